Context: an optimization exercise on an open-source flow, tuned for a short achievable clock period and few clock cycles. The choices shown serve that exercise and are no tape-out recipe. RTL that was checked went through simulation tests only; none was proved equivalent to the original. Order is by start time. A run may have started before the one above it ended, and the first run may already hold edits. The series may have gaps, and a smaller design here may also do less where the tests do not look. Only the layout flow was run in runs 4 and 5; the RTL was not checked for function there. Power figures rest on the tool's default switching activity, not on a simulated workload.

File: design/flow/design.v
module addr(in_a,in_b,out);
input[31:0] in_a,in_b;
output[31:0] out;
assign out = in_a+in_b;
endmodule
module alu(SrcA,SrcB,ALUResult,zero,ALUControl);
input[31:0] SrcA,SrcB;
input[3:0] ALUControl;
output zero;
output reg[31:0] ALUResult;
always @(*) begin
	case(ALUControl)
	0: ALUResult = SrcA+SrcB;
	1: ALUResult = SrcA-SrcB;
	2: ALUResult = SrcA&SrcB;
	3: ALUResult = SrcA|SrcB;
	4: ALUResult = SrcA<<SrcB[4:0];
	5: ALUResult = ($signed(SrcA)<$signed(SrcB));
	6: ALUResult = SrcA>>SrcB[4:0];
	7: ALUResult = SrcA>>>SrcB[4:0];
	8: ALUResult = SrcA^SrcB;
    9: ALUResult = (SrcB<SrcA)?1:0;
    default: ALUResult = 0;
    endcase
end
assign zero = ((SrcA-SrcB)==0)?1:0;
endmodule
module alu_decoder(ALUOp,funct,ALUControl);
input[1:0] ALUOp;
input[4:0] funct;  
output reg[3:0] ALUControl;
always @(*) begin
	case(ALUOp)
	0: ALUControl = 4'b0000;  
	1: ALUControl = 4'b0001;  
	2: begin
		case(funct[2:0]) 
		0:ALUControl=(funct[4]&funct[3])?4'b0001:4'b0000;  
		1:ALUControl=4'b0100;
		2:ALUControl=4'b0101;
		3:ALUControl=4'b1001;
		4:ALUControl=4'b1000;
		5:ALUControl=funct[4]?4'b0111:4'b0110;
		6:ALUControl=4'b0011;
		7:ALUControl=4'b0010;
		default:ALUControl=0;
		endcase
	end
	default:ALUControl=0;
	endcase
end
endmodule
module main_decoder(opcode,funct3,Branch,Jump,ResultSrc,MemWrite,ALUSrc,ImmSrc,MemStrobe,RegWrite,ALUOp);
input[6:0] opcode;
input[2:0] funct3;
output reg Branch,Jump,MemWrite,ALUSrc,RegWrite;
output reg[1:0] ResultSrc,ImmSrc,ALUOp,MemStrobe;
always @(*) begin
    MemStrobe = 2'b00;
	case(opcode)
    7'b0000011:begin
        {RegWrite,ImmSrc,ALUSrc,MemWrite,ResultSrc,Branch,ALUOp,Jump} = 11'b1_00_1_0_01_0_00_0;  
        case(funct3)
        0: MemStrobe = 2'b01;
        1: MemStrobe = 2'b10;
        default: MemStrobe = 2'b11;
        endcase
    end
    7'b0100011:begin
        {RegWrite,ImmSrc,ALUSrc,MemWrite,ResultSrc,Branch,ALUOp,Jump} = 11'b0_01_1_1_00_0_00_0;  
         case(funct3)
        0: MemStrobe = 2'b01;
        1: MemStrobe = 2'b10;
        default: MemStrobe = 2'b11;
        endcase
    end
    7'b0110011:{RegWrite,ImmSrc,ALUSrc,MemWrite,ResultSrc,Branch,ALUOp,Jump} = 11'b1_00_0_0_00_0_10_0;  
    7'b1100011:{RegWrite,ImmSrc,ALUSrc,MemWrite,ResultSrc,Branch,ALUOp,Jump} = 11'b0_10_0_0_00_1_01_0;  
    7'b0010011:{RegWrite,ImmSrc,ALUSrc,MemWrite,ResultSrc,Branch,ALUOp,Jump} = 11'b1_00_1_0_00_0_10_0;  
    7'b1101111:{RegWrite,ImmSrc,ALUSrc,MemWrite,ResultSrc,Branch,ALUOp,Jump} = 11'b1_11_0_0_10_0_00_1;  
    default:{RegWrite,ImmSrc,ALUSrc,MemWrite,ResultSrc,Branch,ALUOp,Jump} = 0;
    endcase
end
endmodule
module control_unit(opcode,funct,RegWrite,ResultSrc,MemWrite,Jump,Branch,ALUControl,ALUSrc,ImmSrc,MemStrobe);
input[6:0] opcode;
input[4:0] funct;
output RegWrite,MemWrite,Jump,Branch,ALUSrc;
output[1:0] ResultSrc,ImmSrc,MemStrobe;
output[3:0] ALUControl;
wire[1:0] ALUOp;
main_decoder main_dec(opcode,funct[2:0],Branch,Jump,ResultSrc,MemWrite,ALUSrc,ImmSrc,MemStrobe,RegWrite,ALUOp);
alu_decoder alu_dec(ALUOp,funct,ALUControl);
endmodule
module hazard_unit(Rs1E,Rs2E,Rs1D,Rs2D,RdE,RdM,RdW,RegWriteM,RegWriteW,ResultSrc0,PCSrcE,FlushE,FlushD,StallD,StallF,ForwardAE,ForwardBE);
input[4:0] Rs1E,Rs2E,Rs1D,Rs2D,RdE,RdM,RdW;
input RegWriteM,RegWriteW,ResultSrc0,PCSrcE;
output reg[1:0] ForwardAE,ForwardBE;
output reg FlushE,FlushD,StallD,StallF;
reg lwStall;
always @(*) begin
	if((Rs1E==RdM) && RegWriteM && (Rs1E!=0)) ForwardAE=2'b10;
	else if((Rs1E==RdW) && RegWriteW && (Rs1E!=0)) ForwardAE=2'b01;
	else ForwardAE=2'b00;
	if((Rs2E==RdM) && RegWriteM && (Rs2E!=0)) ForwardBE=2'b10;
	else if((Rs2E==RdW) && RegWriteW && (Rs2E!=0)) ForwardBE=2'b01;
	else ForwardBE=2'b00;
	lwStall = ((Rs1D==RdE)||(Rs2D==RdE)) && ResultSrc0;
    {FlushE,FlushD,StallD,StallF} = {lwStall|PCSrcE,PCSrcE,lwStall,lwStall};
end
endmodule
module imm_extend(imm,ImmSrc,ImmExt);
input[24:0] imm;
input[1:0] ImmSrc;
output reg[31:0] ImmExt;
always @(*) begin
	case(ImmSrc)
	0: ImmExt = {{20{imm[24]}},imm[24:13]};  
	1: ImmExt = {{20{imm[24]}},imm[24:18],imm[4:0]};  
	2: ImmExt = {{20{imm[24]}},imm[0],imm[23:18],imm[4:1],1'b0};  
	3: ImmExt = {{12{imm[24]}},imm[12:5],imm[13],imm[23:14],1'b0};  
	default: ImmExt=0;
	endcase
end
endmodule
module pc(pc_current,pc_nxt,clk,rst,StallF);
input clk,rst,StallF;
input[31:0] pc_current;
output reg[31:0] pc_nxt;
always @(posedge clk or posedge rst) begin
	if (rst) pc_nxt<=0;
	else if(StallF==0) pc_nxt<=pc_current;	
end
endmodule
module register_file(clk,A1,A2,A3,WD3,RD1,RD2,rst,WE);
input clk,rst,WE;
input[4:0] A1,A2,A3;
input[31:0] WD3;
output[31:0] RD1,RD2;
reg[31:0] reg_file[1:31];
always @(negedge clk) begin
	if (WE && A3!=0) reg_file[A3]<=WD3;
end
assign RD1 = (A1==0) ? 32'd0 : reg_file[A1];
assign RD2 = (A2==0) ? 32'd0 : reg_file[A2];
endmodule
module IF_DEC_Reg(InstrF,InstrD,PCF,PCD,PCPlus4F,PCPlus4D,clk,rst,StallD,FlushD);
input[31:0] InstrF,PCF,PCPlus4F;
input clk,rst,StallD,FlushD;
output reg[31:0] InstrD,PCD,PCPlus4D;
always @(posedge clk or posedge rst) begin
	if (rst) begin
        InstrD<=0;
        PCD<=0;
        PCPlus4D<=0;
	end
	else if (FlushD) begin
        InstrD<=0;
        PCD<=0;
        PCPlus4D<=0;
	end
	else if(StallD==0) begin
		InstrD<=InstrF;
		PCD<=PCF;
		PCPlus4D<=PCPlus4F;
	end
end
endmodule
module DEC_EX_Reg(
	input clk,rst,RegWriteD,MemWriteD,JumpD,BranchD,ALUSrcD,FlushE,
    input[1:0] ResultSrcD,ImmSrcD,MemStrobeD,
    input[3:0] ALUControlD,
    input[31:0] RD1D,RD2D,PCD,ImmExtD,PCPlus4D,
    input[4:0] RdD,Rs1D,Rs2D,
    output reg RegWriteE,MemWriteE,JumpE,BranchE,ALUSrcE,
    output reg[1:0] ResultSrcE,ImmSrcE,MemStrobeE,
    output reg[3:0] ALUControlE,
    output reg[31:0] RD1E,RD2E,PCE,ImmExtE,PCPlus4E,
	output reg[4:0] RdE,Rs1E,Rs2E
	);
always @(posedge clk or posedge rst) begin
	if (rst) begin
		RegWriteE<=0;
		MemWriteE<=0;
		JumpE<=0;
		BranchE<=0;
		ALUSrcE<=0;
		ResultSrcE<=0;
		ImmSrcE<=0;
		MemStrobeE<=0;
		ALUControlE<=0;
		RD1E<=0;
		RD2E<=0;
		PCE<=0;
		ImmExtE<=0;
		PCPlus4E<=0;
		RdE<=0;
		Rs1E<=0;
		Rs2E<=0;
	end
	else if (FlushE) begin
		RegWriteE<=0;
		MemWriteE<=0;
		JumpE<=0;
		BranchE<=0;
		ALUSrcE<=0;
		ResultSrcE<=0;
		ImmSrcE<=0;
		MemStrobeE<=0;
		ALUControlE<=0;
		RD1E<=0;
		RD2E<=0;
		PCE<=0;
		ImmExtE<=0;
		PCPlus4E<=0;
		RdE<=0;
		Rs1E<=0;
		Rs2E<=0;
	end
	else begin
		RegWriteE<=RegWriteD;
		MemWriteE<=MemWriteD;
		JumpE<=JumpD;
		BranchE<=BranchD;
		ALUSrcE<=ALUSrcD;
		ResultSrcE<=ResultSrcD;
		ImmSrcE<=ImmSrcD;
		MemStrobeE<=MemStrobeD;
		ALUControlE<=ALUControlD;
		RD1E<=RD1D;
		RD2E<=RD2D;
		PCE<=PCD;
		ImmExtE<=ImmExtD;
		PCPlus4E<=PCPlus4D;
		RdE<=RdD;
		Rs1E<=Rs1D;
		Rs2E<=Rs2D;
	end
end
endmodule
module EX_MEM_Reg(
	input clk,rst,RegWriteE,MemWriteE,
	input[1:0] ResultSrcE,MemStrobeE,
	input[31:0] ALUResultE,WriteDataE,
	input[4:0] RdE,
	input[31:0] PCPlus4E,
	output reg RegWriteM,MemWriteM,
	output reg[1:0] ResultSrcM,MemStrobeM,
	output reg[31:0] ALUResultM,WriteDataM,PCPlus4M,
	output reg[4:0] RdM
	);
always @(posedge clk or posedge rst) begin
	if (rst) begin
		RegWriteM<=0;
		MemWriteM<=0;
		ResultSrcM<=0;
		MemStrobeM<=0;
		ALUResultM<=0;
		WriteDataM<=0;
		RdM<=0;
		PCPlus4M<=0;
	end
	else begin
		RegWriteM<=RegWriteE;
		MemWriteM<=MemWriteE;
		ResultSrcM<=ResultSrcE;
		MemStrobeM<=MemStrobeE;
		ALUResultM<=ALUResultE;
		WriteDataM<=WriteDataE;
		RdM<=RdE;
		PCPlus4M<=PCPlus4E;
	end
end
endmodule
module MEM_WB_Reg(
	input clk,rst,RegWriteM,
	input[1:0] ResultSrcM,
	input[4:0] RdM,
	input[31:0] ALUResultM,ReadDataM,PCPlus4M,
	output reg RegWriteW,
	output reg[1:0] ResultSrcW,
	output reg[4:0] RdW,
	output reg[31:0] ALUResultW,ReadDataW,PCPlus4W
	);
always @(posedge clk or posedge rst) begin
	if (rst) begin
		RegWriteW<=0;
		ResultSrcW<=0;
		RdW<=0;
		ALUResultW<=0;
		ReadDataW<=0;
		PCPlus4W<=0;
	end
	else begin
		RegWriteW<=RegWriteM;
		ResultSrcW<=ResultSrcM;
		RdW<=RdM;
		ALUResultW<=ALUResultM;
		ReadDataW<=ReadDataM;
		PCPlus4W<=PCPlus4M;
	end
end
endmodule
module RV32I(clk,rst,imem_addr,imem_data,dmem_addr,dmem_wdata,dmem_we,dmem_strobe,dmem_rdata);
input clk,rst;
output[31:0] imem_addr;
input[31:0] imem_data;
output[31:0] dmem_addr,dmem_wdata;
output dmem_we;
output[1:0] dmem_strobe;
input[31:0] dmem_rdata;
wire[31:0] pc_current,pc_nxt,ImmExtD,ImmExtE,ALUResultE,ALUResultM,ALUResultW,PCTargetE,WriteDataM,ReadDataM,ReadDataW;
wire[31:0] PCPlus4F,InstF,InstD,PCD,PCPlus4D,RD1D,RD2D,RD1E,RD2E,PCE,PCPlus4E,PCPlus4M,PCPlus4W,SrcBE1,SrcBE2,SrcAE,ResultW;
wire ZeroE,PCSrcE,BranchCond,FlushE,FlushD,StallD,StallF;
wire RegWriteD,MemWriteD,JumpD,BranchD,ALUSrcD;
wire RegWriteE,MemWriteE,JumpE,BranchE,ALUSrcE;
wire RegWriteM,MemWriteM;
wire RegWriteW;
wire[4:0] RdE,RdM,RdW,Rs1E,Rs2E;
wire[1:0] ResultSrcD,ImmSrcD,MemStrobeD,ResultSrcE,ResultSrcM,ResultSrcW,ImmSrcE,MemStrobeE,MemStrobeM,ForwardAE,ForwardBE;
wire[3:0] ALUControlD,ALUControlE;
hazard_unit HU(
	Rs1E,Rs2E,InstD[19:15],InstD[24:20],
	RdE,RdM,RdW,RegWriteM,RegWriteW,ResultSrcE[0],
	PCSrcE,FlushE,FlushD,StallD,StallF,ForwardAE,ForwardBE);
pc PC(pc_current,pc_nxt,clk,rst,StallF);
assign imem_addr = pc_nxt;
assign InstF = imem_data;
IF_DEC_Reg FD_Reg(InstF,InstD,pc_nxt,PCD,PCPlus4F,PCPlus4D,clk,rst,StallD,FlushD);
addr PCPlus4(pc_nxt,4,PCPlus4F);
control_unit CU(
	InstD[6:0],{InstD[30],InstD[5],InstD[14:12]},
	RegWriteD,ResultSrcD,MemWriteD,JumpD,BranchD,ALUControlD,ALUSrcD,ImmSrcD,MemStrobeD
	);
register_file RF(clk,InstD[19:15],InstD[24:20],RdW,ResultW,RD1D,RD2D,rst,RegWriteW);
imm_extend ImmExt(InstD[31:7],ImmSrcD,ImmExtD);
DEC_EX_Reg DE_Reg(
	 clk,rst,RegWriteD,MemWriteD,JumpD,BranchD,ALUSrcD,FlushE,
     ResultSrcD,ImmSrcD,MemStrobeD,
     ALUControlD,
     RD1D,RD2D,PCD,ImmExtD,PCPlus4D,
     InstD[11:7],InstD[19:15],InstD[24:20],
     RegWriteE,MemWriteE,JumpE,BranchE,ALUSrcE,
     ResultSrcE,ImmSrcE,MemStrobeE,
     ALUControlE,
     RD1E,RD2E,PCE,ImmExtE,PCPlus4E,
	 RdE,Rs1E,Rs2E
	);
assign SrcBE1 = (ForwardBE==2)?ALUResultM:(ForwardBE==1)?ResultW:RD2E;
assign SrcBE2 = ALUSrcE?ImmExtE:SrcBE1;
assign SrcAE = (ForwardAE==2)?ALUResultM:(ForwardAE==1)?ResultW:RD1E;
alu ALU(SrcAE,SrcBE2,ALUResultE,ZeroE,ALUControlE);
addr JMPADDER(PCE,ImmExtE,PCTargetE);
and(BranchCond,ZeroE,BranchE);
or(PCSrcE,JumpE,BranchCond);
assign pc_current = PCSrcE?PCTargetE:PCPlus4F;
EX_MEM_Reg EM_Reg(
	 clk,rst,RegWriteE,MemWriteE,
	 ResultSrcE,MemStrobeE,
	 ALUResultE,SrcBE1,RdE,PCPlus4E,
     RegWriteM,MemWriteM,
	 ResultSrcM,MemStrobeM,
	 ALUResultM,WriteDataM,PCPlus4M,
	 RdM
	);
assign dmem_addr = ALUResultM;
assign dmem_wdata = WriteDataM;
assign dmem_we = MemWriteM;
assign dmem_strobe = MemStrobeM;
assign ReadDataM = (MemStrobeM == 2'b01) ? {{24{dmem_rdata[7]}}, dmem_rdata[7:0]} :
                   (MemStrobeM == 2'b10) ? {{16{dmem_rdata[15]}}, dmem_rdata[15:0]} :
                   dmem_rdata;
MEM_WB_Reg MW_Reg(
	clk,rst,RegWriteM,
	ResultSrcM,
	RdM,
	ALUResultM,ReadDataM,PCPlus4M,
	RegWriteW,
	ResultSrcW,
	RdW,
	ALUResultW,ReadDataW,PCPlus4W
	);
assign ResultW = (ResultSrcW==0)?ALUResultW:(ResultSrcW==1)?ReadDataW:(ResultSrcW==2)?PCPlus4W:0;
endmodule
File: design/flow/constraint.sdc
create_clock -name core_clock -period 9.0 [get_ports {clk}]
set_input_delay 1.8000 -clock core_clock [delete_from_list [all_inputs] [get_ports {clk}]]
set_output_delay 1.8000 -clock core_clock [all_outputs]
set_load 0.01 [all_outputs]
File: design/flow/config.mk
export PLATFORM = sky130hd
export DESIGN_NAME = RV32I
export DESIGN_NICKNAME = RV32I
export VERILOG_FILES = /design/flow/design.v
export SDC_FILE = /design/flow/constraint.sdc
export NUM_CORES = 4
export LEC_CHECK = 0
export CAP_MARGIN = 20
export CORE_MARGIN = 2
export CORE_UTILIZATION = 40
export SLEW_MARGIN = 20
File: design/flow/run.sh
#!/bin/bash
# synth_recipe.tcl (not shown) runs the flow's synth.tcl, then flattens the netlist and writes it again
# the make line also repeats each setting of config.mk as NAME=value (left out here)
make -C /OpenROAD-flow-scripts/flow DESIGN_CONFIG=/design/flow/config.mk WORK_HOME=/design/flow/orfs CLKGATE_MAP_FILE= SYNTH_SCRIPT=/design/flow/synth_recipe.tcl finish
==> results of run 1 <==
## kinds of logic (layout without fill, tap and decap cells)
family,count (synthesis),after routing,share of synthesized area (%)
other,0,21,0
and+or+nand+nor,1268,1268,7.69
DFF,1503,1503,56.2
xor gates and xnor gates,119,119,1.37
adders and majority gates,134,134,2.24
muxes,870,870,21.1
AOI/OAI and AO/OA,1049,1049,8.76
buffers and inverters,504,1770,2.63
## how the worst max path moves through the flow
stage	cells past startpoint	to	start	slack, ns
floorplan	1	DE_Reg.ALUControlE[0]$_DFF_PP0_	rst	0.26
global placement	20	DE_Reg.ALUControlE[3]$_DFF_PP0_	MW_Reg.RdW[4]$_DFF_PP0_	1.22
detailed placement	20	DE_Reg.ALUControlE[1]$_DFF_PP0_	MW_Reg.RdW[4]$_DFF_PP0_	1.18
CTS	20	DE_Reg.ALUControlE[1]$_DFF_PP0_	MW_Reg.RdW[4]$_DFF_PP0_	1.14
global route	20	DE_Reg.ALUControlE[1]$_DFF_PP0_	MW_Reg.RdW[4]$_DFF_PP0_	0.50
finish	21	DE_Reg.ALUControlE[1]$_DFF_PP0_	MW_Reg.ResultSrcW[0]$_DFF_PP0_	1.01
## power breakdown
part / total (mW) / switching, mW / internal [mW]
sequential: 9.16 / 0.589 / 8.57
combinational: 4.81 / 3.14 / 1.67
clock: 9.03 / 4.10 / 4.93
## placed cells by master (no fill, tap or decap), types with 24 or more instances in the layout
master           count
nand3_1             78
mux4_2             581
nor3_1              55
buf_4              176
nor2_1             363
nand2b_1            28
dfrtp_1            498
a211oi_1            65
o21ai_1             24
clkinvlp_2          28
ha_1               131
a22oi_1             94
mux2i_1            256
mux2_2              33
bufinv_16           26
edfxtp_1           992
and3_1              32
clkdlybuf4s50_1    164
xor2_1              33
nor2_4              24
o21ai_0            181
inv_1             1131
nand2_1            427
a21o_1              42
and2_1             103
xnor2_1             85
clkbuf_16          171
nor2b_1             31
o211ai_1            41
o21a_1              28
a21oi_1            335
## area by class of cell
type	count	area (µm²)
antenna	21	52.6
timing repair buffer	354	3240
clock inverter	1111	5140
multi-input combinational	3440	31800
fill	16600	97100
sequential	1503	42600
tap	2495	3120
inverter	117	443
clock buffer	188	4470
## sequential cells by signal, indices dropped and copies added, names as in the netlist, 4 cells and up
| name | flops |
|---|---|
| EM_Reg.ALUResultM | 32 |
| FD_Reg.InstrD | 32 |
| PC.pc_nxt | 32 |
| EM_Reg.PCPlus4M | 32 |
| DE_Reg.RD1E | 32 |
| MW_Reg.ALUResultW | 32 |
| MW_Reg.PCPlus4W | 32 |
| RF.reg_file | 992 |
| DE_Reg.PCE | 32 |
| DE_Reg.RD2E | 32 |
| EM_Reg.WriteDataM | 32 |
| DE_Reg.ImmExtE | 21 |
| EM_Reg.RdM | 5 |
| DE_Reg.RdE | 5 |
| DE_Reg.Rs2E | 5 |
| DE_Reg.Rs1E | 5 |
| FD_Reg.PCD | 32 |
| FD_Reg.PCPlus4D | 30 |
| MW_Reg.ReadDataW | 32 |
| DE_Reg.ALUControlE | 4 |
| DE_Reg.PCPlus4E | 30 |
| MW_Reg.RdW | 5 |
## layer usage
layer  global-route usage, %  vias to the layer above  part of all wire (%)
met5                       0                        -                0.0049
met4                    18.4                        2                   6.6
met3                    5.93                      569                   7.5
met2                    43.8                     2658                    48
met1                    33.9                    28000                    38
li1                        -                    23400                     -
## cells in the mapped netlist (59+ instances only)
| cell type | n | area share (%) |
|---|---|---|
| nor2_1 | 387 | 1.9 |
| a21oi_1 | 336 | 2.2 |
| mux2i_1 | 256 | 3.4 |
| clkbuf_1 | 273 | 1.4 |
| nand3_1 | 78 | 0.51 |
| mux4_2 | 581 | 17 |
| nand2_1 | 428 | 2.1 |
| a22oi_1 | 94 | 0.93 |
| o21ai_0 | 214 | 1.4 |
| inv_1 | 114 | 0.56 |
| xnor2_1 | 86 | 0.99 |
| buf_1 | 59 | 0.29 |
| ha_1 | 131 | 2.2 |
| a211oi_1 | 65 | 0.64 |
| nor3_1 | 66 | 0.44 |
| edfxtp_1 | 992 | 39 |
| and2_1 | 103 | 0.85 |
| dfrtp_1 | 511 | 17 |
## critical path, delay by kind of cell (launching register included)
kind | cells | cell delay [ns]
and+or+nand+nor | 9 | 2.99
AOI/OAI and AO/OA | 6 | 2.04
buffers and inverters | 3 | 1.32
adders and majority gates | 1 | 0.64
DFF | 1 | 0.45
muxes | 2 | 0.43
==> impl_metrics.tcl, run 1 <==
set metrics [dict create \
    synth_seq_cells 1503 \
    netlist_area_um2 75800 \
    drt_iter0_drc 5964 \
    start_kind "register" \
    postCtsSetupBuffers 0 \
    async_reset_ff_share_pct 34.0 \
    wl_mm 267 \
    yosysWarnings 11 \
    dieArea_um2 193000 \
    area_growth_syn_to_layout_pct 19.9 \
    path_cells "nor2b_4 > buf_4 > nand2_1 > o21ai_2 > buf_4 > mux2i_1 > o21ai_0 > mux2i_1 > ha_1 > or4bb_1 > nor4_1 > o211ai_1 > and3_4 > a2111oi_1 > o21ai_0 > nand4_1 > o31ai_4 > nor2_4 > buf_4 > nand2_1 > nor3_1" \
    slowest_stage "o21ai_0" \
    grt_pass1_vias 56600 \
    routabilityCongestion 1.03 \
    grt_usage_pct 27.6 \
    avgSynthCellArea_um2 13.9 \
    grt_max_degree 153 \
    cts_max_path_buffers 3 \
    cts_tree "yes" \
    syn_inst 5447 \
    grt-ovfl-total 0 \
    worstMarginPinSlew_ns 1.16 \
    synth_enable_flop_cells 992 \
    clock_sinks 1503 \
    hold_viol_final 0 \
    slew_headroom_pct 22.1 \
    finalSetupTns_ns 0 \
    antenna_found_initial 12 \
    r2r-end "DE_Reg.ALUControlE[1]$_DFF_PP0_" \
    clock.fmax_ghz 0.125 \
    worst-r2r-cell-count 21 \
    vias 54700 \
    first_pass_iters 6 \
    timing.rr.start "MW_Reg.ResultSrcW[0]$_DFF_PP0_" \
    post_cts_resized 0 \
    nets 6775 \
    final_cells 9229 \
    slew_violations 0 \
    yosysSeqAreaShare_pct 56.2 \
    whs_endpoint "EM_Reg.PCPlus4M[27]$_DFF_PP0_" \
    cp.arrival_ns 8.72 \
    yosys_most_used_dff "edfxtp_1" \
    status "no timing/DRC/antenna violations" \
    path_class "register to register" \
    fin_crit_ns 7.99 \
    final_util_pct 48.3 \
    power_density_nw_per_um2 253 \
    fin_ws_ns 1.01 \
    cts_root_buffer "clkbuf_16" \
    die_w_um 439 \
    drive_gt1_share_pct 17.9 \
    hp-start "DE_Reg.PCPlus4E[27]$_DFF_PP0_" \
    die_h_um 439 \
    ir_drop_v 0.000181 \
    placed_cell_area_um2 81100 \
    setup_violations 0 \
    ant_nets 0 \
    initial_core_util_pct 40.3 \
    critPathMaxStageDelay_ns 0.80 \
    synth_cell_types 96 \
    grt_first_pass_wirelength_mm 383 \
    reg2reg_slack_ns 1.01 \
    fin_crit_sh_pct 88.8 \
    core_um2 188000 \
    insertion_delay_ns 0.83 \
    cp-end-kind "register" \
    fin_area_um2 90900 \
    post_drt_wl_per_cell_um 29.0 \
    viasPerCell 5.93 \
    required_ns 9.73 \
    place_ws_ns 1.18 \
    rows 159 \
    holdPathStages 0 \
    p_leak_nw 36.4 \
    p_total_mw 23.0 \
    hpwl_mm 178 \
    cpMostUsedCell "buf_4" \
    whs_ns 0.316 \
    fin_skew_ns 0.0738 \
    holdBufCountCts 0 \
    cts_buffers 167 \
    cp_max_fo 65 \
    path_clk_slew_ns 0.06 \
    hp-class "register to register" \
    cap_violations 0 \
    boundaryPins 165 \
    h-tree-depth 4 \
    rsz0062_at_grt "no" \
    synth_fp_nets 5647 \
    port_buffers 164 \
    dp.cells 7907 \
    drc 0 \
]
Testbench counts, summed over its fixed seeds: cycles 75,667.
==> run 2, diff against run 1 <==
==> design/flow/design.v (replaced) <==
module RV32I(clk,rst,imem_addr,imem_data,dmem_addr,dmem_wdata,dmem_we,dmem_strobe,dmem_rdata);
input clk,rst;
output[31:0] imem_addr;
input[31:0] imem_data;
output[31:0] dmem_addr,dmem_wdata;
output dmem_we;
output[1:0] dmem_strobe;
input[31:0] dmem_rdata;
reg [31:0] pcF;
reg        vD;
reg [31:0] instD, pcD;
reg        vE, wenE, ldE, stE, brE;
reg [4:0]  rdE;
reg [1:0]  strbE;
reg [31:0] aE, bE, sdE, tgtE;
reg        fAM, fAW, fBM, fBW, fSM, fSW;
reg        sAdd, sSub, sSll, sSr, sSlt, sSltu, sXor, sOr, sAnd;
reg        wenM, ldM, weM;
reg [4:0]  rdM;
reg [1:0]  strbM;
reg [31:0] resM, sdM;
reg        wenW, ldW;
reg [4:0]  rdW;
reg [1:0]  strbW;
reg [31:0] exW, rawW;
reg [31:0] rf [1:31];
wire [31:0] ldext = (strbW == 2'b01) ? {{24{rawW[7]}}, rawW[7:0]} :
                    (strbW == 2'b10) ? {{16{rawW[15]}}, rawW[15:0]} : rawW;
wire [31:0] resW = ldW ? ldext : exW;
always @(posedge clk)
	if (wenW) rf[rdW] <= resW;
wire [6:0] opD = instD[6:0];
wire [2:0] f3D = instD[14:12];
wire [4:0] rs1D = instD[19:15];
wire [4:0] rs2D = instD[24:20];
wire [4:0] rdD = instD[11:7];
wire isOP  = (opD == 7'b0110011);
wire isOPI = (opD == 7'b0010011);
wire isLD  = (opD == 7'b0000011);
wire isST  = (opD == 7'b0100011);
wire isBR  = (opD == 7'b1100011);
wire isJAL = (opD == 7'b1101111);
wire brSame = isBR & (rs1D == rs2D);
wire brReal = isBR & ~brSame;
wire use1 = isOP | isOPI | isLD | isST | brReal;
wire use2 = isOP | isST | brReal;
wire [31:0] immI = {{20{instD[31]}}, instD[31:20]};
wire [31:0] immS = {{20{instD[31]}}, instD[31:25], instD[11:7]};
wire [31:0] immB = {{20{instD[31]}}, instD[7], instD[30:25], instD[11:8], 1'b0};
wire [31:0] immJ = {{12{instD[31]}}, instD[19:12], instD[20], instD[30:21], 1'b0};
wire [31:0] tgtD = pcD + (isJAL ? immJ : immB);
wire [31:0] linkD = pcD + 32'd4;
wire [31:0] rf1 = (rs1D == 5'd0) ? 32'd0 : rf[rs1D];
wire [31:0] rf2 = (rs2D == 5'd0) ? 32'd0 : rf[rs2D];
wire [31:0] rv1 = (wenW && rdW == rs1D) ? resW : rf1;
wire [31:0] rv2 = (wenW && rdW == rs2D) ? resW : rf2;
wire stall = vD & vE & ldE & wenE & ((use1 & (rs1D == rdE)) | (use2 & (rs2D == rdE)));
wire [31:0] A  = fAM ? resM : fAW ? resW : aE;
wire [31:0] B  = fBM ? resM : fBW ? resW : bE;
wire [31:0] SD = fSM ? resM : fSW ? resW : sdE;
wire [31:0] sum = A + (sSub ? ~B : B) + {31'd0, sSub};
wire [31:0] sll = A << B[4:0];
wire [31:0] sr  = A >> B[4:0];    
wire lt  = $signed(A) < $signed(B);
wire ltu = B < A;
wire eq  = (A == B);
wire [31:0] aluE = ({32{sAdd}} & sum) |
                   ({32{sSll}} & sll) |
                   ({32{sSr}}  & sr)  |
                   {31'd0, (sSlt & lt) | (sSltu & ltu)} |
                   ({32{sXor}} & (A ^ B)) |
                   ({32{sOr}}  & (A | B)) |
                   ({32{sAnd}} & (A & B));
wire takenE = vE & brE & eq;
wire redirD = vD & (isJAL | brSame);
assign imem_addr = pcF;
assign dmem_addr = resM;
assign dmem_wdata = sdM;
assign dmem_we = weM;
assign dmem_strobe = strbM;
always @(posedge clk or posedge rst) begin
	if (rst) begin
		pcF <= 32'd0;
		vD <= 1'b0;
		vE <= 1'b0;
		wenE <= 1'b0;
		ldE <= 1'b0;
		stE <= 1'b0;
		brE <= 1'b0;
		wenM <= 1'b0;
		ldM <= 1'b0;
		weM <= 1'b0;
		wenW <= 1'b0;
		ldW <= 1'b0;
	end else begin
		if (takenE) begin
			pcF <= tgtE;
			vD <= 1'b0;
		end else if (redirD) begin
			pcF <= tgtD;
			vD <= 1'b0;
		end else if (!stall) begin
			pcF <= pcF + 32'd4;
			vD <= 1'b1;
		end
		if (takenE || stall || !vD) begin
			vE <= 1'b0;
			wenE <= 1'b0;
			ldE <= 1'b0;
			stE <= 1'b0;
			brE <= 1'b0;
		end else begin
			vE <= 1'b1;
			wenE <= (isOP | isOPI | isLD | isJAL) & (rdD != 5'd0);
			ldE <= isLD;
			stE <= isST;
			brE <= brReal;
		end
		wenM <= wenE;
		ldM <= ldE;
		weM <= stE;
		wenW <= wenM;
		ldW <= ldM;
	end
end
always @(posedge clk) begin
	if (!stall) begin
		instD <= imem_data;
		pcD <= pcF;
	end
	rdE <= rdD;
	strbE <= (f3D == 3'd0) ? 2'b01 : (f3D == 3'd1) ? 2'b10 : 2'b11;
	tgtE <= tgtD;
	aE <= isJAL ? linkD : rv1;
	bE <= isJAL ? 32'd0 : (isOPI | isLD) ? immI : isST ? immS : rv2;
	sdE <= rv2;
	fAM <= use1 & wenE & (rdE == rs1D);
	fAW <= use1 & wenM & (rdM == rs1D);
	fBM <= use2 & ~isST & wenE & (rdE == rs2D);
	fBW <= use2 & ~isST & wenM & (rdM == rs2D);
	fSM <= isST & wenE & (rdE == rs2D);
	fSW <= isST & wenM & (rdM == rs2D);
	sAdd  <= isLD | isST | isJAL | ((isOP | isOPI) & (f3D == 3'd0));
	sSub  <= isOP & (f3D == 3'd0) & instD[30];
	sSll  <= (isOP | isOPI) & (f3D == 3'd1);
	sSr   <= (isOP | isOPI) & (f3D == 3'd5);
	sSlt  <= (isOP | isOPI) & (f3D == 3'd2);
	sSltu <= (isOP | isOPI) & (f3D == 3'd3);
	sXor  <= (isOP | isOPI) & (f3D == 3'd4);
	sOr   <= (isOP | isOPI) & (f3D == 3'd6);
	sAnd  <= (isOP | isOPI) & (f3D == 3'd7);
	rdM <= rdE;
	strbM <= strbE;
	resM <= aluE;
	sdM <= SD;
	rdW <= rdM;
	strbW <= strbM;
	exW <= resM;
	rawW <= dmem_rdata;
end
endmodule
==> run 2 against run 1 <==
- via count fell by 13%
- design area fell by 11%
- synthesized cell count fell by 6.7%
- utilization fell by 2.4 points
- setup slack improved by 2.0 ns
- total power fell by 28%
- sequential share of layout area rose by 1.1 points
- clock skew fell by 0.0078 ns
- largest cell class unchanged
- highest routed layer unchanged
==> impl_metrics.tcl, run 2 <==
set metrics [dict create \
    status "no timing/DRC/antenna violations" \
    cp.arrival_ns 6.70 \
    grt_first_pass_wirelength_mm 334 \
    holdBufCountCts 0 \
    insertion_delay_ns 0.82 \
    clock_sinks 1401 \
    antenna_found_initial 3 \
    initial_core_util_pct 40.3 \
    grt-ovfl-total 0 \
    final_common_cell "edfxtp_1" \
    final_cells 7658 \
    post_cts_resized 0 \
    worst-r2r-cell-count 19 \
    drive_gt1_share_pct 20.5 \
    power_density_nw_per_um2 204 \
    required_ns 9.74 \
    synth_top_area_share_pct 44.6 \
    port_buffers 164 \
    final_cell_mix "edfxtp_1, mux4_2, nor2_1" \
    yosys-top-cells-count "edfxtp_1, mux4_2, nor2_1, nand2_1, dfxtp_1" \
    cpLargestDelayFamily "simple AND/OR/NAND/NOR gates" \
    setup_violations 0 \
    crit_end "pcF[23]$_DFFE_PP0P_" \
    routabilityCongestion 0.977 \
    critPathMaxStageDelay_ns 0.63 \
    start_kind "register" \
    synth_fp_nets 5343 \
    slew_headroom_pct 21.7 \
    grt_usage_pct 25.5 \
    yosys_most_used_dff "edfxtp_1" \
    drc 0 \
    cp_max_fo 35 \
    cts_tree "yes" \
    viasPerCell 6.20 \
    synth.area.top_cells "edfxtp_1, mux4_2, dfxtp_1" \
    startpoint "strbW[0]$_DFF_P_" \
    boundaryPins 165 \
    hold_viol_final 0 \
    cpMostUsedCell "buf_4" \
    nets 5442 \
    cts_root_buffer "clkbuf_16" \
    clock.fmax_ghz 0.168 \
    top_register "rf" \
    grt_max_degree 135 \
    fin_skew_ns 0.0660 \
    postCtsSetupBuffers 0 \
    avgSynthCellArea_um2 14.0 \
    drt_iter0_drc 5811 \
    timing.rr.start "strbW[0]$_DFF_P_" \
    ir_drop_v 0.000139 \
    ant_nets 0 \
    first_pass_iters 8 \
    cp-end-kind "register" \
    rows 154 \
    synth_enable_flop_cells 1056 \
    path_clk_slew_ns 0.06 \
    rsz0062_at_grt "no" \
    dieArea_um2 181000 \
    wl_mm 235 \
    core_um2 176000 \
    reg2reg_slack_ns 3.04 \
    slew_violations 0 \
    cap_violations 0 \
    grt_pass1_vias 46300 \
    cts_buffers 154 \
    yosysMostFrequentCell "edfxtp_1" \
    synth_cell_types 95 \
    synth_seq_cells 1401 \
    die_w_um 426 \
    hpwl_mm 152 \
    worstMarginPinSlew_ns 1.16 \
    slowest_stage "or3_1" \
    fin_crit_ns 5.96 \
    fillers 15400 \
    r2r-end "pcF[23]$_DFFE_PP0P_" \
    async_reset_ff_share_pct 3.07 \
    syn_inst 5084 \
    cts_max_path_buffers 3 \
    largest_register_ffs 992 \
    path_cells "and3b_1 > nor3_4 > buf_4 > a21oi_2 > buf_4 > mux2i_1 > nor2_1 > a21oi_1 > inv_1 > ha_1 > or4_1 > nor2_1 > nand3_1 > nor4_2 > buf_4 > or3_1 > nand2_1 > nor3_1 > a221o_1" \
    yosysSeqAreaShare_pct 54.6 \
    finalSetupTns_ns 0 \
    hp-class "register to register" \
    fin_crit_sh_pct 66.3 \
    dp.cells 7364 \
    netlist_area_um2 71100 \
    h-tree-depth 4 \
    die_h_um 426 \
    post_drt_wl_per_cell_um 30.6 \
    area_growth_syn_to_layout_pct 13.9 \
    path_class "register to register" \
    final_util_pct 45.9 \
    synth_area_leader_cell "edfxtp_1" \
    path_depth 19 \
    path_buf_inv 4 \
    vias 47500 \
    p_leak_nw 27.3 \
    yosysWarnings 1 \
]
[run 2: per-stage QoR]
stage	hold slack, ns	setup slack [ns]	area [µm²]	power (mW)
floorplan	0.310	3.79	71100	9.20
global placement	0.312	3.15	75700	10.2
detailed placement	0.319	3.11	75700	10.2
CTS	0.339	3.05	80800	16.5
global route	0.352	2.62	80900	17.1
finish	0.333	3.04	80900	16.5
[run 2: cells by family after synthesis]
| logic type | after synthesis | synth area share (%) |
|---|---|---|
| adders and majority gates | 193 | 3.42 |
| and+or+nand+nor | 1026 | 6.32 |
| muxes | 856 | 21.8 |
| AOI/OAI and AO/OA | 974 | 9.01 |
| xor gates and xnor gates | 168 | 2.08 |
| DFF | 1401 | 54.6 |
| buffers and inverters | 466 | 2.69 |
[run 2: power breakdown]
part / total, mW / leakage (nW) / internal, mW / switching (mW)
Clock: 6.40 / 2.48 / 3.66 / 2.74
Combinational: 2.59 / 12.5 / 1.07 / 1.52
Sequential: 7.51 / 12.3 / 7.19 / 0.312
Total: 16.5 / 27.3 / 11.9 / 4.57
[run 2: worst min path at each step]
stage                   startpoint          endpoint  slack [ns]  depth (start not counted)
6_report             ldM$_DFF_PP0_     ldW$_DFF_PP0_        0.33                          0
5_1_grt        strbE[0]$_SDFF_PN1_  strbM[0]$_DFF_P_        0.35                          0
4_1_cts        strbE[1]$_SDFF_PN0_  strbM[1]$_DFF_P_        0.34                          0
3_5_place_dp   strbE[0]$_SDFF_PN1_  strbM[0]$_DFF_P_        0.32                          0
3_3_place_gp   strbE[1]$_SDFF_PN0_  strbM[1]$_DFF_P_        0.31                          0
2_1_floorplan  strbE[0]$_SDFF_PN1_  strbM[0]$_DFF_P_        0.31                          0
[run 2: final cells by class]
cell class / instances / area, µm² / share of cell area (%)
Antenna cell: 5 / 12.5 / 0.0155
Clock buffer: 209 / 4240 / 5.23
Clock inverter: 77 / 897 / 1.11
Inverter: 113 / 427 / 0.527
Multi-Input combinational cell: 3217 / 30800 / 38.0
Sequential cell: 1401 / 38900 / 48.0
Tap cell: 2340 / 2930 / 3.62
Timing Repair Buffer: 296 / 2790 / 3.44
[run 2: worst reg2reg max path, stage by stage, from the launching register on]
cell	delay [ns]
dfxtp_1	0.41
and3b_1	0.43
nor3_4	0.20
buf_4	0.33
a21oi_2	0.10
buf_4	0.25
mux2i_1	0.19
nor2_1	0.05
a21oi_1	0.31
inv_1	0.13
ha_1	0.36
or4_1	0.58
nor2_1	0.25
nand3_1	0.35
nor4_2	0.36
buf_4	0.39
or3_1	0.65
nand2_1	0.18
nor3_1	0.24
a221o_1	0.13
[run 2: routing by layer]
| layer | GRT usage, % | wire length, µm | up-vias |
|---|---|---|---|
| li1 | - | - | 20200 |
| met1 | 34.2 | 92800 | 24400 |
| met2 | 40.5 | 110000 | 2423 |
| met3 | 4.75 | 20000 | 467 |
| met4 | 11.5 | 11500 | 2 |
| met5 | 0 | 13 | - |
Testbench counts for the RTL of run 2, summed over its fixed seeds: cycles 71,167.
==> run 3, diff against run 2 <==
--- a/design/flow/config.mk
+++ b/design/flow/config.mk
@@ -6,6 +6,8 @@
 export NUM_CORES = 4
 export LEC_CHECK = 0
+export ABC_CLOCK_PERIOD_IN_PS = 2000
 export CAP_MARGIN = 20
 export CORE_MARGIN = 2
 export CORE_UTILIZATION = 40
+export SETUP_SLACK_MARGIN = 5
 export SLEW_MARGIN = 20
==> run 3 against run 2 <==
- synthesized area is the same
- wire length grew 5.2%
- non-clock buffer count grew 176
- critical endpoint is now resM[30]$_DFF_P_
==> impl_metrics.tcl, run 3 <==
set metrics [dict create \
    status "no timing/DRC/antenna violations" \
    area_growth_syn_to_layout_pct 18.9 \
    slew_violations 0 \
    fin_crit_ns 4.58 \
    drc 0 \
    drt_iter0_drc 6232 \
    antenna_found_initial 4 \
    fin_ws_ns 4.42 \
    final_common_cell "edfxtp_1" \
    yosys-top-cells-count "edfxtp_1, mux4_2, nor2_1, nand2_1, dfxtp_1" \
    worst-r2r-cell-count 18 \
    yosysMostFrequentCell "edfxtp_1" \
    cp-end-kind "register" \
    rsz0062_at_grt "yes" \
    ant_nets 0 \
    die_h_um 426 \
    post_drt_wl_per_cell_um 31.4 \
    slowest_stage "dfrtp_2" \
    timing.rr.start "ldW$_DFF_PP0_" \
    boundaryPins 165 \
    cts_buffers 155 \
    path_buf_inv 2 \
    h-tree-depth 4 \
    holdPathStages 0 \
    setup_violations 0 \
    holdBufCountCts 0 \
    final_util_pct 47.9 \
    clock.fmax_ghz 0.219 \
    cp.arrival_ns 5.18 \
    required_ns 9.61 \
    core_um2 176000 \
    grt_usage_pct 26.6 \
    dp.cells 7356 \
    drive_gt1_share_pct 26.7 \
    p_leak_nw 28.7 \
    routabilityCongestion 1.00 \
    multi_input_area_um2 32300 \
    register_area_um2 38900 \
    cts_tree "yes" \
    async_reset_ff_share_pct 3.07 \
    start_kind "register" \
    rows 154 \
    clock_sinks 1401 \
    cpLargestDelayFamily "compound AO/OA/AOI/OAI gates" \
    path_class "register to register" \
    avgSynthCellArea_um2 14.0 \
    synth_fp_nets 5343 \
    synth_enable_flop_cells 1056 \
    fillers 15000 \
    top_register "rf" \
    final_cell_mix "edfxtp_1, mux4_2, nor2_1" \
    cp_max_fo 7 \
    port_buffers 164 \
    worstMarginPinSlew_ns 1.21 \
    viasPerCell 6.28 \
    synth.area.top_cells "edfxtp_1, mux4_2, dfxtp_1" \
    synth_top_area_share_pct 44.6 \
    synth_cell_types 95 \
    largest_register_ffs 992 \
    p_total_mw 16.9 \
    syn_inst 5084 \
    insertedDiodeCount 0 \
    netlist_area_um2 71100 \
    grt-ovfl-total 0 \
    path_depth 18 \
    cap_violations 0 \
    path_clk_slew_ns 0.06 \
    synth_seq_cells 1401 \
    slew_headroom_pct 18.6 \
    first_pass_iters 8 \
    wl_mm 247 \
    initial_core_util_pct 40.3 \
    hpwl_mm 148 \
    reg2reg_slack_ns 4.42 \
    hp-class "register to register" \
    die_w_um 426 \
    final_cells 7847 \
    hold_viol_final 0 \
    synth_area_leader_cell "edfxtp_1" \
    power_density_nw_per_um2 200 \
    hp-start "strbE[0]$_SDFF_PN1_" \
    vias 49300 \
    startpoint "ldW$_DFF_PP0_" \
    fin_crit_sh_pct 50.8 \
    finalSetupTns_ns 0 \
    critPathMaxStageDelay_ns 0.46 \
    yosysSeqAreaShare_pct 54.6 \
    fin_skew_ns 0.0800 \
    ir_drop_v 0.000148 \
    yosys_most_used_dff "edfxtp_1" \
    nets 5637 \
    path_cells "buf_12 > mux2i_4 > buf_4 > a21o_1 > a21oi_1 > mux2i_2 > nand2_2 > fa_2 > a211oi_4 > o21ai_2 > a311o_1 > a311o_1 > a31o_1 > a21o_1 > o31ai_4 > o221ai_4 > mux2i_1 > o211ai_1" \
    grt_pass1_vias 47900 \
    yosysWarnings 1 \
    cts_root_buffer "clkbuf_16" \
    insertion_delay_ns 0.84 \
    dieArea_um2 181000 \
    grt_max_degree 84 \
    cts_max_path_buffers 3 \
    grt_first_pass_wirelength_mm 348 \
    place_ws_ns 2.53 \
]
-- run 3: changes by cell type in the layout (fill, tap and decap cells not counted), moves of 12 or more --
| cell | delta |
|---|---|
| nor2_4 | +24 |
| ha_1 | -16 |
| buf_4 | +118 |
| a21oi_4 | +12 |
| a21oi_2 | +42 |
| buf_6 | +24 |
| a21oi_1 | -45 |
| nor2_1 | -24 |
| o21ai_1 | +12 |
| a211oi_1 | -19 |
| o21ai_0 | -23 |
| mux2i_1 | -16 |
| buf_12 | +12 |
-- run 3: per-stage QoR --
step / area [µm²] / hold slack [ns]
CTS: 83300 / 0.328
global route: 84500 / 0.349
finish: 84500 / 0.331
global placement: 75900 / 0.313
detailed placement: 75900 / 0.319
floorplan: 71600 / 0.310
-- run 3: where the power goes --
part | switching, mW | internal [mW] | total [mW]
clock network | 2.76 | 3.70 | 6.46
logic | 1.66 | 1.26 | 2.92
registers | 0.314 | 7.19 | 7.51
-- run 3: kinds of logic (layout without fill, tap and decap cells) --
| logic type | after synthesis | after routing | synth area share [%] |
|---|---|---|---|
| XOR/XNOR | 168 | 168 | 2.08 |
| flip-flops | 1401 | 1401 | 54.6 |
| AND/OR/NAND/NOR | 1026 | 1035 | 6.32 |
| multiplexers | 856 | 856 | 21.8 |
| AO/OA/AOI/OAI | 974 | 983 | 9.01 |
| buffers and inverters | 466 | 871 | 2.69 |
| adder cells (fa/ha/maj) | 193 | 193 | 3.42 |
-- run 3: per-layer routing --
layer | global-route usage [%] | up-vias | routed length [µm]
met2 | 41.2 | 2650 | 114000
met5 | 0 | - | 12
li1 | - | 20600 | -
met3 | 4.70 | 576 | 22200
met1 | 36.3 | 25500 | 97400
met4 | 13.0 | 2 | 13700
-- run 3: final timing paths --
kind / end
hold reg to reg: strbM[0]$_DFF_P_
max in group asynchronous: ldW$_DFF_PP0_
setup reg to reg: resM[30]$_DFF_P_
hold / removal: strbM[0]$_DFF_P_
setup / recovery: resM[30]$_DFF_P_
min in group asynchronous: pcF[31]$_DFFE_PP0P_
-- run 3: area by class of cell --
type                    count  area share, %
clock inverters            87           1.22
clock buffers             199           4.93
flip-flops and latches   1401           46.0
repair buffers            472           5.63
well taps                2340           3.46
inverters                 113          0.526
multi-input cells        3235           38.2
-- run 3: worst register-to-register path, cell delays in order, from the launching register on --
cell      delay (ns)
dfrtp_2         0.46
buf_12          0.20
mux2i_4         0.34
buf_4           0.20
a21o_1          0.12
a21oi_1         0.07
mux2i_2         0.18
nand2_2         0.12
fa_2            0.39
a211oi_4        0.27
o21ai_2         0.10
a311o_1         0.38
a311o_1         0.32
a31o_1          0.25
a21o_1          0.22
o31ai_4         0.28
o221ai_4        0.18
mux2i_1         0.17
o211ai_1        0.11
-- run 3: what timing repair did --
item,4_1_cts,5_1_grt
setup buffers,104,68
setup endpoints to repair,123,94
resized for setup,195,134
hold endpoints to repair,0,0
pin swaps,53,59
cloned,27,6
==> run 4, diff against run 3 <==
--- a/design/flow/design.v
+++ b/design/flow/design.v
@@ -20,12 +20,11 @@
 reg [1:0]  strbM;
 reg [31:0] resM, sdM;
-reg        wenW, ldW;
+reg        wenW;
 reg [4:0]  rdW;
-reg [1:0]  strbW;
-reg [31:0] exW, rawW;
+reg [31:0] resW;
 reg [31:0] rf [1:31];
-wire [31:0] ldext = (strbW == 2'b01) ? {{24{rawW[7]}}, rawW[7:0]} :
-                    (strbW == 2'b10) ? {{16{rawW[15]}}, rawW[15:0]} : rawW;
-wire [31:0] resW = ldW ? ldext : exW;
+wire [31:0] ldext = (strbM == 2'b01) ? {{24{dmem_rdata[7]}}, dmem_rdata[7:0]} :
+                    (strbM == 2'b10) ? {{16{dmem_rdata[15]}}, dmem_rdata[15:0]} : dmem_rdata;
+wire [31:0] resMW = ldM ? ldext : resM;
 always @(posedge clk)
 	if (wenW) rf[rdW] <= resW;
@@ -48,6 +47,5 @@
 wire [31:0] immS = {{20{instD[31]}}, instD[31:25], instD[11:7]};
 wire [31:0] immB = {{20{instD[31]}}, instD[7], instD[30:25], instD[11:8], 1'b0};
-wire [31:0] immJ = {{12{instD[31]}}, instD[19:12], instD[20], instD[30:21], 1'b0};
-wire [31:0] tgtD = pcD + (isJAL ? immJ : immB);
+wire [31:0] tgtD = pcD + immB;
 wire [31:0] linkD = pcD + 32'd4;
 wire [31:0] rf1 = (rs1D == 5'd0) ? 32'd0 : rf[rs1D];
@@ -64,5 +62,13 @@
 wire lt  = $signed(A) < $signed(B);
 wire ltu = B < A;
-wire eq  = (A == B);
+wire eqMW = (resM == resW);
+wire eqMb = (resM == bE);
+wire eqWb = (resW == bE);
+wire eqaM = (aE == resM);
+wire eqaW = (aE == resW);
+wire eqab = (aE == bE);
+wire eq = fAM ? (fBM ? 1'b1 : fBW ? eqMW : eqMb) :
+          fAW ? (fBM ? eqMW : fBW ? 1'b1 : eqWb) :
+                (fBM ? eqaM : fBW ? eqaW : eqab);
 wire [31:0] aluE = ({32{sAdd}} & sum) |
                    ({32{sSll}} & sll) |
@@ -73,6 +79,11 @@
                    ({32{sAnd}} & (A & B));
 wire takenE = vE & brE & eq;
-wire redirD = vD & (isJAL | brSame);
 assign imem_addr = pcF;
+wire [31:0] instF = imem_data;
+wire isJALF = (instF[6:0] == 7'b1101111);
+wire redirF = isJALF | ((instF[6:0] == 7'b1100011) & (instF[19:15] == instF[24:20]));
+wire [31:0] tgtJF = pcF + {{12{instF[31]}}, instF[19:12], instF[20], instF[30:21], 1'b0};
+wire [31:0] tgtBF = pcF + {{20{instF[31]}}, instF[7], instF[30:25], instF[11:8], 1'b0};
+wire [31:0] tgtF = instF[2] ? tgtJF : tgtBF;
 assign dmem_addr = resM;
 assign dmem_wdata = sdM;
@@ -92,14 +103,10 @@
 		weM <= 1'b0;
 		wenW <= 1'b0;
-		ldW <= 1'b0;
 	end else begin
 		if (takenE) begin
 			pcF <= tgtE;
 			vD <= 1'b0;
-		end else if (redirD) begin
-			pcF <= tgtD;
-			vD <= 1'b0;
 		end else if (!stall) begin
-			pcF <= pcF + 32'd4;
+			pcF <= redirF ? tgtF : pcF + 32'd4;
 			vD <= 1'b1;
 		end
@@ -121,5 +128,4 @@
 		weM <= stE;
 		wenW <= wenM;
-		ldW <= ldM;
 	end
 end
@@ -155,7 +161,5 @@
 	sdM <= SD;
 	rdW <= rdM;
-	strbW <= strbM;
-	exW <= resM;
-	rawW <= dmem_rdata;
+	resW <= resMW;
 end
 endmodule
==> run 4 against run 3 <==
- still clean
- clock-buffer cell count down 6
- maximum frequency up 13%
- via count is 1.7% higher
- critical path type unchanged
- critical endpoint is now resM[0]$_DFF_P_
==> impl_metrics.tcl, run 4 <==
set metrics [dict create \
    grt_max_degree 146 \
    power_density_nw_per_um2 205 \
    cts_root_buffer "clkbuf_16" \
    first_pass_iters 6 \
    async_reset_ff_share_pct 3.07 \
    synth.area.top_cells "edfxtp_1, mux4_2, dfxtp_1" \
    p_total_mw 17.2 \
    path_buf_inv 3 \
    wl_mm 251 \
    cp.arrival_ns 4.65 \
    area_growth_syn_to_layout_pct 15.1 \
    setup_violations 0 \
    fin_crit_sh_pct 45.1 \
    die_h_um 431 \
    synth_seq_cells 1366 \
    routabilityCongestion 0.982 \
    rows 156 \
    ir_drop_v 0.000217 \
    final_common_cell "edfxtp_1" \
    core_um2 181000 \
    fin_skew_ns 0.0307 \
    hold_viol_final 0 \
    cts_tree "yes" \
    synth_enable_flop_cells 1056 \
    synth_fp_nets 5705 \
    fillers 15700 \
    holdBufCountCts 0 \
    start_kind "register" \
    port_buffers 164 \
    die_w_um 431 \
    dp.cells 7664 \
    antenna_found_initial 11 \
    post_drt_wl_per_cell_um 31.4 \
    clock.fmax_ghz 0.247 \
    cpLargestDelayFamily "compound AO/OA/AOI/OAI gates" \
    hpwl_mm 163 \
    hp-class "register to register" \
    required_ns 9.60 \
    drt_iter0_drc 6143 \
    grt_first_pass_wirelength_mm 356 \
    yosysWarnings 1 \
    top_register "rf" \
    timing.rr.start "fBW$_DFF_P_" \
    synth_area_leader_cell "edfxtp_1" \
    boundaryPins 165 \
    avgSynthCellArea_um2 13.5 \
    final_cell_mix "edfxtp_1, mux4_2, nand2_1" \
    ant_nets 0 \
    nets 5807 \
    grt_pass1_vias 49000 \
    yosysSeqAreaShare_pct 52.3 \
    critPathMaxStageDelay_ns 0.40 \
    slowest_stage "o21bai_1" \
    initial_core_util_pct 40.3 \
    finalSetupTns_ns 0 \
    insertion_delay_ns 0.81 \
    final_cells 8012 \
    h-tree-depth 4 \
    grt-ovfl-total 0 \
    cp_max_fo 69 \
    synth_cell_types 77 \
    drc 0 \
    yosys_most_used_dff "edfxtp_1" \
    drive_gt1_share_pct 22.4 \
    vias 50100 \
    final_util_pct 46.4 \
    rsz0062_at_grt "yes" \
    worstMarginPinSlew_ns 1.36 \
    p_leak_nw 29.1 \
    syn_inst 5416 \
    grt_usage_pct 26.6 \
    yosys-top-cells-count "edfxtp_1, mux4_2, nand2_1, nor2_1, a21oi_1" \
    startpoint "fBW$_DFF_P_" \
    cap_violations 0 \
    dieArea_um2 186000 \
    hp-start "strbE[1]$_SDFF_PN0_" \
    largest_register_ffs 992 \
    clock_sinks 1366 \
    synth_top_area_share_pct 43.5 \
    cp-end-kind "register" \
    status "no timing/DRC/antenna violations" \
    path_clk_slew_ns 0.06 \
    yosysMostFrequentCell "edfxtp_1" \
    viasPerCell 6.25 \
    path_class "register to register" \
    cts_buffers 148 \
    cts_max_path_buffers 3 \
    fin_crit_ns 4.06 \
    slew_violations 0 \
    path_cells "buf_4 > buf_4 > mux2i_1 > o21a_2 > buf_12 > ha_1 > o21bai_1 > a21oi_1 > nor2_1 > o211ai_1 > a21oi_1 > nor2_1 > o21bai_1 > a221o_1 > mux2i_1 > o221ai_1" \
    slew_headroom_pct 8.28 \
    netlist_area_um2 72900 \
]
[run 4: changes by cell type after synthesis, moves of 24 or more]
| cell | previous run | this run |
|---|---|---|
| dfxtp_1 | 302 | 268 |
| nand4_1 | 21 | 45 |
| a21oi_1 | 285 | 347 |
| clkbuf_1 | 206 | 311 |
| buf_2 | 80 | 38 |
| xor2_1 | 69 | 102 |
| nor2_1 | 423 | 361 |
| nand2_1 | 319 | 368 |
| o21ai_0 | 174 | 233 |
| ha_1 | 191 | 220 |
| xnor2_1 | 98 | 199 |
| o21a_1 | 10 | 55 |
| a211oi_1 | 140 | 87 |
[run 4: cell type report]
| cell class | count | area (µm²) | share of cell area [%] |
|---|---|---|---|
| flip-flops and latches | 1366 | 38200 | 45.6 |
| inverters | 125 | 480 | 0.573 |
| repair buffers | 367 | 3710 | 4.43 |
| clock inverters | 72 | 734 | 0.876 |
| multi-input cells | 3510 | 33700 | 40.1 |
| well taps | 2370 | 2970 | 3.54 |
| clock buffers | 193 | 4100 | 4.89 |
| diodes | 9 | 22.5 | 0.0268 |
[run 4: timing repair]
action                                  4_1_cts  5_1_grt
endpoints found under the setup margin      103       57
resized for setup                           162       84
gates cloned                                  5        4
pin swaps                                    29       40
setup buffers                                28       37
[run 4: routing by layer]
layer | track usage [%] | part of all wire (%) | wire (µm)
met1 | 34.6 | 38 | 96300
met2 | 42.6 | 48 | 120000
met3 | 4.51 | 8.2 | 20500
met4 | 14.4 | 6.0 | 15100
met5 | 0 | 0 | 0
[run 4: cells by family (layout without fill, tap and decap cells)]
logic type	Yosys count	count (layout)	share of synthesized area [%]
AO/OA/AOI/OAI	1059	1059	9.08
AND/OR/NAND/NOR	1048	1048	6.39
other	0	9	0
buffers and inverters	540	757	2.88
XOR/XNOR	301	301	3.62
adder cells (fa/ha/maj)	223	223	3.86
multiplexers	879	879	21.8
flip-flops	1366	1366	52.3
[run 4: report_power, final]
part | total, mW | internal, mW | switching (mW) | leakage, nW
Combinational | 3.62 | 1.54 | 2.08 | 14.0
Sequential | 7.39 | 7.04 | 0.352 | 12.7
Clock | 6.15 | 3.56 | 2.59 | 2.36
Total | 17.2 | 12.1 | 5.03 | 29.1
[run 4: worst paths after layout]
path | end | slack (ns) | cells past startpoint
max | resM[0]$_DFF_P_ | 4.94 | 16
min | strbM[1]$_DFF_P_ | 0.33 | 0
max reg2reg | resM[0]$_DFF_P_ | 4.94 | 16
min reg2reg | strbM[1]$_DFF_P_ | 0.33 | 0
max in group asynchronous | ldM$_DFF_PP0_ | 6.98 | 3
min in group asynchronous | pcF[30]$_DFFE_PP0P_ | 1.49 | 3
[run 4: metrics by stage]
step           hold WS, ns  setup WS [ns]  instance area [µm²]
2_1_floorplan        0.310           4.40                73100
5_1_grt              0.338           4.81                83900
3_5_place_dp         0.313           3.12                77300
4_1_cts              0.332           4.86                83200
3_3_place_gp         0.313           3.12                77300
6_report             0.325           4.94                83900
==> run 5, diff against run 4 <==
--- a/design/flow/design.v
+++ b/design/flow/design.v
@@ -1,2 +1,28 @@
+module ksadd(a,b,cin,s,cout);
+input[31:0] a,b;
+input cin;
+output[31:0] s;
+output cout;
+wire[31:0] g[0:5];
+wire[31:0] p[0:5];
+assign g[0] = (a & b) | {31'd0, (a[0] ^ b[0]) & cin};
+assign p[0] = a ^ b;
+genvar l, i;
+generate
+	for (l = 0; l < 5; l = l + 1) begin : lvl
+		for (i = 0; i < 32; i = i + 1) begin : bitpos
+			if (i >= (1 << l)) begin : comb
+				assign g[l+1][i] = g[l][i] | (p[l][i] & g[l][i-(1<<l)]);
+				assign p[l+1][i] = p[l][i] & p[l][i-(1<<l)];
+			end else begin : pass
+				assign g[l+1][i] = g[l][i];
+				assign p[l+1][i] = p[l][i];
+			end
+		end
+	end
+endgenerate
+assign s = p[0] ^ {g[5][30:0], cin};
+assign cout = g[5][31];
+endmodule
 module RV32I(clk,rst,imem_addr,imem_data,dmem_addr,dmem_wdata,dmem_we,dmem_strobe,dmem_rdata);
 input clk,rst;
@@ -14,5 +40,5 @@
 reg [1:0]  strbE;
 reg [31:0] aE, bE, sdE, tgtE;
-reg        fAM, fAW, fBM, fBW, fSM, fSW;
+reg        fAM, fBM, fSM;
 reg        sAdd, sSub, sSll, sSr, sSlt, sSltu, sXor, sOr, sAnd;
 reg        wenM, ldM, weM;
@@ -24,4 +50,8 @@
 reg [31:0] resW;
 reg [31:0] rf [1:31];
+assign dmem_addr = resM;
+assign dmem_wdata = sdM;
+assign dmem_we = weM;
+assign dmem_strobe = strbM;
 wire [31:0] ldext = (strbM == 2'b01) ? {{24{dmem_rdata[7]}}, dmem_rdata[7:0]} :
                     (strbM == 2'b10) ? {{16{dmem_rdata[15]}}, dmem_rdata[15:0]} : dmem_rdata;
@@ -40,6 +70,5 @@
 wire isBR  = (opD == 7'b1100011);
 wire isJAL = (opD == 7'b1101111);
-wire brSame = isBR & (rs1D == rs2D);
-wire brReal = isBR & ~brSame;
+wire brReal = isBR & (rs1D != rs2D);
 wire use1 = isOP | isOPI | isLD | isST | brReal;
 wire use2 = isOP | isST | brReal;
@@ -47,28 +76,24 @@
 wire [31:0] immS = {{20{instD[31]}}, instD[31:25], instD[11:7]};
 wire [31:0] immB = {{20{instD[31]}}, instD[7], instD[30:25], instD[11:8], 1'b0};
-wire [31:0] tgtD = pcD + immB;
-wire [31:0] linkD = pcD + 32'd4;
+wire [31:0] tgtD, linkD;
+ksadd addTgtD(pcD, immB, 1'b0, tgtD, );
+ksadd addLinkD(pcD, 32'd4, 1'b0, linkD, );
 wire [31:0] rf1 = (rs1D == 5'd0) ? 32'd0 : rf[rs1D];
 wire [31:0] rf2 = (rs2D == 5'd0) ? 32'd0 : rf[rs2D];
-wire [31:0] rv1 = (wenW && rdW == rs1D) ? resW : rf1;
-wire [31:0] rv2 = (wenW && rdW == rs2D) ? resW : rf2;
+wire [31:0] rv1 = (wenM && rdM == rs1D) ? resMW : (wenW && rdW == rs1D) ? resW : rf1;
+wire [31:0] rv2 = (wenM && rdM == rs2D) ? resMW : (wenW && rdW == rs2D) ? resW : rf2;
 wire stall = vD & vE & ldE & wenE & ((use1 & (rs1D == rdE)) | (use2 & (rs2D == rdE)));
-wire [31:0] A  = fAM ? resM : fAW ? resW : aE;
-wire [31:0] B  = fBM ? resM : fBW ? resW : bE;
-wire [31:0] SD = fSM ? resM : fSW ? resW : sdE;
-wire [31:0] sum = A + (sSub ? ~B : B) + {31'd0, sSub};
+wire [31:0] A  = fAM ? resM : aE;
+wire [31:0] B  = fBM ? resM : bE;
+wire [31:0] SD = fSM ? resM : sdE;
+wire [31:0] sum;
+ksadd addE(A, sSub ? ~B : B, sSub, sum, );
+wire geS, geU;
+ksadd cmpS({~A[31], A[30:0]}, {B[31], ~B[30:0]}, 1'b1, , geS);   
+ksadd cmpU(B, ~A, 1'b1, , geU);                                   
+wire lt  = ~geS;
+wire ltu = ~geU;    
 wire [31:0] sll = A << B[4:0];
 wire [31:0] sr  = A >> B[4:0];    
-wire lt  = $signed(A) < $signed(B);
-wire ltu = B < A;
-wire eqMW = (resM == resW);
-wire eqMb = (resM == bE);
-wire eqWb = (resW == bE);
-wire eqaM = (aE == resM);
-wire eqaW = (aE == resW);
-wire eqab = (aE == bE);
-wire eq = fAM ? (fBM ? 1'b1 : fBW ? eqMW : eqMb) :
-          fAW ? (fBM ? eqMW : fBW ? 1'b1 : eqWb) :
-                (fBM ? eqaM : fBW ? eqaW : eqab);
 wire [31:0] aluE = ({32{sAdd}} & sum) |
                    ({32{sSll}} & sll) |
@@ -78,16 +103,18 @@
                    ({32{sOr}}  & (A | B)) |
                    ({32{sAnd}} & (A & B));
+wire eqMb = (resM == bE);
+wire eqaM = (aE == resM);
+wire eqab = (aE == bE);
+wire eq = fAM ? (fBM | eqMb) : (fBM ? eqaM : eqab);
 wire takenE = vE & brE & eq;
 assign imem_addr = pcF;
 wire [31:0] instF = imem_data;
-wire isJALF = (instF[6:0] == 7'b1101111);
-wire redirF = isJALF | ((instF[6:0] == 7'b1100011) & (instF[19:15] == instF[24:20]));
-wire [31:0] tgtJF = pcF + {{12{instF[31]}}, instF[19:12], instF[20], instF[30:21], 1'b0};
-wire [31:0] tgtBF = pcF + {{20{instF[31]}}, instF[7], instF[30:25], instF[11:8], 1'b0};
+wire redirF = (instF[6:0] == 7'b1101111) |
+              ((instF[6:0] == 7'b1100011) & (instF[19:15] == instF[24:20]));
+wire [31:0] tgtJF, tgtBF, pcF4;
+ksadd addJF(pcF, {{12{instF[31]}}, instF[19:12], instF[20], instF[30:21], 1'b0}, 1'b0, tgtJF, );
+ksadd addBF(pcF, {{20{instF[31]}}, instF[7], instF[30:25], instF[11:8], 1'b0}, 1'b0, tgtBF, );
+ksadd addF4(pcF, 32'd4, 1'b0, pcF4, );
 wire [31:0] tgtF = instF[2] ? tgtJF : tgtBF;
-assign dmem_addr = resM;
-assign dmem_wdata = sdM;
-assign dmem_we = weM;
-assign dmem_strobe = strbM;
 always @(posedge clk or posedge rst) begin
 	if (rst) begin
@@ -108,5 +135,5 @@
 			vD <= 1'b0;
 		end else if (!stall) begin
-			pcF <= redirF ? tgtF : pcF + 32'd4;
+			pcF <= redirF ? tgtF : pcF4;
 			vD <= 1'b1;
 		end
@@ -142,9 +169,6 @@
 	sdE <= rv2;
 	fAM <= use1 & wenE & (rdE == rs1D);
-	fAW <= use1 & wenM & (rdM == rs1D);
 	fBM <= use2 & ~isST & wenE & (rdE == rs2D);
-	fBW <= use2 & ~isST & wenM & (rdM == rs2D);
 	fSM <= isST & wenE & (rdE == rs2D);
-	fSW <= isST & wenM & (rdM == rs2D);
 	sAdd  <= isLD | isST | isJAL | ((isOP | isOPI) & (f3D == 3'd0));
 	sSub  <= isOP & (f3D == 3'd0) & instD[30];
==> design/flow/flow/run.sh (new file) <==
#!/bin/bash
set -euo pipefail
export SETUP_SLACK_MARGIN=6.5
bash standard.sh > standard_flow.log 2>&1
==> design/flow/standard.sh (new file) <==
#!/bin/bash
# synth_recipe.tcl (not shown) runs the flow's synth.tcl, then flattens the netlist and writes it again
# the make line also repeats each setting of config.mk as NAME=value (left out here)
make -C /OpenROAD-flow-scripts/flow DESIGN_CONFIG=/design/flow/config.mk WORK_HOME=/design/flow/orfs CLKGATE_MAP_FILE= SYNTH_SCRIPT=/design/flow/synth_recipe.tcl "${@:-finish}"
--- a/design/flow/config.mk
+++ b/design/flow/config.mk
@@ -10,4 +10,3 @@
 export CORE_MARGIN = 2
 export CORE_UTILIZATION = 40
-export SETUP_SLACK_MARGIN = 5
 export SLEW_MARGIN = 20
removed: design/flow/run.sh
==> run 5 against run 4 <==
- worst hold slack better by 0.040 ns
- sequential share of layout area is 6.0 points lower
- sequential cell count is 3 lower
- die area is 0.73% lower
- combinational power is 53% higher
- critical path depth is 4 lower
- non-clock buffer count is 645 higher
- first-iteration DRC count is 27% higher
- wire length is 17% higher
- clock skew is 0.0075 ns higher
- utilization is 7.4 points higher
==> impl_metrics.tcl, run 5 <==
set metrics [dict create \
    hp-class "register to register" \
    avgSynthCellArea_um2 13.5 \
    rsz0062_at_grt "yes" \
    cp.arrival_ns 4.42 \
    synth_area_leader_cell "edfxtp_1" \
    wl_mm 293 \
    drive_gt1_share_pct 42.6 \
    cp-end-kind "register" \
    critPathMaxStageDelay_ns 0.37 \
    synth_cell_types 82 \
    async_reset_ff_share_pct 3.08 \
    holdBufCountCts 0 \
    routabilityCongestion 0.974 \
    boundaryPins 165 \
    final_common_cell "edfxtp_1" \
    syn_inst 5346 \
    cpMostUsedCell "a21o_1" \
    synth_top_area_share_pct 43.8 \
    h-tree-depth 4 \
    hpwl_mm 164 \
    grt_first_pass_wirelength_mm 404 \
    slew_headroom_pct 14.8 \
    synth_enable_flop_cells 1056 \
    antenna_found_initial 11 \
    required_ns 9.72 \
    port_buffers 164 \
    status "no timing/DRC/antenna violations" \
    cap_violations 0 \
    die_w_um 429 \
    cts_root_buffer "clkbuf_16" \
    synth_fp_nets 5648 \
    rows 156 \
    core_um2 180000 \
    fin_skew_ns 0.0381 \
    p_leak_nw 35.0 \
    vias 55700 \
    drc 0 \
    finalSetupTns_ns 0 \
    synth_seq_cells 1363 \
    initial_core_util_pct 40.2 \
    yosysMostFrequentCell "edfxtp_1" \
    yosysWarnings 2 \
    top_register "rf" \
    nets 6459 \
    slowest_stage "a2111oi_2" \
    slew_violations 0 \
    grt_usage_pct 30.7 \
    cts_max_path_buffers 3 \
    dieArea_um2 184000 \
    whs_ns 0.365 \
    power_density_nw_per_um2 198 \
    first_pass_iters 8 \
    final_cell_mix "edfxtp_1, mux4_2, buf_4" \
    setup_violations 0 \
    grt-ovfl-total 0 \
    path_clk_slew_ns 0.06 \
    fin_crit_sh_pct 41.1 \
    netlist_area_um2 72300 \
    cts_buffers 149 \
    insertion_delay_ns 0.82 \
    p_total_mw 19.1 \
    path_class "primary input to register" \
    grt_max_degree 68 \
    clock_sinks 1363 \
    worstMarginPinSlew_ns 1.28 \
    yosys-top-cells-count "edfxtp_1, mux4_2, nor2_1, a21oi_1, nand2_1" \
    clock.fmax_ghz 0.270 \
    largest_register_ffs 992 \
    area_growth_syn_to_layout_pct 34.0 \
    viasPerCell 6.44 \
    path_cells "clkdlybuf4s15_2 > ha_4 > a21o_1 > a21o_1 > a21o_1 > nand3_1 > o2111ai_1 > a41oi_4 > o31ai_4 > a2111oi_2 > a31oi_1 > a31o_2" \
    yosysSeqAreaShare_pct 52.6 \
    ir_drop_v 0.000219 \
    post_drt_wl_per_cell_um 33.9 \
    grt_pass1_vias 53800 \
    synth.area.top_cells "edfxtp_1, mux4_2, dfxtp_1" \
    start_kind "primary input" \
    cts_tree "yes" \
    drt_iter0_drc 7778 \
    fin_crit_ns 3.70 \
    cp_max_fo 6 \
    hold_viol_final 0 \
    ant_nets 0 \
    yosys_most_used_dff "edfxtp_1" \
    die_h_um 429 \
]
==> run 5: cell types whose count changed after synthesis, moves of 38 or more <==
cell,change
clkbuf_1,-74
mux2i_1,-60
nand2_1,-47
nor2_1,+59
o21a_1,-41
o21ai_0,+38
==> run 5: final timing paths <==
| check | to | from | slack (ns) | depth (start not counted) |
|---|---|---|---|---|
| max | pcF[29]$_DFFE_PP0P_ | imem_data[16] | 5.30 | 12 |
| min | weM$_DFF_PP0_ | stE$_DFF_PP0_ | 0.37 | 0 |
| max reg2reg | resM[26]$_DFF_P_ | fAM$_DFF_P_ | 5.37 | 15 |
| min reg2reg | weM$_DFF_PP0_ | stE$_DFF_PP0_ | 0.37 | 0 |
| max in group asynchronous | ldM$_DFF_PP0_ | rst | 6.91 | 3 |
| min in group asynchronous | pcF[23]$_DFFE_PP0P_ | rst | 1.53 | 3 |
==> run 5: layout make-up <==
type,count,area [µm²]
Timing Repair Buffer,1012,12800
Clock inverter,76,773
Tap cell,2370,2970
Fill cell,14200,83300
Multi-Input combinational cell,3495,37300
Clock buffer,190,4050
Antenna cell,9,22.5
Sequential cell,1363,38400
Inverter,136,599
==> run 5: logic make-up after synthesis <==
family / after synthesis / synth area share (%)
simple gates: 1064 / 6.50
fa+ha+maj: 236 / 4.12
xor+xnor: 242 / 2.93
buf+inv: 492 / 2.68
mux: 828 / 21.3
flops: 1363 / 52.6
compound gates: 1121 / 9.79
==> run 5: timing repair <==
item,in CTS,in global routing
cloned,105,14
pin swaps,203,249
endpoints found under the setup margin,1006,526
gates resized for setup,1462,487
setup buffers,445,186
==> run 5: through the flow <==
step | std cells | cell area [µm²] | utilization, % | setup WS [ns]
after detailed placement | 7626 | 77600 | 43.1 | 3.48
after global placement | 7626 | 77600 | 43.1 | 3.45
final | 8651 | 96900 | 53.8 | 5.30
after CTS | 8442 | 92800 | 51.5 | 5.29
after global routing | 8645 | 96900 | 53.8 | 5.20
after floorplan | 5346 | 74000 | - | 4.85
==> run 5: report_power, final <==
part / internal, mW / total (mW) / switching [mW] / leakage [nW]
clock network: 3.45 / 6.15 / 2.70 / 2.34
registers: 7.05 / 7.44 / 0.388 / 12.6
logic: 2.56 / 5.55 / 3.00 / 20.0
==> run 5: critical path, delay by kind of cell <==
kind            cells  cell delay, ns
compound gates      9            1.90
buf+inv             1            0.34
fa+ha+maj           1            0.27
simple gates        1            0.08
==> run 5: layer usage <==
| metal | vias up | global-route usage [%] | routed length [µm] |
|---|---|---|---|
| li1 | 22700 | - | - |
| met1 | 28200 | 36.9 | 100000 |
| met2 | 3765 | 50.0 | 139000 |
| met3 | 1077 | 5.88 | 28100 |
| met4 | 2 | 21.3 | 25900 |
| met5 | - | 0 | 14 |
==> run 6, diff against run 5 <==
--- a/design/flow/design.v
+++ b/design/flow/design.v
@@ -33,5 +33,7 @@
 output[1:0] dmem_strobe;
 input[31:0] dmem_rdata;
-reg [31:0] pcF;
+reg [9:0]  pcLo;
+reg [21:0] hiBase, hiInc;
+reg        hiC;
 reg        vD;
 reg [31:0] instD, pcD;
@@ -40,5 +42,4 @@
 reg [1:0]  strbE;
 reg [31:0] aE, bE, sdE, tgtE;
-reg        fAM, fBM, fSM;
 reg        sAdd, sSub, sSll, sSr, sSlt, sSltu, sXor, sOr, sAnd;
 reg        wenM, ldM, weM;
@@ -84,7 +85,6 @@
 wire [31:0] rv2 = (wenM && rdM == rs2D) ? resMW : (wenW && rdW == rs2D) ? resW : rf2;
 wire stall = vD & vE & ldE & wenE & ((use1 & (rs1D == rdE)) | (use2 & (rs2D == rdE)));
-wire [31:0] A  = fAM ? resM : aE;
-wire [31:0] B  = fBM ? resM : bE;
-wire [31:0] SD = fSM ? resM : sdE;
+wire [31:0] A  = aE;
+wire [31:0] B  = bE;
 wire [31:0] sum;
 ksadd addE(A, sSub ? ~B : B, sSub, sum, );
@@ -103,21 +103,27 @@
                    ({32{sOr}}  & (A | B)) |
                    ({32{sAnd}} & (A & B));
-wire eqMb = (resM == bE);
-wire eqaM = (aE == resM);
-wire eqab = (aE == bE);
-wire eq = fAM ? (fBM | eqMb) : (fBM ? eqaM : eqab);
+wire eq = (A == B);
 wire takenE = vE & brE & eq;
-assign imem_addr = pcF;
+wire [31:0] hiSum;
+ksadd addHi({10'd0, hiBase}, {10'd0, hiInc}, hiC, hiSum, );
+wire [21:0] hiTrue = hiSum[21:0];
+wire [31:0] pcF = {hiTrue, pcLo};
+assign imem_addr = {hiBase, pcLo};
 wire [31:0] instF = imem_data;
 wire redirF = (instF[6:0] == 7'b1101111) |
               ((instF[6:0] == 7'b1100011) & (instF[19:15] == instF[24:20]));
-wire [31:0] tgtJF, tgtBF, pcF4;
-ksadd addJF(pcF, {{12{instF[31]}}, instF[19:12], instF[20], instF[30:21], 1'b0}, 1'b0, tgtJF, );
-ksadd addBF(pcF, {{20{instF[31]}}, instF[7], instF[30:25], instF[11:8], 1'b0}, 1'b0, tgtBF, );
-ksadd addF4(pcF, 32'd4, 1'b0, pcF4, );
-wire [31:0] tgtF = instF[2] ? tgtJF : tgtBF;
+wire [31:0] immJF = {{12{instF[31]}}, instF[19:12], instF[20], instF[30:21], 1'b0};
+wire [31:0] immBF = {{20{instF[31]}}, instF[7], instF[30:25], instF[11:8], 1'b0};
+wire [10:0] loJF = {1'b0, pcLo} + {1'b0, immJF[9:0]};
+wire [10:0] loBF = {1'b0, pcLo} + {1'b0, immBF[9:0]};
+wire [10:0] lo4F = {1'b0, pcLo} + 11'd4;
+wire [10:0] loF  = redirF ? (instF[2] ? loJF : loBF) : lo4F;
+wire [21:0] incF = redirF ? (instF[2] ? immJF[31:10] : immBF[31:10]) : 22'd0;
 always @(posedge clk or posedge rst) begin
 	if (rst) begin
-		pcF <= 32'd0;
+		pcLo <= 10'd0;
+		hiBase <= 22'd0;
+		hiInc <= 22'd0;
+		hiC <= 1'b0;
 		vD <= 1'b0;
 		vE <= 1'b0;
@@ -132,8 +138,14 @@
 	end else begin
 		if (takenE) begin
-			pcF <= tgtE;
+			pcLo <= tgtE[9:0];
+			hiBase <= tgtE[31:10];
+			hiInc <= 22'd0;
+			hiC <= 1'b0;
 			vD <= 1'b0;
 		end else if (!stall) begin
-			pcF <= redirF ? tgtF : pcF4;
+			pcLo <= loF[9:0];
+			hiBase <= hiTrue;
+			hiInc <= incF;
+			hiC <= loF[10];
 			vD <= 1'b1;
 		end
@@ -165,10 +177,8 @@
 	strbE <= (f3D == 3'd0) ? 2'b01 : (f3D == 3'd1) ? 2'b10 : 2'b11;
 	tgtE <= tgtD;
-	aE <= isJAL ? linkD : rv1;
-	bE <= isJAL ? 32'd0 : (isOPI | isLD) ? immI : isST ? immS : rv2;
-	sdE <= rv2;
-	fAM <= use1 & wenE & (rdE == rs1D);
-	fBM <= use2 & ~isST & wenE & (rdE == rs2D);
-	fSM <= isST & wenE & (rdE == rs2D);
+	aE <= (use1 & wenE & (rdE == rs1D)) ? aluE : isJAL ? linkD : rv1;
+	bE <= (use2 & ~isST & wenE & (rdE == rs2D)) ? aluE :
+	      isJAL ? 32'd0 : (isOPI | isLD) ? immI : isST ? immS : rv2;
+	sdE <= (isST & wenE & (rdE == rs2D)) ? aluE : rv2;
 	sAdd  <= isLD | isST | isJAL | ((isOP | isOPI) & (f3D == 3'd0));
 	sSub  <= isOP & (f3D == 3'd0) & instD[30];
@@ -183,5 +193,5 @@
 	strbM <= strbE;
 	resM <= aluE;
-	sdM <= SD;
+	sdM <= sdE;
 	rdW <= rdM;
 	resW <= resMW;
==> run 6 against run 5 <==
- still clean on timing, DRC and antenna
- synthesized area decreased by 2.2%
- global-route usage decreased by 1.3 points
- register-to-register slack improved by 0.15 ns
- sequential cell count increased by 9
- worst hold slack got worse by 0.037 ns
- sequential share of layout area increased by 2.7 points
- maximum frequency increased by 6.4%
- clock-buffer cell count increased by 14
- first-iteration DRC count decreased by 13%
- largest cell class unchanged
==> impl_metrics.tcl, run 6 <==
set metrics [dict create \
    core_um2 176000 \
    p_total_mw 18.1 \
    fin_crit_sh_pct 38.6 \
    grt_max_degree 67 \
    largest_register_ffs 992 \
    yosys_most_used_dff "edfxtp_1" \
    grtUsageMet3_pct 6.09 \
    worstMarginPinSlew_ns 1.15 \
    path_cells "buf_4 > buf_12 > xor2_2 > ha_1 > a21o_1 > nand2_1 > nand2_1 > a21o_1 > o211ai_1 > buf_4 > buf_4 > nand2_2 > a31o_4 > a21o_1 > a211oi_2 > o221ai_1" \
    first_pass_iters 7 \
    yosysWarnings 2 \
    cp_max_fo 6 \
    synth_seq_cells 1372 \
    fin_ws_ns 5.52 \
    cp-end-kind "register" \
    hold_viol_final 0 \
    critPathMaxStageDelay_ns 0.37 \
    drive_gt1_share_pct 40.6 \
    finalSetupTns_ns 0 \
    die_w_um 425 \
    syn_inst 4998 \
    path_buf_inv 4 \
    final_util_pct 51.9 \
    area_growth_syn_to_layout_pct 29.1 \
    drt_iter0_drc 6739 \
    port_buffers 164 \
    slew_headroom_pct 22.9 \
    synth.area.top_cells "edfxtp_1, mux4_2, dfxtp_1" \
    yosys-top-cells-count "edfxtp_1, mux4_2, nor2_1, a21oi_1, nand2_1" \
    grt_first_pass_wirelength_mm 377 \
    rows 154 \
    slew_violations 0 \
    cts_max_path_buffers 3 \
    cp.arrival_ns 4.14 \
    yosysMostFrequentCell "edfxtp_1" \
    grt_usage_pct 29.4 \
    fin_skew_ns 0.0349 \
    place_ws_ns 4.01 \
    clock_sinks 1372 \
    hpwl_mm 150 \
    p_leak_nw 33.4 \
    grt_pass1_vias 50300 \
    hp-start "sdE[17]$_DFF_P_" \
    drc 0 \
    netlist_area_um2 70700 \
    wl_mm 273 \
    path_class "register to register" \
    initial_core_util_pct 40.2 \
    status "no timing/DRC/antenna violations" \
    fin_crit_ns 3.48 \
    grt.met2_usage_pct 47.4 \
    ir_drop_v 0.000148 \
    setup_violations 0 \
    synth_fp_nets 5294 \
    avgSynthCellArea_um2 14.2 \
    cts_tree "yes" \
    cts_buffers 149 \
    rsz0062_at_grt "yes" \
    synth_top_area_share_pct 44.8 \
    viasPerCell 6.41 \
    synth_cell_types 87 \
    cpLargestDelayFamily "compound AO/OA/AOI/OAI gates" \
    dieArea_um2 180000 \
    nets 5921 \
    clock.fmax_ghz 0.288 \
    routabilityCongestion 0.944 \
    power_density_nw_per_um2 198 \
    path_clk_slew_ns 0.07 \
    placed_cell_area_um2 75800 \
    final_cell_mix "edfxtp_1, mux4_2, buf_4" \
    async_reset_ff_share_pct 3.94 \
    required_ns 9.67 \
    boundaryPins 165 \
    final_common_cell "edfxtp_1" \
    met1_usage_pct 36.5 \
    startpoint "sSub$_DFF_P_" \
    cap_violations 0 \
    insertion_delay_ns 0.82 \
    fin_area_um2 91400 \
    vias 51800 \
    top_register "rf" \
    hp-class "register to register" \
    antenna_found_initial 4 \
    cts_root_buffer "clkbuf_16" \
    synth_enable_flop_cells 1056 \
    grt-ovfl-total 0 \
    h-tree-depth 4 \
    top_usage_layer "met2" \
    fillers 14300 \
    post_drt_wl_per_cell_um 33.8 \
    timing.rr.start "sSub$_DFF_P_" \
    die_h_um 425 \
    start_kind "register" \
    yosysSeqAreaShare_pct 54.1 \
    synth_area_leader_cell "edfxtp_1" \
    holdBufCountCts 0 \
    slowest_stage "dfxtp_4" \
    ant_nets 0 \
]
==> run 6: cell count changes after synthesis, moves of 36 or more <==
cell	before	now
clkbuf_1	237	193
nand3_1	81	45
xnor2_1	163	70
buf_1	70	30
nand2_1	321	265
o21ai_0	271	204
mux4_2	554	591
==> run 6: worst paths after layout <==
path,cells past startpoint,slack [ns],endpoint
setup / recovery,16,5.52,bE[30]$_DFF_P_
hold / removal,0,0.33,sdM[17]$_DFF_P_
setup reg to reg,16,5.52,bE[30]$_DFF_P_
hold reg to reg,0,0.33,sdM[17]$_DFF_P_
max in group asynchronous,3,6.77,ldM$_DFF_PP0_
min in group asynchronous,3,1.60,weM$_DFF_PP0_
==> run 6: layout make-up <==
type | instances | area (µm²) | area share, %
inverter | 147 | 621 | 0.679
timing repair buffer | 801 | 9810 | 10.7
sequential | 1372 | 38600 | 42.3
multi-input combinational | 3147 | 34500 | 37.8
clock inverter | 69 | 599 | 0.656
antenna | 1 | 2.50 | 0.00274
clock buffer | 204 | 4150 | 4.55
timing repair inverter | 7 | 104 | 0.114
tap | 2340 | 2930 | 3.20
==> run 6: logic make-up (layout without fill, tap and decap cells) <==
group | count (synthesis) | in the layout | share of synthesized area, %
adders and majority gates | 230 | 230 | 4.12
DFF | 1372 | 1372 | 54.1
muxes | 788 | 788 | 21.7
AOI/OAI and AO/OA | 1035 | 1036 | 9.34
other | 0 | 1 | 0
and+or+nand+nor | 919 | 923 | 5.64
xor gates and xnor gates | 170 | 170 | 2.10
buffers and inverters | 484 | 1228 | 2.96
==> run 6: what timing repair did <==
item                       4_1_cts  5_1_grt
resized for setup             1277      331
setup endpoints to repair     1108      444
buffers inserted               337      129
gates cloned                    76       13
pin swaps                      215      194
==> run 6: per-stage QoR <==
step	hold WS [ns]	std cells
after global routing	0.315	8087
after floorplan	0.310	4998
after CTS	0.324	7945
final	0.328	8088
after global placement	0.315	7259
after detailed placement	0.312	7259
==> run 6: worst reg2reg max path: stages, from the launching register on <==
cell and delay (ns):
dfxtp_4 0.37, buf_4 0.14, buf_12 0.14, xor2_2 0.16, ha_1 0.33, a21o_1 0.24, nand2_1 0.09, nand2_1 0.06
a21o_1 0.23, o211ai_1 0.20, buf_4 0.18, buf_4 0.12, nand2_2 0.08, a31o_4 0.32, a21o_1 0.22, a211oi_2 0.31
o221ai_1 0.17
==> run 6: power by group <==
part           switching [mW]  leakage (nW)  internal (mW)
sequential              0.415          13.0           7.11
combinational            2.35          18.0           2.15
clock                    2.63          2.33           3.45
total                    5.39          33.4           12.7
==> run 6: metal layers <==
metal	wire length (µm)	share of wire (%)
met3	25900	9.5
met5	9	0.0033
met4	19800	7.3
met1	98000	36
met2	129000	47
Testbench counts for the RTL of run 6, summed over its fixed seeds: cycles 66,879.
==> run 7, diff against run 6 <==
--- a/design/flow/design.v
+++ b/design/flow/design.v
@@ -72,4 +72,5 @@
 wire isJAL = (opD == 7'b1101111);
 wire brReal = isBR & (rs1D != rs2D);
+wire subD = isOP & (f3D == 3'd0) & instD[30];
 wire use1 = isOP | isOPI | isLD | isST | brReal;
 wire use2 = isOP | isST | brReal;
@@ -88,5 +89,5 @@
 wire [31:0] B  = bE;
 wire [31:0] sum;
-ksadd addE(A, sSub ? ~B : B, sSub, sum, );
+ksadd addE(A, B, sSub, sum, );    
 wire geS, geU;
 ksadd cmpS({~A[31], A[30:0]}, {B[31], ~B[30:0]}, 1'b1, , geS);   
@@ -115,7 +116,11 @@
 wire [31:0] immJF = {{12{instF[31]}}, instF[19:12], instF[20], instF[30:21], 1'b0};
 wire [31:0] immBF = {{20{instF[31]}}, instF[7], instF[30:25], instF[11:8], 1'b0};
-wire [10:0] loJF = {1'b0, pcLo} + {1'b0, immJF[9:0]};
-wire [10:0] loBF = {1'b0, pcLo} + {1'b0, immBF[9:0]};
-wire [10:0] lo4F = {1'b0, pcLo} + 11'd4;
+wire [31:0] sJF, sBF, s4F;
+ksadd addJF({22'd0, pcLo}, {22'd0, immJF[9:0]}, 1'b0, sJF, );
+ksadd addBF({22'd0, pcLo}, {22'd0, immBF[9:0]}, 1'b0, sBF, );
+ksadd addF4({22'd0, pcLo}, 32'd4, 1'b0, s4F, );
+wire [10:0] loJF = sJF[10:0];
+wire [10:0] loBF = sBF[10:0];
+wire [10:0] lo4F = s4F[10:0];
 wire [10:0] loF  = redirF ? (instF[2] ? loJF : loBF) : lo4F;
 wire [21:0] incF = redirF ? (instF[2] ? immJF[31:10] : immBF[31:10]) : 22'd0;
@@ -178,9 +183,9 @@
 	tgtE <= tgtD;
 	aE <= (use1 & wenE & (rdE == rs1D)) ? aluE : isJAL ? linkD : rv1;
-	bE <= (use2 & ~isST & wenE & (rdE == rs2D)) ? aluE :
-	      isJAL ? 32'd0 : (isOPI | isLD) ? immI : isST ? immS : rv2;
+	bE <= ((use2 & ~isST & wenE & (rdE == rs2D)) ? aluE :
+	       isJAL ? 32'd0 : (isOPI | isLD) ? immI : isST ? immS : rv2) ^ {32{subD}};
 	sdE <= (isST & wenE & (rdE == rs2D)) ? aluE : rv2;
 	sAdd  <= isLD | isST | isJAL | ((isOP | isOPI) & (f3D == 3'd0));
-	sSub  <= isOP & (f3D == 3'd0) & instD[30];
+	sSub  <= subD;
 	sSll  <= (isOP | isOPI) & (f3D == 3'd1);
 	sSr   <= (isOP | isOPI) & (f3D == 3'd5);
==> run 7 against run 6 <==
- non-clock buffer count grew 41
- clock power shrank 3%
- critical path depth stayed put
- wire length up 3.2%
- via count increased by 2.6%
- combinational power decreased by 6.2%
- worst hold slack worse by 0.0017 ns
- clock skew increased by 0.0054 ns
==> impl_metrics.tcl, run 7 <==
set metrics [dict create \
    hp-class "register to register" \
    hpwl_mm 161 \
    ant_nets 0 \
    wl_met3_mm 26.0 \
    area_growth_syn_to_layout_pct 28.7 \
    first_pass_iters 7 \
    avgSynthCellArea_um2 14.0 \
    core_um2 178000 \
    wl_mm 282 \
    cp.arrival_ns 4.15 \
    synth_fp_nets 5386 \
    viasPerCell 6.45 \
    drive_gt1_share_pct 41.8 \
    hold_viol_final 0 \
    vias 53200 \
    cpLargestDelayFamily "compound AO/OA/AOI/OAI gates" \
    h-tree-depth 4 \
    yosys-top-cells-count "edfxtp_1, mux4_2, nor2_1, a21oi_1, nand2_1" \
    status "no timing/DRC/antenna violations" \
    nets 6030 \
    rsz0062_at_grt "yes" \
    top_register "rf" \
    drt-met1-wl_mm 101 \
    yosys_most_used_dff "edfxtp_1" \
    cp-end-kind "register" \
    yosysWarnings 2 \
    ir_drop_v 0.000199 \
    initial_core_util_pct 40.2 \
    synth_area_leader_cell "edfxtp_1" \
    dieArea_um2 182000 \
    top_layer "met5" \
    grt-ovfl-total 0 \
    path_cells "buf_12 > buf_16 > fa_2 > buf_6 > buf_6 > buf_6 > a211oi_4 > nor2_4 > a211oi_4 > buf_6 > nor4_4 > o2111a_2 > or4_4 > o21ai_4 > a211oi_2 > xnor2_1" \
    grt_pass1_vias 51600 \
    start_kind "register" \
    grt_max_degree 66 \
    critPathMaxStageDelay_ns 0.50 \
    cpMostUsedCell "buf_6" \
    final_cell_mix "edfxtp_1, mux4_2, buf_4" \
    clock_sinks 1372 \
    syn_inst 5121 \
    worstMarginPinSlew_ns 1.18 \
    setup_violations 0 \
    grt_first_pass_wirelength_mm 391 \
    die_h_um 427 \
    routabilityCongestion 1.00 \
    cts_max_path_buffers 3 \
    post_drt_wl_per_cell_um 34.2 \
    yosysMostFrequentCell "edfxtp_1" \
    async_reset_ff_share_pct 3.94 \
    drt_iter0_drc 7098 \
    rows 155 \
    synth.area.top_cells "edfxtp_1, mux4_2, dfxtp_1" \
    antenna_found_initial 4 \
    cts_buffers 148 \
    slew_headroom_pct 20.9 \
    required_ns 9.68 \
    drc 0 \
    p_leak_nw 33.7 \
    die_w_um 427 \
    path_class "register to register" \
    slowest_stage "or4_4" \
    synth_seq_cells 1372 \
    port_buffers 164 \
    path_buf_inv 6 \
    fillers 14400 \
    synth_enable_flop_cells 1056 \
    final_common_cell "edfxtp_1" \
    fin_skew_ns 0.0403 \
    yosysSeqAreaShare_pct 53.5 \
    clock.fmax_ghz 0.288 \
    cap_violations 0 \
    finalSetupTns_ns 0 \
    synth_cell_types 92 \
    largest_register_ffs 992 \
    fin_crit_ns 3.47 \
    netlist_area_um2 71600 \
    synth_top_area_share_pct 44.3 \
    cp_max_fo 3 \
    path_clk_slew_ns 0.06 \
    cts_root_buffer "clkbuf_16" \
    grt_usage_pct 30.3 \
    insertion_delay_ns 0.83 \
    met2WireLength_mm 132 \
    boundaryPins 165 \
    cts_tree "yes" \
    slew_violations 0 \
    fin_crit_sh_pct 38.5 \
    final_util_pct 51.7 \
    power_density_nw_per_um2 191 \
]
-- run 7: final cells by class --
cell class / count / area [µm²] / area share [%]
Timing Repair Buffer: 842 / 9820 / 10.7
Antenna cell: 2 / 5.00 / 0.00543
Inverter: 156 / 676 / 0.733
Clock inverter: 77 / 621 / 0.673
Timing Repair inverter: 5 / 75.1 / 0.0814
Tap cell: 2355 / 2950 / 3.20
Multi-Input combinational cell: 3240 / 35400 / 38.4
Clock buffer: 189 / 3990 / 4.32
Sequential cell: 1372 / 38700 / 42.0
-- run 7: path summary, 6_finish.rpt --
check | start | end | slack (ns) | cells after the start
min in group asynchronous | rst | weM$_DFF_PP0_ | 1.59 | 3
max in group asynchronous | rst | hiInc[20]$_DFFE_PP0P_ | 6.74 | 3
worst min register to register | sdE[25]$_DFF_P_ | sdM[25]$_DFF_P_ | 0.33 | 0
worst min-delay path | sdE[25]$_DFF_P_ | sdM[25]$_DFF_P_ | 0.33 | 0
worst max register to register | bE[0]$_DFF_P_ | bE[27]$_DFF_P_ | 5.53 | 16
worst max-delay path | bE[0]$_DFF_P_ | bE[27]$_DFF_P_ | 5.53 | 16
-- run 7: logic make-up (layout without fill, tap and decap cells) --
kind of cell,Yosys count,count (layout),synth area share [%]
muxes,852,852,21.8
and+or+nand+nor,928,939,5.88
AOI/OAI and AO/OA,1082,1083,9.93
xor gates and xnor gates,167,167,2.04
buffers and inverters,521,1269,3.28
adders and majority gates,199,199,3.55
DFF,1372,1372,53.5
other,0,2,0
-- run 7: worst register-to-register path: stages, from the launching register on --
cell,delay (ns)
dfxtp_4,0.35
buf_12,0.13
buf_16,0.13
fa_2,0.39
buf_6,0.14
buf_6,0.11
buf_6,0.11
a211oi_4,0.29
nor2_4,0.08
a211oi_4,0.21
buf_6,0.15
nor4_4,0.06
o2111a_2,0.32
or4_4,0.50
o21ai_4,0.10
a211oi_2,0.10
xnor2_1,0.15
-- run 7: metrics by stage --
stage / std cells / cell area (µm²) / total power, mW / setup WS (ns) / hold WS [ns]
finish: 8238 / 92200 / 17.6 / 5.53 / 0.326
global route: 8236 / 92200 / 18.2 / 5.44 / 0.330
CTS: 8115 / 89700 / 17.2 / 5.54 / 0.327
detailed placement: 7388 / 76500 / 10.6 / 4.26 / 0.314
global placement: 7388 / 76500 / 10.5 / 4.27 / 0.310
floorplan: 5121 / 73000 / 9.54 / 5.39 / 0.310
-- run 7: repair_timing --
| action | in CTS | in global routing |
|---|---|---|
| hold buffers | 0 | 0 |
| buffers inserted | 393 | 113 |
| gates resized for setup | 1441 | 345 |
| pin swaps | 248 | 171 |
| endpoints found under the setup margin | 1013 | 481 |
| cloned | 68 | 8 |
-- run 7: where the power goes --
part	internal, mW	leakage (nW)	total (mW)	switching (mW)
combinational	1.99	18.6	4.22	2.24
clock	3.23	2.26	5.91	2.68
sequential	7.10	12.8	7.51	0.402
total	12.3	33.7	17.6	5.32
-- run 7: per-layer routing --
layer | global-route usage, % | up-vias
li1 | - | 21600
met1 | 37.0 | 27400
met2 | 48.4 | 3327
met3 | 6.44 | 846
met4 | 20.1 | 2
met5 | 0 | -
Testbench counts for the RTL of run 7, summed over its fixed seeds: cycles 66,879.
==> run 8, diff against run 7 <==
--- a/design/flow/design.v
+++ b/design/flow/design.v
@@ -42,4 +42,5 @@
 reg [1:0]  strbE;
 reg [31:0] aE, bE, sdE, tgtE;
+reg [31:0] aXn, bXn;    
 reg        sAdd, sSub, sSll, sSr, sSlt, sSltu, sXor, sOr, sAnd;
 reg        wenM, ldM, weM;
@@ -85,9 +86,12 @@
 wire [31:0] rv1 = (wenM && rdM == rs1D) ? resMW : (wenW && rdW == rs1D) ? resW : rf1;
 wire [31:0] rv2 = (wenM && rdM == rs2D) ? resMW : (wenW && rdW == rs2D) ? resW : rf2;
+wire [31:0] aNext = (use1 & wenE & (rdE == rs1D)) ? aluE : isJAL ? linkD : rv1;
+wire [31:0] bNext = ((use2 & ~isST & wenE & (rdE == rs2D)) ? aluE :
+                     isJAL ? 32'd0 : (isOPI | isLD) ? immI : isST ? immS : rv2) ^ {32{subD}};
 wire stall = vD & vE & ldE & wenE & ((use1 & (rs1D == rdE)) | (use2 & (rs2D == rdE)));
-wire [31:0] A  = aE;
-wire [31:0] B  = bE;
+wire [31:0] A  = ~aXn;
+wire [31:0] B  = ~bXn;
 wire [31:0] sum;
-ksadd addE(A, B, sSub, sum, );    
+ksadd addE(aE, bE, sSub, sum, );    
 wire geS, geU;
 ksadd cmpS({~A[31], A[30:0]}, {B[31], ~B[30:0]}, 1'b1, , geS);   
@@ -182,7 +186,8 @@
 	strbE <= (f3D == 3'd0) ? 2'b01 : (f3D == 3'd1) ? 2'b10 : 2'b11;
 	tgtE <= tgtD;
-	aE <= (use1 & wenE & (rdE == rs1D)) ? aluE : isJAL ? linkD : rv1;
-	bE <= ((use2 & ~isST & wenE & (rdE == rs2D)) ? aluE :
-	       isJAL ? 32'd0 : (isOPI | isLD) ? immI : isST ? immS : rv2) ^ {32{subD}};
+	aE <= aNext;
+	bE <= bNext;
+	aXn <= ~aNext;
+	bXn <= ~bNext;
 	sdE <= (isST & wenE & (rdE == rs2D)) ? aluE : rv2;
 	sAdd  <= isLD | isST | isJAL | ((isOP | isOPI) & (f3D == 3'd0));
==> run 8 against run 7 <==
- sequential cell count rose by 64
- sequential power rose by 3.9%
- critical path type is now register to output pin
- clock power rose by 4.6%
- critical endpoint is now dmem_strobe[1]
- global-route usage rose by 0.63 points
- clock-buffer cell count rose by 16
- clock skew barely moved
- critical path depth fell by 15
==> impl_metrics.tcl, run 8 <==
set metrics [dict create \
    rows 157 \
    final_common_cell "edfxtp_1" \
    fin_crit_ns 3.25 \
    vias 55400 \
    required_ns 7.20 \
    ant_nets 0 \
    whs_ns 0.312 \
    boundaryPins 165 \
    cap_violations 0 \
    area_growth_syn_to_layout_pct 32.1 \
    p_leak_nw 35.5 \
    antenna_found_initial 8 \
    path_clk_slew_ns 0.07 \
    synth_enable_flop_cells 1056 \
    core_um2 183000 \
    met1_usage_pct 37.8 \
    path_cells "buf_6" \
    synth_cell_types 92 \
    cts_max_path_buffers 3 \
    path_class "register to output pin" \
    synth_area_leader_cell "edfxtp_1" \
    yosysSeqAreaShare_pct 54.0 \
    synth_fp_nets 5643 \
    yosys_most_used_dff "edfxtp_1" \
    p_total_mw 18.3 \
    slew_violations 0 \
    die_w_um 432 \
    rsz0062_at_grt "yes" \
    grt_usage_pct 30.9 \
    syn_inst 5347 \
    grt_first_pass_wirelength_mm 409 \
    dieArea_um2 187000 \
    yosysMostFrequentCell "edfxtp_1" \
    path_buf_inv 1 \
    register_area_um2 39900 \
    netlist_area_um2 73300 \
    grt.met2_usage_pct 49.3 \
    first_pass_iters 8 \
    power_density_nw_per_um2 189 \
    routabilityCongestion 1.01 \
    critPathMaxStageDelay_ns 0.49 \
    cp.arrival_ns 1.45 \
    cp_max_fo 2 \
    holdBufCountCts 0 \
    final_cell_mix "edfxtp_1, mux4_2, buf_4" \
    grt_pass1_vias 53800 \
    startpoint "strbM[1]$_DFF_P_" \
    synth_top_area_share_pct 43.2 \
    top_usage_layer "met2" \
    cts_root_buffer "clkbuf_16" \
    drc 0 \
    hpwl_mm 168 \
    drt_iter0_drc 7358 \
    cts_tree "yes" \
    viasPerCell 6.43 \
    setup_violations 0 \
    start_kind "register" \
    drive_gt1_share_pct 41.4 \
    top_register "rf" \
    cp-end-kind "output pin" \
    h-tree-depth 4 \
    die_h_um 432 \
    hp-start "sdE[24]$_DFF_P_" \
    timing.rr.start "instD[21]$_DFFE_PN_" \
    post_drt_wl_per_cell_um 34.4 \
    yosys-top-cells-count "edfxtp_1, mux4_2, nor2_1, nand2_1, dfxtp_1" \
    dp.cells 7680 \
    multi_input_area_um2 36700 \
    clock_sinks 1436 \
    worstMarginPinSlew_ns 1.12 \
    nets 6412 \
    synth_seq_cells 1436 \
    yosysWarnings 2 \
    cts_buffers 153 \
    fillers 14700 \
    grt_max_degree 79 \
    fin_crit_sh_pct 36.1 \
    avgSynthCellArea_um2 13.7 \
    finalSetupTns_ns 0 \
    hp-class "register to register" \
    fin_skew_ns 0.0405 \
    grt-ovfl-total 0 \
    final_cells 8623 \
    async_reset_ff_share_pct 3.76 \
    hold_viol_final 0 \
    port_buffers 164 \
    grtUsageMet3_pct 6.72 \
    ir_drop_v 0.000127 \
    clock.fmax_ghz 0.308 \
    slew_headroom_pct 25.2 \
    synth.area.top_cells "edfxtp_1, mux4_2, dfxtp_1" \
    initial_core_util_pct 40.1 \
    slowest_stage "dfxtp_4" \
    largest_register_ffs 992 \
    status "no timing/DRC/antenna violations" \
    insertion_delay_ns 0.84 \
    wl_mm 297 \
    cpLargestDelayFamily "flip-flops" \
]
## run 8: cell count changes after synthesis, moves of 28 or more
cell / before / now
a21o_1: 71 / 43
nand2_1: 267 / 347
mux2_2: 79 / 39
nor2_1: 341 / 372
mux2i_1: 218 / 265
ha_1: 192 / 223
dfxtp_1: 262 / 326
## run 8: layer usage
layer  up-vias  wire [µm]
li1      22600          -
met3       888      28500
met4         8      23200
met2      3463     139000
met1     28400     106000
met5         -         54
## run 8: path summary, 6_finish.rpt
path / slack, ns / cells past startpoint / to
min reg2reg: 0.31 / 0 / sdM[24]$_DFF_P_
min in group asynchronous: 1.59 / 3 / hiBase[7]$_DFFE_PP0P_
min: 0.31 / 0 / sdM[24]$_DFF_P_
max in group asynchronous: 6.78 / 3 / ldM$_DFF_PP0_
max reg2reg: 5.77 / 15 / bE[8]$_DFF_P_
max: 5.75 / 1 / dmem_strobe[1]
## run 8: area by class of cell
cell class / instances / area share [%]
timing repair inverter: 4 / 0.0491
antenna: 3 / 0.00775
timing repair buffer: 955 / 12.2
multi-input combinational: 3414 / 37.9
clock inverter: 69 / 0.606
sequential: 1436 / 41.2
inverter: 152 / 0.653
clock buffer: 205 / 4.33
tap: 2385 / 3.08
## run 8: repair_timing
item / 4_1_cts / 5_1_grt
resized for setup: 1674 / 367
buffers inserted: 430 / 129
gates cloned: 87 / 20
setup endpoints to repair: 1106 / 534
pin swaps: 262 / 230
## run 8: power by group
group	internal (mW)	total (mW)	switching (mW)
clock network	3.41	6.18	2.77
logic	2.02	4.35	2.33
registers	7.39	7.80	0.401
## run 8: cell families after synthesis
family,share of synthesized area (%)
adder cells (fa/ha/maj),4.00
XOR/XNOR,2.36
flip-flops,54.0
AND/OR/NAND/NOR,6.31
multiplexers,20.4
buffers and inverters,3.05
AO/OA/AOI/OAI,9.93
## run 8: through the flow
| step | utilization, % | setup slack, ns | cell area, µm² |
|---|---|---|---|
| global placement | 42.8 | 4.52 | 78200 |
| global route | 53.0 | 5.71 | 96900 |
| detailed placement | 42.8 | 4.43 | 78200 |
| floorplan | - | 5.22 | 74100 |
| CTS | 51.4 | 5.75 | 93900 |
| finish | 53.0 | 5.75 | 96900 |
Testbench counts for the RTL of run 8, summed over its fixed seeds: cycles 66,879.
==> run 9, diff against run 8 <==
--- a/design/flow/design.v
+++ b/design/flow/design.v
@@ -87,11 +87,13 @@
 wire [31:0] rv2 = (wenM && rdM == rs2D) ? resMW : (wenW && rdW == rs2D) ? resW : rf2;
 wire [31:0] aNext = (use1 & wenE & (rdE == rs1D)) ? aluE : isJAL ? linkD : rv1;
-wire [31:0] bNext = ((use2 & ~isST & wenE & (rdE == rs2D)) ? aluE :
-                     isJAL ? 32'd0 : (isOPI | isLD) ? immI : isST ? immS : rv2) ^ {32{subD}};
+wire [31:0] bNext = (use2 & ~isST & wenE & (rdE == rs2D)) ? aluE :
+                    isJAL ? 32'd0 : (isOPI | isLD) ? immI : isST ? immS : rv2;
 wire stall = vD & vE & ldE & wenE & ((use1 & (rs1D == rdE)) | (use2 & (rs2D == rdE)));
 wire [31:0] A  = ~aXn;
 wire [31:0] B  = ~bXn;
 wire [31:0] sum;
-ksadd addE(aE, bE, sSub, sum, );    
+ksadd addE(aE, bE, 1'b0, sum, );
+wire [31:0] diff;
+ksadd subE(aE, ~bE, 1'b1, diff, );
 wire geS, geU;
 ksadd cmpS({~A[31], A[30:0]}, {B[31], ~B[30:0]}, 1'b1, , geS);   
@@ -102,4 +104,5 @@
 wire [31:0] sr  = A >> B[4:0];    
 wire [31:0] aluE = ({32{sAdd}} & sum) |
+                   ({32{sSub}} & diff) |
                    ({32{sSll}} & sll) |
                    ({32{sSr}}  & sr)  |
@@ -191,5 +194,5 @@
 	bXn <= ~bNext;
 	sdE <= (isST & wenE & (rdE == rs2D)) ? aluE : rv2;
-	sAdd  <= isLD | isST | isJAL | ((isOP | isOPI) & (f3D == 3'd0));
+	sAdd  <= isLD | isST | isJAL | ((isOP | isOPI) & (f3D == 3'd0) & ~subD);
 	sSub  <= subD;
 	sSll  <= (isOP | isOPI) & (f3D == 3'd1);
==> run 9 against run 8 <==
- still clean
- clock-buffer cell count is 2 higher
- non-clock buffer count is 9 higher
- sequential cell count stayed put
- cell count is 3.0% higher
- via count is 2.5% higher
- worst hold slack better by 0.014 ns
- synthesized cell count is 2.6% higher
- critical path type unchanged
- critical endpoint is now dmem_addr[1]
==> impl_metrics.tcl, run 9 <==
set metrics [dict create \
    status "no timing/DRC/antenna violations" \
    synth_top_area_share_pct 42.1 \
    grt_first_pass_wirelength_mm 417 \
    drc 0 \
    finalSetupTns_ns 0 \
    clock_sinks 1436 \
    slew_violations 0 \
    die_w_um 438 \
    yosysWarnings 2 \
    grt-ovfl-total 0 \
    yosys-top-cells-count "edfxtp_1, mux4_2, nor2_1, a21oi_1, dfxtp_1" \
    avgSynthCellArea_um2 13.7 \
    power_density_nw_per_um2 203 \
    grt_pass1_vias 55400 \
    rows 159 \
    final_cells 8881 \
    wl_mm 302 \
    path_buf_inv 1 \
    whs_ns 0.327 \
    netlist_area_um2 75300 \
    fin_area_um2 100000 \
    p_total_mw 20.4 \
    cts_buffers 154 \
    clock.fmax_ghz 0.306 \
    p_leak_nw 36.7 \
    top_register "rf" \
    fin_crit_sh_pct 36.3 \
    core_um2 187000 \
    path_cells "buf_6" \
    fin_ws_ns 5.73 \
    final_util_pct 53.5 \
    largest_register_ffs 992 \
    cts_max_path_buffers 3 \
    initial_core_util_pct 40.2 \
    yosysSeqAreaShare_pct 52.6 \
    reg2reg_slack_ns 5.78 \
    yosys_most_used_dff "edfxtp_1" \
    vias 56800 \
    die_h_um 438 \
    drt_iter0_drc 7113 \
    grt_max_degree 62 \
    h-tree-depth 4 \
    cts_tree "yes" \
    synth_cell_types 98 \
    synth_area_leader_cell "edfxtp_1" \
    insertion_delay_ns 0.86 \
    cpLargestDelayFamily "flip-flops" \
    place_ws_ns 4.42 \
    ir_drop_v 0.000206 \
    final_common_cell "edfxtp_1" \
    hpwl_mm 168 \
    antenna_found_initial 10 \
    start_kind "register" \
    fin_crit_ns 3.27 \
    path_class "register to output pin" \
    yosysMostFrequentCell "edfxtp_1" \
    synth_fp_nets 5817 \
    path_clk_slew_ns 0.06 \
    hold_viol_final 0 \
    setup_violations 0 \
    cp_max_fo 2 \
    drive_gt1_share_pct 44.3 \
    port_buffers 164 \
    nets 6584 \
    slew_headroom_pct 25.4 \
    cap_violations 0 \
    required_ns 7.20 \
    grt_usage_pct 30.5 \
    cts_root_buffer "clkbuf_16" \
    cp-end-kind "output pin" \
    critPathMaxStageDelay_ns 0.48 \
    placed_cell_area_um2 80600 \
    area_growth_syn_to_layout_pct 33.3 \
    post_drt_wl_per_cell_um 34.0 \
    first_pass_iters 7 \
    cp.arrival_ns 1.47 \
    viasPerCell 6.39 \
    hp-class "register to register" \
    async_reset_ff_share_pct 3.76 \
    fillers 15000 \
    synth.area.top_cells "edfxtp_1, mux4_2, dfxtp_1" \
    final_cell_mix "edfxtp_1, mux4_2, buf_4" \
    rsz0062_at_grt "yes" \
    boundaryPins 165 \
    slowest_stage "dfxtp_4" \
    synth_seq_cells 1436 \
    ant_nets 0 \
    synth_enable_flop_cells 1056 \
    dieArea_um2 192000 \
    fin_skew_ns 0.0737 \
    dp.cells 7885 \
    syn_inst 5488 \
    routabilityCongestion 0.971 \
    worstMarginPinSlew_ns 1.12 \
]
[run 9: changes by cell type after synthesis, sizes merged, moves of 22 or more]
cell / previous run / this run
inv: 150 / 260
mux4: 526 / 607
mux2i: 265 / 189
xnor2: 117 / 69
nand2: 347 / 301
ha: 223 / 256
nand2b: 15 / 42
xor2: 81 / 58
a21o: 43 / 65
clkbuf: 188 / 210
[run 9: logic make-up after synthesis]
kind of cell             Yosys count  share of synthesized area, %
flip-flops                      1436                          52.6
multiplexers                     835                          21.3
adder cells (fa/ha/maj)          263                          4.44
buffers and inverters            630                          3.63
AND/OR/NAND/NOR                 1015                          6.17
AO/OA/AOI/OAI                   1182                          10.4
XOR/XNOR                         127                          1.48
[run 9: final cells by class]
| class | instances | area (µm²) | area share, % |
|---|---|---|---|
| clock buffers | 207 | 4200 | 4.18 |
| inverters | 263 | 1100 | 1.10 |
| clock inverters | 75 | 838 | 0.835 |
| repair buffers | 964 | 12100 | 12.1 |
| well taps | 2495 | 3120 | 3.11 |
| diodes | 5 | 12.5 | 0.0125 |
| multi-input cells | 3427 | 38900 | 38.7 |
| repair inverters | 9 | 143 | 0.142 |
| flip-flops and latches | 1436 | 40000 | 39.8 |
[run 9: path summary, 6_finish.rpt]
check / startpoint / to / cells after the start
setup reg to reg: aE[0]$_DFF_P_ / bXn[26]$_DFF_P_ / 13
setup / recovery: resM[1]$_DFF_P_ / dmem_addr[1] / 1
max in group asynchronous: rst / ldM$_DFF_PP0_ / 3
hold / removal: sdE[22]$_DFF_P_ / sdM[22]$_DFF_P_ / 0
min in group asynchronous: rst / hiInc[20]$_DFFE_PP0P_ / 3
hold reg to reg: sdE[22]$_DFF_P_ / sdM[22]$_DFF_P_ / 0
[run 9: repair_timing]
| item | CTS | global route |
|---|---|---|
| resized for setup | 1668 | 456 |
| endpoints found under the setup margin | 852 | 715 |
| cloned | 107 | 8 |
| buffers inserted | 416 | 178 |
| pin swaps | 295 | 325 |
| hold buffers | 0 | 0 |
[run 9: worst register-to-register path, delay by kind of cell (launching register included)]
kind | cells | cell delay (ns)
compound gates | 8 | 1.97
fa+ha+maj | 2 | 0.49
flops | 1 | 0.35
xor+xnor | 1 | 0.21
buf+inv | 2 | 0.13
[run 9: routing by layer]
layer | track usage (%) | vias to the layer above | wire (µm)
met5 | 0 | - | 18
met2 | 48.5 | 3513 | 140000
met4 | 19.7 | 2 | 24000
li1 | - | 23200 | -
met1 | 38.0 | 29200 | 109000
met3 | 6.16 | 928 | 28400
[run 9: report_power, final]
part,internal (mW),switching (mW)
clock network,3.53,2.87
registers,7.71,0.697
logic,2.63,2.95
total,13.9,6.52
Testbench counts for the RTL of run 9, summed over its fixed seeds: cycles 66,879.
==> run 10, diff against run 9 <==
--- a/design/flow/design.v
+++ b/design/flow/design.v
@@ -4,24 +4,17 @@
 output[31:0] s;
 output cout;
-wire[31:0] g[0:5];
-wire[31:0] p[0:5];
-assign g[0] = (a & b) | {31'd0, (a[0] ^ b[0]) & cin};
-assign p[0] = a ^ b;
-genvar l, i;
-generate
-	for (l = 0; l < 5; l = l + 1) begin : lvl
-		for (i = 0; i < 32; i = i + 1) begin : bitpos
-			if (i >= (1 << l)) begin : comb
-				assign g[l+1][i] = g[l][i] | (p[l][i] & g[l][i-(1<<l)]);
-				assign p[l+1][i] = p[l][i] & p[l][i-(1<<l)];
-			end else begin : pass
-				assign g[l+1][i] = g[l][i];
-				assign p[l+1][i] = p[l][i];
-			end
-		end
-	end
-endgenerate
-assign s = p[0] ^ {g[5][30:0], cin};
-assign cout = g[5][31];
+wire[31:0] g0 = (a & b) | {31'd0, (a[0] ^ b[0]) & cin};
+wire[31:0] p0 = a ^ b;
+wire[31:0] g1 = g0 | (p0 & {g0[30:0], 1'd0});
+wire[31:0] p1 = p0 & {p0[30:0], 1'd1};
+wire[31:0] g2 = g1 | (p1 & {g1[29:0], 2'd0});
+wire[31:0] p2 = p1 & {p1[29:0], 2'b11};
+wire[31:0] g3 = g2 | (p2 & {g2[27:0], 4'd0});
+wire[31:0] p3 = p2 & {p2[27:0], 4'hf};
+wire[31:0] g4 = g3 | (p3 & {g3[23:0], 8'd0});
+wire[31:0] p4 = p3 & {p3[23:0], 8'hff};
+wire[31:0] g5 = g4 | (p4 & {g4[15:0], 16'd0});
+assign s = p0 ^ {g5[30:0], cin};
+assign cout = g5[31];
 endmodule
 module RV32I(clk,rst,imem_addr,imem_data,dmem_addr,dmem_wdata,dmem_we,dmem_strobe,dmem_rdata);
==> run 10 against run 9 <==
- design area down 2.9%
- combinational power shrank 4.7%
- wire length is 3.5% lower
- sequential cell count unchanged
- utilization is 0.87 points lower
- non-clock buffer count is 69 lower
- global-route usage shrank 0.82 points
- critical path depth rose by 13
- critical path type is now register to register
- synthesized area shrank 1.3%
- clock-buffer cell count down 18
- critical endpoint is now sdE[29]$_DFF_P_
==> impl_metrics.tcl, run 10 <==
set metrics [dict create \
    path_depth 14 \
    ant_nets 0 \
    r2r-end "sdE[29]$_DFF_P_" \
    synth.area.top_cells "edfxtp_1, mux4_2, dfxtp_1" \
    path_clk_slew_ns 0.06 \
    slew_headroom_pct 19.3 \
    initial_core_util_pct 40.2 \
    port_buffers 164 \
    grt_first_pass_wirelength_mm 405 \
    grt_usage_pct 29.7 \
    p_leak_nw 35.7 \
    grt_max_degree 77 \
    yosys-top-cells-count "edfxtp_1, mux4_2, nor2_1, a21oi_1, dfxtp_1" \
    dieArea_um2 189000 \
    area_growth_syn_to_layout_pct 31.2 \
    grt-ovfl-total 0 \
    hpwl_mm 165 \
    muxShareOfSynthArea_pct 20.6 \
    power_density_nw_per_um2 208 \
    synth_adder_area_share_pct 4.50 \
    slew_violations 0 \
    grt_pass1_vias 54200 \
    insertion_delay_ns 0.82 \
    yosys_most_used_dff "edfxtp_1" \
    holdBufCountCts 0 \
    drt_iter0_drc 7431 \
    post_drt_wl_per_cell_um 33.1 \
    cpLargestDelayFamily "compound AO/OA/AOI/OAI gates" \
    wl_mm 291 \
    worstMarginPinSlew_ns 1.21 \
    ir_drop_v 0.000215 \
    reg2reg_slack_ns 5.65 \
    whs_endpoint "sdM[29]$_DFF_P_" \
    top_register "rf" \
    syn_inst 5498 \
    boundaryPins 165 \
    drc 0 \
    finalSetupTns_ns 0 \
    routabilityCongestion 0.962 \
    yosysSeqAreaShare_pct 53.3 \
    cts_buffers 152 \
    fin_skew_ns 0.0326 \
    vias 55800 \
    cp.arrival_ns 4.04 \
    fillers 15000 \
    slowest_stage "dfxtp_2" \
    hold_viol_final 0 \
    cts_max_path_buffers 3 \
    timing.rr.start "bE[2]$_DFF_P_" \
    netlist_area_um2 74300 \
    antenna_found_initial 13 \
    synth_top_area_share_pct 42.7 \
    synth_top_family_by_area "multiplexers" \
    viasPerCell 6.35 \
    largest_register_ffs 992 \
    fin_crit_ns 3.35 \
    synth-xor-area-share_pct 1.52 \
    register_area_um2 39900 \
    die_h_um 435 \
    cp-end-kind "register" \
    synth_area_leader_cell "edfxtp_1" \
    async_reset_ff_share_pct 3.76 \
    clock_sinks 1436 \
    core_um2 185000 \
    path_buf_inv 2 \
    hp-class "register to register" \
    start_kind "register" \
    clock.fmax_ghz 0.298 \
    yosysWarnings 1 \
    synth_enable_flop_cells 1056 \
    setup_violations 0 \
    synth-compound-area-share_pct 10.3 \
    cts_tree "yes" \
    nets 6512 \
    synth_cell_types 91 \
    synth_fp_nets 5827 \
    rsz0062_at_grt "yes" \
    synth_seq_cells 1436 \
    placed_cell_area_um2 79600 \
    critPathMaxStageDelay_ns 0.34 \
    first_pass_iters 6 \
    h-tree-depth 4 \
    hp-start "sdE[29]$_DFF_P_" \
    avgSynthCellArea_um2 13.5 \
    whs_ns 0.319 \
    yosysMostFrequentCell "edfxtp_1" \
    multi_input_area_um2 37200 \
    path_class "register to register" \
    fin_crit_sh_pct 37.3 \
    drive_gt1_share_pct 41.4 \
    worst-r2r-cell-count 14 \
    final_common_cell "edfxtp_1" \
    cp_max_fo 6 \
    final_util_pct 52.7 \
    rows 158 \
    die_w_um 435 \
    required_ns 9.68 \
    final_cell_mix "edfxtp_1, mux4_2, buf_4" \
    path_cells "inv_2 > ha_4 > nand3b_1 > a21oi_2 > or2_4 > a311oi_4 > buf_6 > a2111o_1 > nand3_2 > a31o_1 > a211o_1 > mux2i_2 > o21ai_4 > mux2_4" \
    status "no timing/DRC/antenna violations" \
    cts_root_buffer "clkbuf_16" \
    fin_area_um2 97500 \
    holdPathStages 0 \
    cap_violations 0 \
    synthSimpleGateAreaFrac_pct 6.43 \
]
[run 10: changes by cell type in the layout (fill, tap and decap cells not counted), moves of 18 or more]
cell	previous run	this run
inv_1	214	191
ha_1	182	202
ha_4	61	43
clkbuf_1	41	22
nand2_1	230	286
nand2_4	35	4
buf_6	235	215
mux4_2	607	571
dfxtp_2	89	70
nor2_1	294	378
a22oi_1	7	29
[run 10: timing repair]
action | 4_1_cts | 5_1_grt
gates resized for setup | 1551 | 362
cloned | 82 | 17
setup buffers | 395 | 142
pin swaps | 285 | 251
endpoints found under the setup margin | 1244 | 449
[run 10: how the worst max path moves through the flow]
stage,from,to
4_1_cts,bE[0]$_DFF_P_,aXn[26]$_DFF_P_
2_1_floorplan,imem_data[21],pcLo[9]$_DFFE_PP0P_
6_report,bE[2]$_DFF_P_,sdE[29]$_DFF_P_
3_3_place_gp,imem_data[2],pcLo[8]$_DFFE_PP0P_
5_1_grt,bE[14]$_DFF_P_,aXn[26]$_DFF_P_
3_5_place_dp,register,aE[18]$_DFF_P_
[run 10: per-layer routing]
layer  global-route usage (%)  part of all wire, %  vias up
li1                         -                    -    22800
met1                     36.7                   36    28600
met2                     47.4                   47     3476
met4                     19.9                  8.1        6
met5                        0                0.012        -
met3                     5.76                  9.3      904
[run 10: where the power goes]
part           switching, mW  internal (mW)  total (mW)  leakage, nW
Clock                   2.73           3.64        6.37         2.44
Combinational           2.83           2.50        5.32         20.0
Sequential             0.793           7.77        8.57         13.2
[run 10: kinds of logic after synthesis]
logic type | count (synthesis)
flops | 1436
mux | 809
compound gates | 1171
fa+ha+maj | 263
buf+inv | 603
xor+xnor | 129
simple gates | 1087
[run 10: final cells by class]
| type | count | share of cell area [%] |
|---|---|---|
| Multi-Input combinational cell | 3459 | 38.2 |
| Tap cell | 2480 | 3.18 |
| Antenna cell | 13 | 0.0334 |
| Inverter | 235 | 1.01 |
| Clock buffer | 189 | 4.25 |
| Timing Repair inverter | 4 | 0.0449 |
| Timing Repair Buffer | 895 | 11.4 |
| Sequential cell | 1436 | 41.0 |
| Clock inverter | 86 | 0.840 |
[run 10: through the flow]
step | setup slack (ns) | std cells | total power, mW
after floorplan | 5.32 | 5498 | 10.8
after global placement | 4.39 | 7873 | 12.3
after detailed placement | 4.38 | 7873 | 12.3
after CTS | 5.70 | 8625 | 19.7
after global routing | 5.58 | 8793 | 20.9
final | 5.65 | 8797 | 20.3
Testbench counts for the RTL of run 10, summed over its fixed seeds: cycles 66,879.
==> run 11, diff against run 10 <==
--- a/design/flow/design.v
+++ b/design/flow/design.v
@@ -4,17 +4,58 @@
 output[31:0] s;
 output cout;
-wire[31:0] g0 = (a & b) | {31'd0, (a[0] ^ b[0]) & cin};
-wire[31:0] p0 = a ^ b;
-wire[31:0] g1 = g0 | (p0 & {g0[30:0], 1'd0});
-wire[31:0] p1 = p0 & {p0[30:0], 1'd1};
-wire[31:0] g2 = g1 | (p1 & {g1[29:0], 2'd0});
-wire[31:0] p2 = p1 & {p1[29:0], 2'b11};
-wire[31:0] g3 = g2 | (p2 & {g2[27:0], 4'd0});
-wire[31:0] p3 = p2 & {p2[27:0], 4'hf};
-wire[31:0] g4 = g3 | (p3 & {g3[23:0], 8'd0});
-wire[31:0] p4 = p3 & {p3[23:0], 8'hff};
-wire[31:0] g5 = g4 | (p4 & {g4[15:0], 16'd0});
-assign s = p0 ^ {g5[30:0], cin};
-assign cout = g5[31];
+wire[31:0] c;    
+genvar i;
+generate
+	for (i = 0; i < 32; i = i + 1) begin : bitpos
+		wire g0, p0;
+		if (i == 0) begin : b0
+			assign g0 = (a[0] & b[0]) | ((a[0] ^ b[0]) & cin);
+		end else begin : bn
+			assign g0 = a[i] & b[i];
+		end
+		assign p0 = a[i] ^ b[i];
+		wire g1, p1, g2, p2, g3, p3, g4, p4, g5;
+		if (i >= 1) begin : l1
+			assign g1 = g0 | (p0 & bitpos[i-1].g0);
+			assign p1 = p0 & bitpos[i-1].p0;
+		end else begin : l1n
+			assign g1 = g0;
+			assign p1 = p0;
+		end
+		if (i >= 2) begin : l2
+			assign g2 = g1 | (p1 & bitpos[i-2].g1);
+			assign p2 = p1 & bitpos[i-2].p1;
+		end else begin : l2n
+			assign g2 = g1;
+			assign p2 = p1;
+		end
+		if (i >= 4) begin : l3
+			assign g3 = g2 | (p2 & bitpos[i-4].g2);
+			assign p3 = p2 & bitpos[i-4].p2;
+		end else begin : l3n
+			assign g3 = g2;
+			assign p3 = p2;
+		end
+		if (i >= 8) begin : l4
+			assign g4 = g3 | (p3 & bitpos[i-8].g3);
+			assign p4 = p3 & bitpos[i-8].p3;
+		end else begin : l4n
+			assign g4 = g3;
+			assign p4 = p3;
+		end
+		if (i >= 16) begin : l5
+			assign g5 = g4 | (p4 & bitpos[i-16].g4);
+		end else begin : l5n
+			assign g5 = g4;
+		end
+		if (i < 31) begin : cn
+			assign c[i+1] = g5;
+		end else begin : co
+			assign cout = g5;
+		end
+		assign s[i] = p0 ^ c[i];
+	end
+endgenerate
+assign c[0] = cin;
 endmodule
 module RV32I(clk,rst,imem_addr,imem_data,dmem_addr,dmem_wdata,dmem_we,dmem_strobe,dmem_rdata);
==> run 11 against run 10 <==
- via count shrank 0.12%
- combinational power rose by 0.9%
- die area increased by 0.58%
- non-clock buffer count decreased by 46
- synthesized cell count shrank 0.64%
- still clean
- first-iteration DRC count up 1.3%
- global-route usage increased by 0.086 points
- sequential cell count unchanged
- wire length about the same
- cell count shrank 1.0%
==> impl_metrics.tcl, run 11 <==
set metrics [dict create \
    cap_violations 0 \
    hpwl_mm 166 \
    core_um2 186000 \
    synth-xor-area-share_pct 1.49 \
    path_clk_slew_ns 0.06 \
    cp_max_fo 5 \
    fin_crit_ns 3.59 \
    area_growth_syn_to_layout_pct 29.9 \
    yosysWarnings 1 \
    top_usage_layer "met2" \
    ir_drop_v 0.000186 \
    avgSynthCellArea_um2 13.7 \
    die_h_um 436 \
    grt_pass1_vias 54500 \
    fin_skew_ns 0.0495 \
    p_int_mw 13.9 \
    nets 6426 \
    synth_area_leader_cell "edfxtp_1" \
    boundaryPins 165 \
    initial_core_util_pct 40.3 \
    placed_cell_area_um2 80100 \
    rsz0062_at_grt "yes" \
    place_ws_ns 4.41 \
    path_cells "inv_2 > ha_4 > or4_4 > or4_4 > a21oi_4 > or4b_4 > a221oi_4 > buf_12 > o211a_4 > a221o_1 > a221o_2 > buf_6 > a221oi_2" \
    grtUsageMet3_pct 5.93 \
    rows 158 \
    drt_iter0_drc 7524 \
    routabilityCongestion 0.960 \
    synth_fp_nets 5790 \
    final_util_pct 52.3 \
    start_kind "register" \
    power_frac_clock_pct 31.4 \
    drc 0 \
    holdBufCountCts 0 \
    slew_violations 0 \
    yosys-top-cells-count "edfxtp_1, mux4_2, nor2_1, a21oi_1, dfxtp_1" \
    cts_max_path_buffers 3 \
    cp.arrival_ns 4.32 \
    syn_inst 5463 \
    slew_headroom_pct 4.92 \
    grt_usage_pct 29.8 \
    power_density_nw_per_um2 208 \
    synth.area.top_cells "edfxtp_1, mux4_2, dfxtp_1" \
    hold_viol_final 0 \
    met1_usage_pct 36.8 \
    cp-end-kind "register" \
    finalSetupTns_ns 0 \
    required_ns 9.73 \
    cts_root_buffer "clkbuf_16" \
    final_common_cell "edfxtp_1" \
    p_leak_nw 35.2 \
    grt_max_degree 65 \
    hp-class "register to register" \
    wl_mm 291 \
    synth_top_family_by_area "multiplexers" \
    seqPwrFrac_pct 42.0 \
    whs_ns 0.323 \
    fin_ws_ns 5.41 \
    antenna_found_initial 5 \
    slowest_stage "or4_4" \
    insertion_delay_ns 0.82 \
    yosysMostFrequentCell "edfxtp_1" \
    vias 55800 \
    synth-compound-area-share_pct 10.6 \
    p_comb_share_pct 26.6 \
    fin_crit_sh_pct 39.9 \
    grt_first_pass_wirelength_mm 406 \
    p_sw_share_pct 31.5 \
    grt-ovfl-total 0 \
    ant_nets 0 \
    cpMostUsedCell "or4_4" \
    grt.met2_usage_pct 48.3 \
    cts_buffers 151 \
    yosys_most_used_dff "edfxtp_1" \
    top_register "rf" \
    netlist_area_um2 74700 \
    cts_tree "yes" \
    path_class "register to register" \
    path_buf_inv 3 \
    fin_area_um2 97100 \
    async_reset_ff_share_pct 3.76 \
    status "no timing/DRC/antenna violations" \
    dieArea_um2 190000 \
    critPathMaxStageDelay_ns 0.54 \
    muxShareOfSynthArea_pct 21.2 \
    synth_seq_cells 1436 \
    setup_violations 0 \
    drive_gt1_share_pct 41.3 \
    synth_enable_flop_cells 1056 \
    yosysSeqAreaShare_pct 53.0 \
    clock.fmax_ghz 0.279 \
    final_cell_mix "edfxtp_1, mux4_2, buf_4" \
    h-tree-depth 4 \
    clock_sinks 1436 \
    largest_register_ffs 992 \
    die_w_um 436 \
    port_buffers 164 \
    p_switching_mw 6.36 \
    first_pass_iters 5 \
    worstMarginPinSlew_ns 1.41 \
    synth_cell_types 86 \
    cpLargestDelayFamily "compound AO/OA/AOI/OAI gates" \
    synth_adder_area_share_pct 4.44 \
    synth_top_area_share_pct 42.4 \
    viasPerCell 6.41 \
    synthSimpleGateAreaFrac_pct 6.15 \
    post_drt_wl_per_cell_um 33.5 \
]
==> run 11: changes by cell type in the layout (fill, tap and decap cells not counted), moves of 15 or more <==
cell,delta
mux4_2,+24
o21ai_1,-15
dfxtp_2,+19
nor2_1,-71
o211ai_1,+17
==> run 11: worst paths after layout <==
kind	cells past startpoint	slack, ns	endpoint	startpoint
min reg2reg	0	0.32	sdM[16]$_DFF_P_	sdE[16]$_DFF_P_
min in group asynchronous	3	1.60	hiInc[4]$_DFFE_PP0P_	rst
max reg2reg	13	5.41	bXn[21]$_DFF_P_	bE[11]$_DFF_P_
max in group asynchronous	3	6.78	hiInc[20]$_DFFE_PP0P_	rst
min	0	0.32	sdM[16]$_DFF_P_	sdE[16]$_DFF_P_
max	13	5.41	bXn[21]$_DFF_P_	bE[11]$_DFF_P_
==> run 11: power groups by stage <==
stage | sequential, mW | combinational, mW | clock [mW]
after floorplan | 8.24 | 2.62 | 0
after global placement | 8.61 | 3.67 | 0
after detailed placement | 8.62 | 3.68 | 0
after CTS | 8.45 | 4.94 | 6.38
after global routing | 8.51 | 5.65 | 6.65
final | 8.49 | 5.37 | 6.35
==> run 11: worst reg2reg max path, delay by kind of cell (launching register included) <==
family | cells | cell delay, ns
compound gates | 6 | 1.44
simple gates | 3 | 1.15
buf+inv | 3 | 0.35
flops | 1 | 0.33
fa+ha+maj | 1 | 0.24
==> run 11: cells by family (layout without fill, tap and decap cells) <==
logic type,after synthesis,in the layout
AO/OA/AOI/OAI,1191,1191
XOR/XNOR,127,127
adder cells (fa/ha/maj),261,261
buffers and inverters,597,1350
flip-flops,1436,1436
multiplexers,830,830
other,0,8
AND/OR/NAND/NOR,1021,1025
==> run 11: routing by layer <==
layer	part of all wire, %	vias to the layer above	wire, µm
li1	-	22800	-
met1	36	28700	105000
met2	47	3448	138000
met3	9.0	815	26300
met4	7.3	2	21300
met5	0.0045	-	13
==> run 11: through the flow <==
step	power, mW	cells
after global routing	20.8	8706
after detailed placement	12.3	7840
final	20.2	8708
after floorplan	10.9	5463
after CTS	19.8	8587
after global placement	12.3	7840
==> run 11: repair_timing <==
action	in CTS	in global routing
gates cloned	76	7
setup endpoints to repair	1206	489
pin swaps	275	177
resized for setup	1570	270
buffers inserted	397	105
==> run 11: layout make-up <==
| type | count | area (µm²) |
|---|---|---|
| fillers | 14900 | 88500 |
| flip-flops and latches | 1436 | 39900 |
| multi-input cells | 3434 | 37800 |
| repair buffers | 849 | 10200 |
| clock buffers | 193 | 4140 |
| well taps | 2480 | 3100 |
| inverters | 222 | 941 |
| clock inverters | 81 | 872 |
| repair inverters | 5 | 93.8 |
| diodes | 8 | 20.0 |
Testbench counts for the RTL of run 11, summed over its fixed seeds: cycles 66,879.

## afterwards: timing with drivers on the ports
The flow's constraints put no driver on any port. The routed layouts listed below were extracted and timed again, unchanged, in two steps. Step 1 assumes that a clkbuf_16 drives the clock port and a buf_2 every other input. Step 2 moves the port delays by t, midway between the first and last clock arrival at a register: inputs arrive t later, outputs are due t later. That takes back most of the time a late clock gives input paths. Slacks: no drivers / after step 1 / after step 2; pairs: no drivers / after step 1.
run | t, ns | slack for setup (ns) | hold WS [ns] | latest minus earliest clock arrival (ns)
run 2 | 0.880 | 3.036 / 3.036 / 3.036 | 0.333 / 0.333 / 0.333 | 0.068 / 0.068
run 3 | 0.893 | 4.424 / 4.424 / 4.424 | 0.331 / 0.331 / 0.331 | 0.085 / 0.085
run 4 | 0.883 | 4.943 / 4.895 / 4.183 | 0.325 / 0.325 / 0.325 | 0.037 / 0.038
run 5 | 0.893 | 5.301 / 5.347 / 4.454 | 0.365 / 0.365 / 0.365 | 0.048 / 0.048
run 6 | 0.885 | 5.524 / 5.524 / 4.995 | 0.328 / 0.328 / 0.328 | 0.035 / 0.036
run 7 | 0.901 | 5.534 / 5.534 / 4.718 | 0.326 / 0.326 / 0.326 | 0.045 / 0.045
run 8 | 0.898 | 5.752 / 5.671 / 4.982 | 0.312 / 0.312 / 0.312 | 0.042 / 0.042
run 9 | 0.905 | 5.735 / 5.651 / 5.077 | 0.327 / 0.327 / 0.327 | 0.080 / 0.080
run 10 | 0.893 | 5.647 / 5.647 / 4.908 | 0.319 / 0.319 / 0.319 | 0.041 / 0.041
run 11 | 0.882 | 5.411 / 5.411 / 5.067 | 0.323 / 0.323 / 0.323 | 0.054 / 0.054
After both steps every run listed still meets setup and hold. The setup slack of run 5, which loses most, moves by +0.046 ns with the drivers and by -0.847 ns with both steps.
